Source: an optimization exercise on an open RTL-to-GDS flow (aim: small area). Production flows keep margins and buffers that such runs may drop.
Only simulation tests tie the RTL to the original design; equivalence was not proved.
The runs stand in the order in which they began. Some may have run side by side, so a run need not build on the results above it, and the first need not be the original design.
The series may have gaps, and a smaller design here may also do less where the tests do not look.
Power and IR drop assume default switching activity. The clock port is modelled as an ideal driver; clocking choices that lean on that would not hold on a real chip.

[flow/run.sh]
#!/bin/bash
# synth_recipe.tcl (not shown) runs the flow's synth.tcl, then flattens the netlist and writes it again
# the make line also repeats each setting of config.mk as NAME=value (left out here)
make -C /OpenROAD-flow-scripts/flow DESIGN_CONFIG=/design/flow/config.mk WORK_HOME=/design/flow/orfs CLKGATE_MAP_FILE= SYNTH_SCRIPT=/design/flow/synth_recipe.tcl finish
[flow/config.mk]
export PLATFORM = sky130hd
export DESIGN_NAME = beginner_encrypted_fifo
export DESIGN_NICKNAME = beginner_encrypted_fifo
export VERILOG_FILES = /design/flow/design.v
export SDC_FILE = /design/flow/constraint.sdc
export NUM_CORES = 4
export LEC_CHECK = 0
export CAP_MARGIN = 20
export CORE_MARGIN = 2
export CORE_UTILIZATION = 50
export SLEW_MARGIN = 20
[flow/constraint.sdc]
create_clock -name core_clock -period 5.0 [get_ports {clk}]
set_input_delay 1.0000 -clock core_clock [delete_from_list [all_inputs] [get_ports {clk}]]
set_output_delay 1.0000 -clock core_clock [all_outputs]
set_load 0.01 [all_outputs]
[flow/design.v]
module simple_encrypt(
    input [127:0] plain_data,      
    input [127:0] key,            
    output [127:0] encrypted_data  
);
assign encrypted_data = plain_data ^ key;
endmodule
module simple_decrypt(
    input [127:0] encrypted_data,  
    input [127:0] key,            
    output [127:0] plain_data     
);
assign plain_data = encrypted_data ^ key;
endmodule
`timescale 1ns / 1ps
module simple_fifo_128(
    input              clk,
    input              rst_n,            
    input      [127:0]   data_in,
    input              wr_en,
    input              rd_en,
    output             full_o,
    output             emty_o,
    output reg [127:0]   data_out
);
    parameter DEPTH = 8;                 
    reg [127:0] mem [0:DEPTH-1];           
    reg [2:0] wr_ptr;                    
    reg [2:0] rd_ptr;                    
    reg [3:0] count;                     
    assign full_o = (count == DEPTH);
    assign emty_o = (count == 0);
    always @(posedge clk or negedge rst_n) begin
        if (!rst_n) begin
            wr_ptr <= 3'd0;
        end else if (wr_en && !full_o) begin
            mem[wr_ptr] <= data_in;
            wr_ptr      <= wr_ptr + 3'd1;
        end
    end
    always @(posedge clk or negedge rst_n) begin
        if (!rst_n) begin
            rd_ptr   <= 3'd0;
            data_out <= 8'd0;
        end else if (rd_en && !emty_o) begin
            data_out <= mem[rd_ptr];
            rd_ptr   <= rd_ptr + 3'd1;
        end
    end
    always @(posedge clk or negedge rst_n) begin
        if (!rst_n) begin
            count <= 4'd0;
        end else begin
            case ({wr_en && !full_o, rd_en && !emty_o})
                2'b10: count <= count + 4'd1;    
                2'b01: count <= count - 4'd1;    
                default: count <= count;         
            endcase
        end
    end
endmodule
`timescale 1ns/1ps
module beginner_encrypted_fifo (
    input              clk,
    input              rst_n,            
    input      [127:0] secret_key,
    input      [127:0] plain_data_in,
    input              wr_en,
    output             full_o,           
    input              rd_en,
    output     [127:0] plain_data_out,
    output             empty_o           
);
    wire [127:0] encrypted_data;   
    wire [127:0] stored_data;      
    simple_encrypt u_encrypt (
        .plain_data     (plain_data_in),
        .key            (secret_key),
        .encrypted_data (encrypted_data)
    );
    simple_fifo_128 u_fifo (
        .clk      (clk),
        .rst_n    (rst_n),
        .data_in  (encrypted_data),
        .wr_en    (wr_en),           
        .rd_en    (rd_en),           
        .data_out (stored_data),
        .full_o   (full_o),
        .emty_o   (empty_o)
    );
    simple_decrypt u_decrypt (
        .encrypted_data (stored_data),
        .key            (secret_key),
        .plain_data     (plain_data_out)
    );
endmodule
==> results of run 1 <==
==> cell usage in the layout (no fill, tap or decap), drive strengths merged, types with 80 or more instances in the layout <==
cell and count:
a222oi 80, edfxtp 1024, nand2 137, o21ai 264, a22o 85, clkbuf 166
a22oi 112, xor2 257, clkdlybuf4s50 388, dfrtp 138, mux2 101
==> worst max-delay path by stage <==
| stage | endpoint | slack, ns |
|---|---|---|
| after floorplan | u_fifo.mem[3][0] | 0.11 |
| after global placement | plain_data_out[56] | 1.30 |
| after detailed placement | u_fifo.mem[5][12] | 1.26 |
| after CTS | plain_data_out[56] | 1.30 |
| after global routing | plain_data_out[56] | 1.30 |
| final | plain_data_out[56] | 1.28 |
==> area by class of cell <==
cell class / count / area, um2
Clock inverter: 52 / 537
Clock buffer: 166 / 3280
Fill cell: 6656 / 35400
Tap cell: 1176 / 1470
Inverter: 13 / 51.3
Multi-Input combinational cell: 1376 / 10200
Timing Repair Buffer: 438 / 4560
Sequential cell: 1162 / 34200
==> state kept, by name, indices dropped and copies added (netlist names) <==
register	cells
u_fifo.data_out	128
u_fifo.count	4
u_fifo.wr_ptr	3
u_fifo.rd_ptr	3
u_fifo.mem	1024
==> worst max-delay path: stages <==
cell                              delay, ns
sky130_fd_sc_hd__clkdlybuf4s50_1       0.59
sky130_fd_sc_hd__xor2_1                0.47
sky130_fd_sc_hd__clkdlybuf4s50_1       0.64
==> cells by family after synthesis <==
| kind of cell | share of synthesized area, % |
|---|---|
| fa+ha+maj | 0.460 |
| mux | 2.56 |
| compound gates | 11.0 |
| flops | 75.7 |
| simple gates | 3.34 |
| xor+xnor | 5.04 |
| buf+inv | 1.93 |
==> through the flow <==
| step | std cells | power [mW] | hold slack [ns] | instance area [um2] |
|---|---|---|---|---|
| 4_1_cts | 4383 | 31.2 | 0.220 | 54300 |
| 2_1_floorplan | 2725 | 18.4 | 0.469 | 45200 |
| 6_report | 4383 | 31.0 | 0.241 | 54300 |
| 3_5_place_dp | 4165 | 22.6 | 0.490 | 50500 |
| 5_1_grt | 4383 | 32.4 | 0.241 | 54300 |
| 3_3_place_gp | 4165 | 22.4 | 0.486 | 50500 |
==> layer usage <==
layer	vias up	share of wire, %
li1	11543	-
met1	13617	43
met4	0	1.9
met3	150	5.8
met5	-	0
met2	965	49
==> power by group through the flow <==
stage	combinational [mW]	clock [mW]	sequential, mW
after floorplan	5.84	0	12.6
after global routing	10.5	9.15	12.8
after global placement	9.54	0	12.9
final	9.66	8.63	12.7
after detailed placement	9.71	0	12.9
after CTS	9.76	8.76	12.7
==> parameters.txt, run 1 <==
Parameter                              Value

Setup path
  Worst Setup SP ... secret_key[56]
  Worst Reg-to-Reg Cells ... 6
  FF-to-FF setup slack ... 1.66 ns
  CP Max Fanout ... 2
  Startpoint types ... input port
  FF-to-FF End ... u_fifo.data_out[1]
  Critical path data arrival time ... 2.72 ns
  Endpoint required time on the critical path ... 4.00 ns
  Sort of element at the end of the critical path ... output pin
  Class of the most critical setup path ... input port to output pin
  Worst reg2reg path startpoint ... u_fifo.rd_ptr[2]

Power and ir drop
  Share of total power consumed by net switching ... 32.4%
  Clock share of power ... 27.8%
  Worst ir drop on vdd ... 0.611 mV
  Static Leakage ... 18.4 nW
  Switching power ... 10.0 mW
  Fraction of power consumed by combinational cells ... 31.2%
  Portion of total power attributed to sequential cells ... 41.0%
  Internal Dissipation ... 21.0 mW
  Power density relative to cell area ... 570 nW/um2

Cells and area
  Final design utilization ... 60.6%
  Fraction of final layout cells with drive strength greater than 1 ... 10.7%
  ANT cells ... 0
  Nets ... 3383
  Area added between synthesis and finish ... 20.3%

Timing
  RSZ-0062 raised after global routing ... no
  Min setup slack post-route ... 1.28 ns
  Final setup skew ... 0.0275 ns
  Final critical delay including setup and external delays ... 3.72 ns
  Setup Viol. Count Final ... 0
  Worst rel slew slack ... 27.3%
  Fin Setup TNS ... 0 ns
  Worst-Margin Slew ... 1.09 ns
  Fin. Hold Viols ... 0
  Fmax ... 0.269 GHz
  Final worst path period share ... 74.3%
  Pins Over Slew Limit ... 0

Synthesis
  Cell with the most instances after synthesis ... sky130_fd_sc_hd__edfxtp_1
  Area of the mapped netlist ... 45200 um2
  Leading cell types by count after synthesis ... sky130_fd_sc_hd__edfxtp_1 (1024), sky130_fd_sc_hd__xor2_1 (257), sky130_fd_sc_hd__o21ai_0 (187)
  Prevailing post-synth register cell ... sky130_fd_sc_hd__edfxtp_1
  Top cells by area, synth ... sky130_fd_sc_hd__edfxtp_1 (68%), sky130_fd_sc_hd__dfrtp_1 (7.6%), sky130_fd_sc_hd__xor2_1 (5.0%)
  Syn_nets ... 3001
  Number of flip-flops and latches in the synthesized netlist ... 1162
  Most area-hungry cell type in the Yosys netlist ... sky130_fd_sc_hd__edfxtp_1
  Syn Inst Count ... 2725
  Top-area cell type share of the netlist area ... 68.1%
  Mean area per synthesized cell ... 16.6 um2
  Yosys synthesis warning count ... 2
  Number of distinct library cells after synthesis ... 40
  Post-synth EDFFs ... 1024
  Share of the yosys chip area belonging to registers ... 75.7%
  Asr flop ratio synth ... 11.9%

Die
  Number of ports placed on the die boundary ... 390
  Starting utilization of the core area ... 50.3%
  Core footprint ... 89700 um2
  Standard-cell rows ... 110
  Die area ... 92800 um2
  Die Span X ... 305 um
  DIE HEIGHT ... 305 um

Placement
  Number of buffer cells added on primary ports ... 389
  Half-perimeter wire length of the detailed placement result ... 59200 um
  Placer's final routability congestion estimate ... 0.745
  DP Worst Slack ... 1.26 ns

Job
  Number of max-cap violations ... 0

Global routing
  Most used routing layer ... met2
  Total congestion overflow ... 0
  Number of antenna violations at the first check in global routing ... 0
  Global-route wire length before repair ... 169000 um
  Met2 track demand over resource ... 40.4%
  All-Layer GR Usage ... 24.0%
  Vias in the first global route ... 27177
  Maximum number of pins on one net before global-route repair ... 159
  Met3 track demand over resource ... 2.98%
  GR Layer Usage met1 ... 33.9%

CTS
  Buffer type at the clock tree root ... sky130_fd_sc_hd__clkbuf_16
  Number of buffers created by CTS ... 116
  Htree depth ... 3
  Clock net sink count ... 1162
  Number of gates resized after cts ... 0
  Worst-skew pair later-pin latency ... 0.67 ns
  Post-CTS setup repair buffer count ... 0
  Number of buffers inserted by hold repair at cts ... 0
  Clk slew on worst S/H paths ... 0.06 ns
  Maximum buffer depth of the clock tree ... 3
  TritonCTS clock tree ... yes

Routing
  Post-detailed-route via-to-cell ratio ... 5.99
  Antenna-violating nets left ... 0
  Drt first-iter violations ... 2457
  Post-Route WL ... 113000 um
  DR WL/cell ... 25.8 um
  Number of optimization iterations in the first detailed-route pass ... 8
  Number of vias in the routed layout ... 26275
  Detailed-route DRC error count ... 0

Hold path
  Path class of the lowest-slack min-delay path ... input port to async pin

Status
  Result of the run ... timing/DRC/antenna clean
==> run 2, diff against run 1 <==
--- a/flow/design.v
+++ b/flow/design.v
@@ -17,46 +17,57 @@
     input              clk,
     input              rst_n,            
-    input      [127:0]   data_in,
+    input      [127:0] data_in,
     input              wr_en,
     input              rd_en,
     output             full_o,
     output             emty_o,
-    output reg [127:0]   data_out
+    output     [127:0] data_out
 );
-    parameter DEPTH = 8;                 
-    reg [127:0] mem [0:DEPTH-1];           
-    reg [2:0] wr_ptr;                    
-    reg [2:0] rd_ptr;                    
-    reg [3:0] count;                     
-    assign full_o = (count == DEPTH);
-    assign emty_o = (count == 0);
+    reg [2:0] wr_ptr;
+    reg [2:0] rd_ptr;
+    reg       full_q;
+    reg       empty_q;
+    assign full_o = full_q;
+    assign emty_o = empty_q;
+    wire wr_acc = wr_en & ~full_q;
+    wire rd_acc = rd_en & ~empty_q;
+    wire [2:0] wr_ptr_inc = wr_ptr + 3'd1;
+    wire [2:0] rd_ptr_inc = rd_ptr + 3'd1;
     always @(posedge clk or negedge rst_n) begin
         if (!rst_n) begin
-            wr_ptr <= 3'd0;
-        end else if (wr_en && !full_o) begin
-            mem[wr_ptr] <= data_in;
-            wr_ptr      <= wr_ptr + 3'd1;
+            wr_ptr  <= 3'd0;
+            rd_ptr  <= 3'd0;
+            full_q  <= 1'b0;
+            empty_q <= 1'b1;
+        end else begin
+            if (wr_acc) wr_ptr <= wr_ptr_inc;
+            if (rd_acc) rd_ptr <= rd_ptr_inc;
+            if (wr_acc & ~rd_acc) begin
+                empty_q <= 1'b0;
+                full_q  <= (wr_ptr_inc == rd_ptr);
+            end else if (rd_acc & ~wr_acc) begin
+                full_q  <= 1'b0;
+                empty_q <= (rd_ptr_inc == wr_ptr);
+            end
         end
     end
-    always @(posedge clk or negedge rst_n) begin
-        if (!rst_n) begin
-            rd_ptr   <= 3'd0;
-            data_out <= 8'd0;
-        end else if (rd_en && !emty_o) begin
-            data_out <= mem[rd_ptr];
-            rd_ptr   <= rd_ptr + 3'd1;
+    reg  [127:0] rd_or;
+    wire [127:0] row_q [0:7];
+    genvar i;
+    generate
+        for (i = 0; i < 8; i = i + 1) begin : g_row
+            reg [127:0] q;
+            always @(posedge clk)
+                if (wr_acc && wr_ptr == i) q <= data_in;
+            assign row_q[i] = q;
         end
+    endgenerate
+    integer j;
+    always @* begin
+        rd_or = 128'd0;
+        for (j = 0; j < 8; j = j + 1)
+            rd_or = rd_or | ({128{rd_ptr == ((j + 1) % 8)}} & row_q[j]);
     end
-    always @(posedge clk or negedge rst_n) begin
-        if (!rst_n) begin
-            count <= 4'd0;
-        end else begin
-            case ({wr_en && !full_o, rd_en && !emty_o})
-                2'b10: count <= count + 4'd1;    
-                2'b01: count <= count - 4'd1;    
-                default: count <= count;         
-            endcase
-        end
-    end
+    assign data_out = rd_or;
 endmodule
 `timescale 1ns/1ps
==> run 2 against run 1 <==
Count of clock-buffer cells in the layout down 37. Clock skew down 0.018 ns. Routed wire length down 14%. Critical path depth up 5. Hold slack better by 0.32 ns. Largest cell class unchanged. Largest power group unchanged. Highest routed layer unchanged.
==> parameters.txt, run 2 <==
Parameter                              Value

Timing
  Final setup skew ... 0.00966 ns (was 0.0275 ns)
  Min setup slack post-route ... 0.157 ns (was 1.28 ns)
  Setup Viol. Count Final ... 0 (unchanged)
  Final worst path period share ... 96.9% (was 74.3%)
  Worst hold margin ... 0.558 ns (was 0.241 ns)
  Worst rel slew slack ... 33.2% (was 27.3%)
  Fin Setup TNS ... 0 ns (unchanged)
  Final critical delay including setup and external delays ... 4.84 ns (was 3.72 ns)
  Pins Over Slew Limit ... 0 (unchanged)
  Fin. Hold Viols ... 0 (unchanged)
  RSZ-0062 raised after global routing ... no (unchanged)
  Fmax ... 0.206 GHz (was 0.269 GHz)
  Worst-Margin Slew ... 1.00 ns (was 1.09 ns)

Die
  Number of ports placed on the die boundary ... 390 (unchanged)
  Die Span X ... 284 um (was 305 um)
  Standard-cell rows ... 102 (was 110)
  Starting utilization of the core area ... 50.5% (was 50.3%)
  Die area ... 80700 um2 (was 92800 um2)
  DIE HEIGHT ... 284 um (was 305 um)
  Core footprint ... 77600 um2 (was 89700 um2)

Setup path
  Critical path data arrival time ... 3.84 ns (was 2.72 ns)
  Slowest cell on the critical path ... sky130_fd_sc_hd__a222oi_1 (was sky130_fd_sc_hd__clkdlybuf4s50_1)
  Endpoint required time on the critical path ... 4.00 ns (about the same)
  Cell type with the highest occurrence count on the critical path ... sky130_fd_sc_hd__a222oi_1 (was sky130_fd_sc_hd__clkdlybuf4s50_1)
  Sort of element at the end of the critical path ... output pin (unchanged)
  List of cells traversed by the critical path ... inv_1, ha_4, buf_4, a222oi_1, nand2_1, a222oi_1, xnor2_1, clkdlybuf4s50_1 (was clkdlybuf4s50_1, xor2_1, clkdlybuf4s50_1)
  Longest individual stage delay on the worst path ... 0.72 ns (was 0.64 ns)
  Class of the most critical setup path ... flop to output pin (was input port to output pin)
  CP Max Fanout ... 24 (was 2)
  Startpoint types ... flop (was input port)

Cells and area
  ANT cells ... 0 (unchanged)
  Number of flip-flops under the largest register name ... 1024 (unchanged)
  Post-route cell area ... 47800 um2 (was 54300 um2)
  Filler Cells Inserted ... 5670 (was 6656)
  Top library cells by usage in the layout, fill and taps aside ... sky130_fd_sc_hd__edfxtp_1 (1024), sky130_fd_sc_hd__clkdlybuf4s50_1 (389), sky130_fd_sc_hd__xor2_1 (257) (was sky130_fd_sc_hd__edfxtp_1 (1024), sky130_fd_sc_hd__clkdlybuf4s50_1 (388), sky130_fd_sc_hd__xor2_1 (257))
  Nets ... 2786 (was 3383)
  Most common cell after layout, fill and taps aside ... sky130_fd_sc_hd__edfxtp_1 (unchanged)
  Largest register by flop count ... u_fifo.g_row.q (was u_fifo.mem)
  Largest registers ... u_fifo.g_row.q x1024, u_fifo.rd_ptr x3, u_fifo.wr_ptr x3 (was u_fifo.mem x1024, u_fifo.data_out x128, u_fifo.count x4)
  Area of the multi-input gates ... 7760 um2 (was 10200 um2)
  Area added between synthesis and finish ... 21.9% (was 20.3%)
  Fraction of final layout cells with drive strength greater than 1 ... 9.56% (was 10.7%)
  Combined flip-flop and latch cell area ... 31000 um2 (was 34200 um2)

Synthesis
  Most area-hungry cell type in the Yosys netlist ... sky130_fd_sc_hd__edfxtp_1 (unchanged)
  Top-area cell type share of the netlist area ... 78.4% (was 68.1%)
  Top cells by area, synth ... sky130_fd_sc_hd__edfxtp_1 (78%), sky130_fd_sc_hd__xor2_1 (5.7%), sky130_fd_sc_hd__a222oi_1 (5.7%) (was sky130_fd_sc_hd__edfxtp_1 (68%), sky130_fd_sc_hd__dfrtp_1 (7.6%), sky130_fd_sc_hd__xor2_1 (5.0%))
  Syn Inst Count ... 2098 (was 2725)
  Prevailing post-synth register cell ... sky130_fd_sc_hd__edfxtp_1 (unchanged)
  Number of distinct library cells after synthesis ... 31 (was 40)
  Leading cell types by count after synthesis ... sky130_fd_sc_hd__edfxtp_1 (1024), sky130_fd_sc_hd__xor2_1 (257), sky130_fd_sc_hd__a222oi_1 (224) (was sky130_fd_sc_hd__edfxtp_1 (1024), sky130_fd_sc_hd__xor2_1 (257), sky130_fd_sc_hd__o21ai_0 (187))
  Mean area per synthesized cell ... 18.7 um2 (was 16.6 um2)
  Asr flop ratio synth ... 0.775% (was 11.9%)
  Post-synth EDFFs ... 1024 (unchanged)
  Area of the mapped netlist ... 39200 um2 (was 45200 um2)
  Yosys synthesis warning count ... 1 (was 2)
  Cell with the most instances after synthesis ... sky130_fd_sc_hd__edfxtp_1 (unchanged)
  Number of flip-flops and latches in the synthesized netlist ... 1032 (was 1162)
  Share of the yosys chip area belonging to registers ... 78.9% (was 75.7%)
  Syn_nets ... 2371 (was 3001)

CTS
  Buffer type at the clock tree root ... sky130_fd_sc_hd__clkbuf_16 (unchanged)
  Worst-skew pair later-pin latency ... 0.64 ns (was 0.67 ns)
  Number of buffers inserted by hold repair at cts ... 0 (unchanged)
  Htree depth ... 3 (unchanged)
  Clk slew on worst S/H paths ... 0.06 ns (about the same)
  TritonCTS clock tree ... yes (unchanged)
  Clock net sink count ... 1032 (was 1162)
  Number of buffers created by CTS ... 101 (was 116)
  Maximum buffer depth of the clock tree ... 3 (unchanged)

Routing
  Wl on met1 ... 40100 um (was 48400 um)
  Post-detailed-route via-to-cell ratio ... 6.10 (was 5.99)
  Number of optimization iterations in the first detailed-route pass ... 7 (was 8)
  Number of vias in the routed layout ... 22159 (was 26275)
  Routed length on met2 ... 47500 um (was 55700 um)
  Post-Route WL ... 96700 um (was 113000 um)
  Antenna-violating nets left ... 0 (unchanged)
  Routed wire length on met3 ... 7290 um (was 6550 um)
  Detailed-route DRC error count ... 0 (unchanged)
  Drt first-iter violations ... 2922 (was 2457)
  DR WL/cell ... 26.6 um (was 25.8 um)
  Top routing layer used ... met4 (unchanged)

Power and ir drop
  PnR Total Power ... 28.9 mW (was 31.0 mW)
  Share of total power consumed by net switching ... 32.4% (about the same)
  Static Leakage ... 15.3 nW (was 18.4 nW)
  Worst ir drop on vdd ... 0.352 mV (was 0.611 mV)
  Fraction of power consumed by combinational cells ... 36.3% (was 31.2%)
  Portion of total power attributed to sequential cells ... 39.3% (was 41.0%)
  Internal Dissipation ... 19.5 mW (was 21.0 mW)
  Clock share of power ... 24.4% (was 27.8%)
  Switching power ... 9.38 mW (was 10.0 mW)
  Power density relative to cell area ... 605 nW/um2 (was 570 nW/um2)

Placement
  DP Worst Slack ... 0.670 ns (was 1.26 ns)
  Placer's final routability congestion estimate ... 0.750 (was 0.745)
  Total cell area at the placement stage ... 44600 um2 (was 50500 um2)
  Number of buffer cells added on primary ports ... 389 (unchanged)
  Half-perimeter wire length of the detailed placement result ... 51400 um (was 59200 um)

Global routing
  Number of antenna violations at the first check in global routing ... 0 (unchanged)
  Total congestion overflow ... 0 (unchanged)
  All-Layer GR Usage ... 23.5% (was 24.0%)
  Maximum number of pins on one net before global-route repair ... 80 (was 159)
  Global-route wire length before repair ... 143000 um (was 169000 um)
  Vias in the first global route ... 22997 (was 27177)

Status
  Result of the run ... timing/DRC/antenna clean (unchanged)

Hold path
  Path class of the lowest-slack min-delay path ... flop to flop (was input port to async pin)

Job
  Number of max-cap violations ... 0 (unchanged)
-- run 2: cell types whose count changed in the layout (fill, tap and decap cells not counted), moves of 51 or more --
cell / change
sky130_fd_sc_hd__a222oi_1: +144
sky130_fd_sc_hd__a22o_1: -53
sky130_fd_sc_hd__dfrtp_1: -131
sky130_fd_sc_hd__mux2_2: -51
sky130_fd_sc_hd__nand2_1: -54
sky130_fd_sc_hd__o211ai_1: +85
sky130_fd_sc_hd__o21ai_0: -183
sky130_fd_sc_hd__o21ai_1: -73
-- run 2: power groups by stage --
stage                     combinational (mW)  clock (mW)  sequential, mW
after floorplan                         5.38           0            11.6
after global placement                  10.4           0            11.5
after detailed placement                10.4           0            11.5
after CTS                               10.5        7.17            11.4
after global routing                    11.2        7.49            11.5
final                                   10.5        7.05            11.4
-- run 2: critical path, delay by kind of cell, from the launching register on --
family                   cells  cell delay, ns
buffers and inverters        3            1.02
AND/OR/NAND/NOR              1            0.09
adder cells (fa/ha/maj)      1            0.33
flip-flops                   1            0.47
AO/OA/AOI/OAI                2            1.07
XOR/XNOR                     1            0.20
-- run 2: worst paths after layout --
| kind | slack (ns) | end | cells after the start | start |
|---|---|---|---|---|
| min | 0.56 | u_fifo.full_q | 2 | u_fifo.full_q |
| min in group asynchronous | 0.68 | u_fifo.rd_ptr[2] | 1 | rst_n |
| max reg2reg | 2.52 | u_fifo.g_row[4].q[41] | 4 | u_fifo.full_q |
| max | 0.16 | plain_data_out[115] | 8 | u_fifo.rd_ptr[1] |
| min reg2reg | 0.56 | u_fifo.full_q | 2 | u_fifo.full_q |
| max in group asynchronous | 3.97 | u_fifo.rd_ptr[2] | 1 | rst_n |
-- run 2: what timing repair did --
item,CTS,global route
pin swaps,2,2
buffers inserted,1,3
gates resized for setup,1,1
hold endpoints to repair,0,0
endpoints found under the setup margin,3,9
-- run 2: final cells by class --
| cell class | count | share of cell area (%) |
|---|---|---|
| clock buffers | 129 | 5.69 |
| clock inverters | 54 | 0.736 |
| inverters | 7 | 0.0550 |
| multi-input cells | 926 | 16.2 |
| flip-flops and latches | 1032 | 64.8 |
| well taps | 1040 | 2.72 |
| repair buffers | 445 | 9.81 |
-- run 2: cells by family after synthesis --
logic type | after synthesis | synth area share, %
xor gates and xnor gates | 263 | 5.88
muxes | 39 | 1.12
AOI/OAI and AO/OA | 472 | 10.5
DFF | 1032 | 78.9
adders and majority gates | 13 | 0.415
buffers and inverters | 140 | 1.53
and+or+nand+nor | 139 | 1.57
-- run 2: metal layers --
layer  track usage [%]  vias up
li1                  -     9633
met1              32.5    11421
met2              39.3      970
met3              3.85      135
met4              5.46        0
met5                 0        -
-- run 2: through the flow --
step	cells	utilization [%]
finish	3633	61.6
global route	3633	61.6
detailed placement	3446	57.5
global placement	3446	57.5
CTS	3630	61.5
floorplan	2098	-
==> run 3, diff against run 2 <==
--- a/flow/design.v
+++ b/flow/design.v
@@ -25,5 +25,5 @@
 );
     reg [2:0] wr_ptr;
-    reg [2:0] rd_ptr;
+    reg [7:0] rd_sel;    
     reg       full_q;
     reg       empty_q;
@@ -33,41 +33,67 @@
     wire rd_acc = rd_en & ~empty_q;
     wire [2:0] wr_ptr_inc = wr_ptr + 3'd1;
-    wire [2:0] rd_ptr_inc = rd_ptr + 3'd1;
+    wire [7:0] rd_next = {rd_sel[6:0], rd_sel[7]};    
+    wire [7:0] rd_next2 = {rd_sel[5:0], rd_sel[7:6]};
     always @(posedge clk or negedge rst_n) begin
         if (!rst_n) begin
             wr_ptr  <= 3'd0;
-            rd_ptr  <= 3'd0;
+            rd_sel  <= 8'b1000_0000;
             full_q  <= 1'b0;
             empty_q <= 1'b1;
         end else begin
             if (wr_acc) wr_ptr <= wr_ptr_inc;
-            if (rd_acc) rd_ptr <= rd_ptr_inc;
+            if (rd_acc) rd_sel <= rd_next;
             if (wr_acc & ~rd_acc) begin
                 empty_q <= 1'b0;
-                full_q  <= (wr_ptr_inc == rd_ptr);
+                full_q  <= rd_next[wr_ptr_inc];
             end else if (rd_acc & ~wr_acc) begin
                 full_q  <= 1'b0;
-                empty_q <= (rd_ptr_inc == wr_ptr);
+                empty_q <= rd_next2[wr_ptr];
             end
         end
     end
-    reg  [127:0] rd_or;
     wire [127:0] row_q [0:7];
     genvar i;
     generate
         for (i = 0; i < 8; i = i + 1) begin : g_row
-            reg [127:0] q;
-            always @(posedge clk)
-                if (wr_acc && wr_ptr == i) q <= data_in;
+            reg  [127:0] q;
+            wire [127:0] q_next;
+            wire         we = wr_acc & (wr_ptr == i);
+            fifo_hold_mux u_hold (.q(q), .hold(~we), .load(we), .d(data_in), .y(q_next));
+            always @(posedge clk) q <= q_next;
             assign row_q[i] = q;
         end
     endgenerate
-    integer j;
-    always @* begin
-        rd_or = 128'd0;
-        for (j = 0; j < 8; j = j + 1)
-            rd_or = rd_or | ({128{rd_ptr == ((j + 1) % 8)}} & row_q[j]);
-    end
-    assign data_out = rd_or;
+    wire [127:0] grp0_n, grp1_n, grp2_n;
+    fifo_sel3_n u_grp0 (.s0(rd_sel[0]), .s1(rd_sel[1]), .s2(rd_sel[2]),
+                        .d0(row_q[0]), .d1(row_q[1]), .d2(row_q[2]), .y_n(grp0_n));
+    fifo_sel3_n u_grp1 (.s0(rd_sel[3]), .s1(rd_sel[4]), .s2(rd_sel[5]),
+                        .d0(row_q[3]), .d1(row_q[4]), .d2(row_q[5]), .y_n(grp1_n));
+    fifo_sel2_n u_grp2 (.s0(rd_sel[6]), .s1(rd_sel[7]),
+                        .d0(row_q[6]), .d1(row_q[7]), .y_n(grp2_n));
+    assign data_out = ~(grp0_n & grp1_n & grp2_n);
+endmodule
+module fifo_hold_mux(
+    input  [127:0] q,
+    input          hold,
+    input          load,
+    input  [127:0] d,
+    output [127:0] y
+);
+    assign y = (q & {128{hold}}) | (d & {128{load}});
+endmodule
+module fifo_sel3_n(
+    input          s0, s1, s2,
+    input  [127:0] d0, d1, d2,
+    output [127:0] y_n
+);
+    assign y_n = ~(({128{s0}} & d0) | ({128{s1}} & d1) | ({128{s2}} & d2));
+endmodule
+module fifo_sel2_n(
+    input          s0, s1,
+    input  [127:0] d0, d1,
+    output [127:0] y_n
+);
+    assign y_n = ~(({128{s0}} & d0) | ({128{s1}} & d1));
 endmodule
 `timescale 1ns/1ps
==> flow/flow/run.sh (new file) <==
#!/bin/bash
# The standard layout (standard.sh) with two changes:
#  - the port buffers are buf_1 rather than the resizer's default clkdlybuf4s50_1;
#  - CTS uses clkbuf_16 leaf buffers with larger sink clusters and no dummy loads.
# Every ORFS step writes its own log under orfs/logs/; make's output goes to flow_make.log.
set -euo pipefail
export BUFFER_PORTS_ARGS="-buffer_cell sky130_fd_sc_hd__buf_1"
export CTS_ARGS="-sink_clustering_enable -repair_clock_nets -dont_use_dummy_load -buf_list {sky130_fd_sc_hd__clkbuf_16} -sink_clustering_size 30 -sink_clustering_max_diameter 80"
bash standard.sh finish > flow_make.log 2>&1
==> flow/standard.sh (new file) <==
#!/bin/bash
# synth_recipe.tcl (not shown) runs the flow's synth.tcl, then flattens the netlist and writes it again
# the make line also repeats each setting of config.mk as NAME=value (left out here)
make -C /OpenROAD-flow-scripts/flow DESIGN_CONFIG=/design/flow/config.mk WORK_HOME=/design/flow/orfs CLKGATE_MAP_FILE= SYNTH_SCRIPT=/design/flow/synth_recipe.tcl "${@:-finish}"
--- a/flow/config.mk
+++ b/flow/config.mk
@@ -10,2 +10,4 @@
 export CORE_UTILIZATION = 50
 export SLEW_MARGIN = 20
+export SYNTH_HIERARCHICAL = 1
+export SYNTH_MINIMUM_KEEP_SIZE = 0
removed: flow/run.sh
==> run 3 against run 2 <==
Largest cell class unchanged. Core utilization decreased by 9.8 points. Clock power decreased by 41%. Critical path depth shrank 3. Combinational power fell by 33%. Count of clock-buffer cells in the layout shrank 84. Non-clock buffer count decreased by 5. Via count rose by 37%. Still clean on timing, DRC and antenna. Worst setup slack improved by 0.72 ns. Global-route usage increased by 5.6 points.
==> parameters.txt, run 3 <==
Parameter                              Value

Status
  Result of the run ... timing/DRC/antenna clean (unchanged)

Timing
  Final critical delay including setup and external delays ... 4.12 ns (was 4.84 ns)
  Final setup skew ... 0.0435 ns (was 0.00966 ns)
  Setup Viol. Count Final ... 0 (unchanged)
  Worst rel slew slack ... 19.7% (was 33.2%)
  Fmax ... 0.242 GHz (was 0.206 GHz)
  Fin. Hold Viols ... 0 (unchanged)
  Final worst path period share ... 82.5% (was 96.9%)
  Fin Setup TNS ... 0 ns (unchanged)
  Pins Over Slew Limit ... 0 (unchanged)
  RSZ-0062 raised after global routing ... no (unchanged)
  Worst-Margin Slew ... 1.20 ns (was 1.00 ns)
  Min setup slack post-route ... 0.875 ns (was 0.157 ns)

Cells and area
  Nets ... 3640 (was 2786)
  Filler Cells Inserted ... 6970 (was 5670)
  Largest register by flop count ... u_fifo.g_row.q (unchanged)
  Number of flip-flops under the largest register name ... 1024 (unchanged)
  Fraction of final layout cells with drive strength greater than 1 ... 5.13% (was 9.56%)
  Largest registers ... u_fifo.g_row.q x1024, u_fifo.rd_sel x8, u_fifo.wr_ptr x3 (was u_fifo.g_row.q x1024, u_fifo.rd_ptr x3, u_fifo.wr_ptr x3)
  Top library cells by usage in the layout, fill and taps aside ... sky130_fd_sc_hd__a22o_1 (1024), sky130_fd_sc_hd__dfxtp_1 (1024), sky130_fd_sc_hd__buf_1 (389) (was sky130_fd_sc_hd__edfxtp_1 (1024), sky130_fd_sc_hd__clkdlybuf4s50_1 (389), sky130_fd_sc_hd__xor2_1 (257))
  Area added between synthesis and finish ... 2.72% (was 21.9%)

Die
  Standard-cell rows ... 104 (was 102)
  Starting utilization of the core area ... 50.4% (was 50.5%)
  Die area ... 83200 um2 (was 80700 um2)
  Number of ports placed on the die boundary ... 390 (unchanged)
  DIE HEIGHT ... 288 um (was 284 um)
  Core footprint ... 80300 um2 (was 77600 um2)
  Die Span X ... 288 um (was 284 um)

Setup path
  Class of the most critical setup path ... flop to output pin (unchanged)
  Sort of element at the end of the critical path ... output pin (unchanged)
  CP Max Fanout ... 70 (was 24)
  Endpoint required time on the critical path ... 4.00 ns (about the same)
  Startpoint types ... flop (unchanged)
  Critical path data arrival time ... 3.12 ns (was 3.84 ns)

Synthesis
  Post-synth EDFFs ... 0 (was 1024)
  Yosys synthesis warning count ... 7 (was 1)
  Mean area per synthesized cell ... 12.5 um2 (was 18.7 um2)
  Syn_nets ... 3492 (was 2371)
  Most area-hungry cell type in the Yosys netlist ... sky130_fd_sc_hd__dfxtp_1 (was sky130_fd_sc_hd__edfxtp_1)
  Syn Inst Count ... 3225 (was 2098)
  Share of the yosys chip area belonging to registers ... 51.5% (was 78.9%)
  Top-area cell type share of the netlist area ... 50.7% (was 78.4%)
  Number of flip-flops and latches in the synthesized netlist ... 1037 (was 1032)
  Asr flop ratio synth ... 1.25% (was 0.775%)
  Leading cell types by count after synthesis ... sky130_fd_sc_hd__a22o_1 (1024), sky130_fd_sc_hd__dfxtp_1 (1024), sky130_fd_sc_hd__buf_6 (273) (was sky130_fd_sc_hd__edfxtp_1 (1024), sky130_fd_sc_hd__xor2_1 (257), sky130_fd_sc_hd__a222oi_1 (224))
  Area of the mapped netlist ... 40500 um2 (was 39200 um2)
  Top cells by area, synth ... sky130_fd_sc_hd__dfxtp_1 (51%), sky130_fd_sc_hd__a22o_1 (22%), sky130_fd_sc_hd__buf_6 (7.6%) (was sky130_fd_sc_hd__edfxtp_1 (78%), sky130_fd_sc_hd__xor2_1 (5.7%), sky130_fd_sc_hd__a222oi_1 (5.7%))
  Number of distinct library cells after synthesis ... 33 (was 31)
  Prevailing post-synth register cell ... sky130_fd_sc_hd__dfxtp_1 (was sky130_fd_sc_hd__edfxtp_1)

Placement
  Half-perimeter wire length of the detailed placement result ... 64400 um (was 51400 um)
  Placer's final routability congestion estimate ... 0.758 (was 0.750)
  DP Worst Slack ... 1.54 ns (was 0.670 ns)
  Number of buffer cells added on primary ports ... 389 (unchanged)

CTS
  Post-CTS setup repair buffer count ... 0 (was 1)
  Number of buffers created by CTS ... 45 (was 101)
  Htree depth ... 2 (was 3)
  Clk slew on worst S/H paths ... 0.11 ns (was 0.06 ns)
  Worst-skew pair later-pin latency ... 0.63 ns (was 0.64 ns)
  Maximum buffer depth of the clock tree ... 3 (unchanged)
  Clock net sink count ... 1037 (was 1032)
  Number of buffers inserted by hold repair at cts ... 0 (unchanged)
  Number of gates resized after cts ... 0 (was 1)
  TritonCTS clock tree ... yes (unchanged)
  Buffer type at the clock tree root ... sky130_fd_sc_hd__clkbuf_16 (unchanged)

Routing
  Number of optimization iterations in the first detailed-route pass ... 10 (was 7)
  Post-Route WL ... 127000 um (was 96700 um)
  Antenna-violating nets left ... 0 (unchanged)
  Detailed-route DRC error count ... 0 (unchanged)
  Drt first-iter violations ... 4076 (was 2922)
  Post-detailed-route via-to-cell ratio ... 6.86 (was 6.10)
  DR WL/cell ... 28.7 um (was 26.6 um)
  Number of vias in the routed layout ... 30387 (was 22159)

Global routing
  Number of antenna violations at the first check in global routing ... 1 (was 0)
  Vias in the first global route ... 30099 (was 22997)
  All-Layer GR Usage ... 29.1% (was 23.5%)
  Total congestion overflow ... 0 (unchanged)
  Global-route wire length before repair ... 188000 um (was 143000 um)
  Maximum number of pins on one net before global-route repair ... 129 (was 80)

Power and ir drop
  Static Leakage ... 16.2 nW (was 15.3 nW)
  Worst ir drop on vdd ... 0.333 mV (was 0.352 mV)
  Power density relative to cell area ... 615 nW/um2 (was 605 nW/um2)

Hold path
  Path class of the lowest-slack min-delay path ... input port to async pin (was flop to flop)

Job
  Number of max-cap violations ... 0 (unchanged)
run 3: final timing paths:
path	startpoint	end	slack, ns	cells after the start
worst max-delay path	u_fifo.rd_sel[4]	plain_data_out[16]	0.88	5
worst min-delay path	rst_n	u_fifo.full_q	0.40	1
worst max register to register	u_fifo.wr_ptr[0]	u_fifo.g_row[4].q[118]	2.20	6
worst min register to register	u_fifo.g_row[5].q[102]	u_fifo.g_row[5].q[102]	0.49	1
max in group asynchronous	rst_n	u_fifo.rd_sel[1]	4.00	1
min in group core_clock	u_fifo.g_row[5].q[102]	u_fifo.g_row[5].q[102]	0.49	1
run 3: final cells by class:
cell class / count / area (um2) / share of cell area [%]
Sequential cell: 1037 / 20900 / 50.2
Multi-Input combinational cell: 1838 / 16100 / 38.7
Timing Repair Buffer: 440 / 2120 / 5.10
Tap cell: 1060 / 1330 / 3.19
Clock buffer: 45 / 1130 / 2.71
Inverter: 11 / 61.3 / 0.148
Antenna cell: 1 / 2.50 / 0.00602
run 3: cell families (layout without fill, tap and decap cells):
kind of cell / Yosys count / count (layout) / synth area share (%)
compound gates: 1413 / 1413 / 31.5
flops: 1037 / 1037 / 51.5
buf+inv: 350 / 496 / 8.98
xor+xnor: 257 / 257 / 5.56
simple gates: 147 / 147 / 1.83
mux: 14 / 14 / 0.442
fa+ha+maj: 7 / 7 / 0.216
other cells: 0 / 1 / 0
run 3: critical path, stage by stage (launching register included):
cell and delay (ns):
sky130_fd_sc_hd__dfrtp_4 1.22, sky130_fd_sc_hd__buf_12 0.47, sky130_fd_sc_hd__a222oi_1 0.17, sky130_fd_sc_hd__nand3_1 0.24, sky130_fd_sc_hd__xor2_1 0.17, sky130_fd_sc_hd__buf_1 0.17
run 3: metrics by stage:
step | total power [mW] | utilization [%] | hold slack (ns) | cell area (um2) | std cells
final | 25.6 | 51.8 | 0.400 | 41600 | 4432
after global routing | 26.7 | 51.8 | 0.445 | 41600 | 4432
after CTS | 25.4 | 51.8 | 0.390 | 41600 | 4431
after detailed placement | 21.4 | 50.4 | 0.470 | 40400 | 4386
after global placement | 20.9 | 50.4 | 0.465 | 40400 | 4386
after floorplan | 19.9 | - | 0.455 | 40500 | 3225
run 3: modules after synthesis (local to each module, per instance), a selection:
module           copies in the design  flops+latches  cell area (um2)  cells
simple_decrypt                      1              0             1120    128
simple_encrypt                      1              0             1120    128
fifo_sel3_n                         2              0             1670    170
simple_fifo_128                     1           1037            21900   1225
fifo_hold_mux                       8              0             1440    156
fifo_sel2_n                         1              0             1430    156
run 3: per-layer routing:
metal	wire length [um]	global-route usage [%]	vias up	part of all wire, %
met1	54000	39.1	15418	42
li1	-	-	13192	-
met3	9850	3.65	188	7.7
met5	0	0	-	0
met2	60400	48.8	1589	47
met4	3120	8.77	0	2.4
run 3: power by group:
group	internal [mW]	total, mW	leakage, nW	switching, mW
clock	1.62	4.15	0.555	2.53
sequential	12.2	14.4	8.73	2.17
combinational	3.93	7.04	6.94	3.11
==> run 4, diff against run 3 <==
--- a/flow/design.v
+++ b/flow/design.v
@@ -22,5 +22,6 @@
     output             full_o,
     output             emty_o,
-    output     [127:0] data_out
+    output     [127:0] data_out,
+    output             phase_o
 );
     reg [2:0] wr_ptr;
@@ -28,6 +29,8 @@
     reg       full_q;
     reg       empty_q;
-    assign full_o = full_q;
-    assign emty_o = empty_q;
+    reg       phase;
+    assign full_o  = full_q;
+    assign emty_o  = empty_q;
+    assign phase_o = phase;
     wire wr_acc = wr_en & ~full_q;
     wire rd_acc = rd_en & ~empty_q;
@@ -41,5 +44,7 @@
             full_q  <= 1'b0;
             empty_q <= 1'b1;
+            phase   <= 1'b0;
         end else begin
+            phase <= ~phase;
             if (wr_acc) wr_ptr <= wr_ptr_inc;
             if (rd_acc) rd_sel <= rd_next;
@@ -60,5 +65,5 @@
             wire [127:0] q_next;
             wire         we = wr_acc & (wr_ptr == i);
-            fifo_hold_mux u_hold (.q(q), .hold(~we), .load(we), .d(data_in), .y(q_next));
+            fifo_flip_load u_next (.q(q), .load(we), .hold(~we), .d(data_in), .y(q_next));
             always @(posedge clk) q <= q_next;
             assign row_q[i] = q;
@@ -74,12 +79,12 @@
     assign data_out = ~(grp0_n & grp1_n & grp2_n);
 endmodule
-module fifo_hold_mux(
+module fifo_flip_load(
     input  [127:0] q,
+    input          load,
     input          hold,
-    input          load,
     input  [127:0] d,
     output [127:0] y
 );
-    assign y = (q & {128{hold}}) | (d & {128{load}});
+    assign y = ~((q | {128{load}}) & (d | {128{hold}}));
 endmodule
 module fifo_sel3_n(
@@ -109,9 +114,11 @@
     output             empty_o           
 );
+    wire         phase;
+    wire [127:0] key_ph = secret_key ^ {128{phase}};
     wire [127:0] encrypted_data;   
     wire [127:0] stored_data;      
     simple_encrypt u_encrypt (
         .plain_data     (plain_data_in),
-        .key            (secret_key),
+        .key            (key_ph),
         .encrypted_data (encrypted_data)
     );
@@ -124,9 +131,10 @@
         .data_out (stored_data),
         .full_o   (full_o),
-        .emty_o   (empty_o)
+        .emty_o   (empty_o),
+        .phase_o  (phase)
     );
     simple_decrypt u_decrypt (
         .encrypted_data (stored_data),
-        .key            (secret_key),
+        .key            (key_ph),
         .plain_data     (plain_data_out)
     );
==> run 4 against run 3 <==
Highest routed layer is now met5. Hold slack better by 0.013 ns. Sequential cell count increased by 1. Non-clock buffer count rose by 5. Synthesized area down 4.2%. Largest cell class unchanged. Register-to-register slack worse by 0.68 ns. Sequential power is 6% higher. Global-route usage is 0.45 points higher. Design area fell by 3.6%.
==> parameters.txt, run 4 <==
Parameter                              Value

Status
  Result of the run ... timing/DRC/antenna clean (unchanged)

Die
  DIE HEIGHT ... 282 um (was 288 um)
  Die Span X ... 282 um (was 288 um)
  Core footprint ... 77100 um2 (was 80300 um2)
  Number of ports placed on the die boundary ... 390 (unchanged)
  Die area ... 79800 um2 (was 83200 um2)
  Starting utilization of the core area ... 50.3% (was 50.4%)
  Standard-cell rows ... 102 (was 104)

Global routing
  Met2 track demand over resource ... 48.8% (about the same)
  Maximum number of pins on one net before global-route repair ... 129 (unchanged)
  Most used routing layer ... met2 (unchanged)
  All-Layer GR Usage ... 29.5% (was 29.1%)
  Global-route wire length before repair ... 185000 um (was 188000 um)
  GR Layer Usage met1 ... 39.5% (was 39.1%)
  Met3 track demand over resource ... 3.97% (was 3.65%)
  Number of antenna violations at the first check in global routing ... 1 (unchanged)
  Vias in the first global route ... 30839 (was 30099)
  Total congestion overflow ... 0 (unchanged)

CTS
  Maximum buffer depth of the clock tree ... 3 (unchanged)
  Number of buffers inserted by hold repair at cts ... 0 (unchanged)
  Buffer type at the clock tree root ... sky130_fd_sc_hd__clkbuf_16 (unchanged)
  Number of gates resized after cts ... 0 (unchanged)
  Worst-skew pair later-pin latency ... 0.63 ns (about the same)
  Htree depth ... 2 (unchanged)
  Clk slew on worst S/H paths ... 0.11 ns (about the same)
  Number of buffers created by CTS ... 42 (was 45)
  TritonCTS clock tree ... yes (unchanged)
  Post-CTS setup repair buffer count ... 0 (unchanged)
  Clock net sink count ... 1038 (was 1037)

Placement
  Half-perimeter wire length of the detailed placement result ... 67100 um (was 64400 um)
  Total cell area at the placement stage ... 39000 um2 (was 40400 um2)
  Number of placed cells counting well taps ... 4500 (was 4386)
  DP Worst Slack ... 1.10 ns (was 1.54 ns)
  Placer's final routability congestion estimate ... 0.795 (was 0.758)
  Number of buffer cells added on primary ports ... 389 (unchanged)

Setup path
  Worst Setup SP ... u_fifo.rd_sel[2] (was u_fifo.rd_sel[4])
  FF-to-FF setup slack ... 1.52 ns (was 2.20 ns)
  Worst Reg-to-Reg Cells ... 6 (unchanged)
  Sort of element at the end of the critical path ... output pin (unchanged)
  Endpoint required time on the critical path ... 4.00 ns (about the same)
  Worst reg2reg path startpoint ... u_fifo.full_q (was u_fifo.wr_ptr[0])
  Capture point of the critical path ... plain_data_out[15] (was plain_data_out[16])
  Critical path data arrival time ... 3.17 ns (was 3.12 ns)
  CP Max Fanout ... 60 (was 70)
  FF-to-FF End ... u_fifo.g_row[4].q[35] (was u_fifo.g_row[4].q[118])
  Startpoint types ... flop (unchanged)
  Class of the most critical setup path ... flop to output pin (unchanged)

Routing
  Number of vias in the routed layout ... 31398 (was 30387)
  Detailed-route DRC error count ... 0 (unchanged)
  Drt first-iter violations ... 4448 (was 4076)
  Post-Route WL ... 124000 um (was 127000 um)
  Number of optimization iterations in the first detailed-route pass ... 6 (was 10)
  Antenna-violating nets left ... 0 (unchanged)
  Post-detailed-route via-to-cell ratio ... 6.91 (was 6.86)
  DR WL/cell ... 27.3 um (was 28.7 um)

Hold path
  Path class of the lowest-slack min-delay path ... input port to async pin (unchanged)

Timing
  Pins Over Slew Limit ... 0 (unchanged)
  Min setup slack post-route ... 0.830 ns (was 0.875 ns)
  RSZ-0062 raised after global routing ... no (unchanged)
  Worst-Margin Slew ... 1.17 ns (was 1.20 ns)
  Fin. Hold Viols ... 0 (unchanged)
  Worst hold margin ... 0.413 ns (was 0.400 ns)
  Final setup skew ... 0.0708 ns (was 0.0435 ns)
  Fmax ... 0.240 GHz (was 0.242 GHz)
  Setup Viol. Count Final ... 0 (unchanged)
  Final critical delay including setup and external delays ... 4.17 ns (was 4.12 ns)
  Final worst path period share ... 83.4% (was 82.5%)
  Fin Setup TNS ... 0 ns (unchanged)
  Worst rel slew slack ... 21.9% (was 19.7%)

Power and ir drop
  Static Leakage ... 14.4 nW (was 16.2 nW)
  Internal Dissipation ... 17.1 mW (was 17.7 mW)
  Fraction of power consumed by combinational cells ... 23.6% (was 27.5%)
  Switching power ... 8.22 mW (was 7.81 mW)
  Worst ir drop on vdd ... 0.327 mV (was 0.333 mV)
  Share of total power consumed by net switching ... 32.5% (was 30.6%)
  Clock share of power ... 15.8% (was 16.2%)
  Power density relative to cell area ... 631 nW/um2 (was 615 nW/um2)
  PnR Total Power ... 25.3 mW (was 25.6 mW)
  Portion of total power attributed to sequential cells ... 60.7% (was 56.2%)

Synthesis
  Syn_nets ... 3636 (was 3492)
  Area of the mapped netlist ... 38800 um2 (was 40500 um2)
  Yosys synthesis warning count ... 7 (unchanged)
  Number of distinct library cells after synthesis ... 33 (unchanged)
  Prevailing post-synth register cell ... sky130_fd_sc_hd__dfxtp_1 (unchanged)
  Top cells by area, synth ... sky130_fd_sc_hd__dfxtp_1 (53%), sky130_fd_sc_hd__o22ai_1 (17%), sky130_fd_sc_hd__xor2_1 (8.7%) (was sky130_fd_sc_hd__dfxtp_1 (51%), sky130_fd_sc_hd__a22o_1 (22%), sky130_fd_sc_hd__buf_6 (7.6%))
  Most area-hungry cell type in the Yosys netlist ... sky130_fd_sc_hd__dfxtp_1 (unchanged)
  Share of the yosys chip area belonging to registers ... 53.8% (was 51.5%)
  Top-area cell type share of the netlist area ... 52.9% (was 50.7%)
  Number of flip-flops and latches in the synthesized netlist ... 1038 (was 1037)
  Post-synth EDFFs ... 0 (unchanged)
  Asr flop ratio synth ... 1.35% (was 1.25%)
  Mean area per synthesized cell ... 11.5 um2 (was 12.5 um2)
  Syn Inst Count ... 3369 (was 3225)
  Leading cell types by count after synthesis ... sky130_fd_sc_hd__dfxtp_1 (1024), sky130_fd_sc_hd__o22ai_1 (1024), sky130_fd_sc_hd__xor2_1 (384) (was sky130_fd_sc_hd__a22o_1 (1024), sky130_fd_sc_hd__dfxtp_1 (1024), sky130_fd_sc_hd__buf_6 (273))

Cells and area
  Number of flip-flops under the largest register name ... 1024 (unchanged)
  Nets ... 3772 (was 3640)
  Post-route cell area ... 40100 um2 (was 41600 um2)
  Fraction of final layout cells with drive strength greater than 1 ... 5.00% (was 5.13%)
  ANT cells ... 0 (was 1)
  Filler Cells Inserted ... 6863 (was 6970)
  Largest register by flop count ... u_fifo.g_row.q (unchanged)
  Largest registers ... u_fifo.g_row.q x1024, u_fifo.rd_sel x8, u_fifo.wr_ptr x3 (unchanged)
  Final non-filler cell total ... 4543 (was 4432)
  Final design utilization ... 52.0% (was 51.8%)
  Area added between synthesis and finish ... 3.30% (was 2.72%)
  Top library cells by usage in the layout, fill and taps aside ... sky130_fd_sc_hd__o22ai_1 (1024), sky130_fd_sc_hd__dfxtp_1 (1024), sky130_fd_sc_hd__buf_1 (389) (was sky130_fd_sc_hd__a22o_1 (1024), sky130_fd_sc_hd__dfxtp_1 (1024), sky130_fd_sc_hd__buf_1 (389))

Job
  Number of max-cap violations ... 0 (unchanged)
==> run 4: power by group through the flow <==
| stage | registers [mW] | clock network (mW) | logic [mW] |
|---|---|---|---|
| finish | 15.3 | 3.98 | 5.96 |
| global route | 15.8 | 4.32 | 6.41 |
| CTS | 15.2 | 4.04 | 5.83 |
| detailed placement | 15.4 | 0 | 5.85 |
| global placement | 15.1 | 0 | 5.49 |
| floorplan | 14.7 | 0 | 4.74 |
==> run 4: worst min path at each step <==
| stage | end | from | slack [ns] | cells past startpoint |
|---|---|---|---|---|
| floorplan | u_fifo.g_row[0].q[126] | u_fifo.g_row[0].q[126] | 0.42 | 1 |
| global placement | u_fifo.g_row[0].q[106] | u_fifo.g_row[0].q[106] | 0.43 | 1 |
| detailed placement | u_fifo.g_row[3].q[97] | u_fifo.g_row[3].q[97] | 0.44 | 1 |
| CTS | u_fifo.full_q | rst_n | 0.42 | 1 |
| global route | u_fifo.full_q | rst_n | 0.45 | 1 |
| finish | u_fifo.rd_sel[2] | rst_n | 0.41 | 1 |
==> run 4: final cells by class <==
cell class / count / area [um2] / share of cell area, %
inverters: 12 / 65.1 / 0.162
well taps: 1040 / 1300 / 3.25
flip-flops and latches: 1038 / 20900 / 52.1
clock buffers: 42 / 1050 / 2.62
multi-input cells: 1966 / 14600 / 36.5
repair buffers: 445 / 2130 / 5.31
==> run 4: worst max-delay path: stages (launching register included) <==
cell	delay (ns)
sky130_fd_sc_hd__dfrtp_4	1.15
sky130_fd_sc_hd__buf_4	0.44
sky130_fd_sc_hd__a222oi_1	0.12
sky130_fd_sc_hd__nand3_1	0.17
sky130_fd_sc_hd__xor2_1	0.42
sky130_fd_sc_hd__buf_1	0.21
==> run 4: layer usage <==
layer	wire length, um	share of wire (%)
met1	51000	41
met2	58500	47
met3	10800	8.7
met4	3480	2.8
met5	10	0.0081
==> run 4: cell families after synthesis <==
kind of cell,synth area share [%]
AO/OA/AOI/OAI,26.3
XOR/XNOR,8.70
adder cells (fa/ha/maj),0.226
buffers and inverters,8.68
flip-flops,53.8
multiplexers,0.410
AND/OR/NAND/NOR,1.91
==> run 4: Yosys stat by module (local to each module, per instance) <==
module,flip-flops and latches,copies in the design,cells inside
simple_fifo_128,1038,1,1227
fifo_sel3_n,0,2,170
fifo_sel2_n,0,1,156
beginner_encrypted_fifo,0,1,142
simple_decrypt,0,1,128
simple_encrypt,0,1,128
fifo_flip_load,0,8,156
==> run 5, diff against run 4 <==
--- a/flow/design.v
+++ b/flow/design.v
@@ -26,5 +26,5 @@
 );
     reg [2:0] wr_ptr;
-    reg [7:0] rd_sel;    
+    reg [7:0] rd_sel_n;  
     reg       full_q;
     reg       empty_q;
@@ -36,4 +36,5 @@
     wire rd_acc = rd_en & ~empty_q;
     wire [2:0] wr_ptr_inc = wr_ptr + 3'd1;
+    wire [7:0] rd_sel = ~rd_sel_n;
     wire [7:0] rd_next = {rd_sel[6:0], rd_sel[7]};    
     wire [7:0] rd_next2 = {rd_sel[5:0], rd_sel[7:6]};
@@ -41,5 +42,5 @@
         if (!rst_n) begin
             wr_ptr  <= 3'd0;
-            rd_sel  <= 8'b1000_0000;
+            rd_sel_n <= 8'b0111_1111;
             full_q  <= 1'b0;
             empty_q <= 1'b1;
@@ -48,5 +49,5 @@
             phase <= ~phase;
             if (wr_acc) wr_ptr <= wr_ptr_inc;
-            if (rd_acc) rd_sel <= rd_next;
+            if (rd_acc) rd_sel_n <= ~rd_next;
             if (wr_acc & ~rd_acc) begin
                 empty_q <= 1'b0;
@@ -70,12 +71,12 @@
         end
     endgenerate
-    wire [127:0] grp0_n, grp1_n, grp2_n;
-    fifo_sel3_n u_grp0 (.s0(rd_sel[0]), .s1(rd_sel[1]), .s2(rd_sel[2]),
-                        .d0(row_q[0]), .d1(row_q[1]), .d2(row_q[2]), .y_n(grp0_n));
-    fifo_sel3_n u_grp1 (.s0(rd_sel[3]), .s1(rd_sel[4]), .s2(rd_sel[5]),
-                        .d0(row_q[3]), .d1(row_q[4]), .d2(row_q[5]), .y_n(grp1_n));
-    fifo_sel2_n u_grp2 (.s0(rd_sel[6]), .s1(rd_sel[7]),
-                        .d0(row_q[6]), .d1(row_q[7]), .y_n(grp2_n));
-    assign data_out = ~(grp0_n & grp1_n & grp2_n);
+    wire [127:0] pair_z [0:3];
+    generate
+        for (i = 0; i < 4; i = i + 1) begin : g_pair
+            fifo_pick2_n u_pick (.ns0(rd_sel_n[2*i]), .ns1(rd_sel_n[2*i+1]),
+                                 .d0(row_q[2*i]), .d1(row_q[2*i+1]), .z(pair_z[i]));
+        end
+    endgenerate
+    assign data_out = ~(pair_z[0] | pair_z[1] | pair_z[2] | pair_z[3]);
 endmodule
 module fifo_flip_load(
@@ -88,17 +89,10 @@
     assign y = ~((q | {128{load}}) & (d | {128{hold}}));
 endmodule
-module fifo_sel3_n(
-    input          s0, s1, s2,
-    input  [127:0] d0, d1, d2,
-    output [127:0] y_n
+module fifo_pick2_n(
+    input          ns0, ns1,
+    input  [127:0] d0, d1,
+    output [127:0] z
 );
-    assign y_n = ~(({128{s0}} & d0) | ({128{s1}} & d1) | ({128{s2}} & d2));
-endmodule
-module fifo_sel2_n(
-    input          s0, s1,
-    input  [127:0] d0, d1,
-    output [127:0] y_n
-);
-    assign y_n = ~(({128{s0}} & d0) | ({128{s1}} & d1));
+    assign z = ~((d0 | {128{ns0}}) & (d1 | {128{ns1}}));
 endmodule
 `timescale 1ns/1ps
==> run 5 against run 4 <==
Still clean on timing, DRC and antenna. Power up 2.9%. Synthesized area down 0.92%. Die area down 0.90%. First-iteration DRC count down 37%. Critical path type unchanged. Largest cell class unchanged.
==> parameters.txt, run 5 <==
Parameter                              Value

Routing
  Drt first-iter violations ... 2822 (was 4448)
  Post-detailed-route via-to-cell ratio ... 6.65 (was 6.91)
  Detailed-route DRC error count ... 0 (unchanged)
  Number of vias in the routed layout ... 31073 (was 31398)
  Post-Route WL ... 120000 um (was 124000 um)
  Number of optimization iterations in the first detailed-route pass ... 5 (was 6)
  DR WL/cell ... 25.6 um (was 27.3 um)
  Antenna-violating nets left ... 0 (unchanged)

Cells and area
  Top library cells by usage in the layout, fill and taps aside ... sky130_fd_sc_hd__o22ai_1 (1536), sky130_fd_sc_hd__dfxtp_1 (1024), sky130_fd_sc_hd__buf_1 (389) (was sky130_fd_sc_hd__o22ai_1 (1024), sky130_fd_sc_hd__dfxtp_1 (1024), sky130_fd_sc_hd__buf_1 (389))
  Area of the multi-input gates ... 14300 um2 (was 14600 um2)
  Combined flip-flop and latch cell area ... 20900 um2 (about the same)
  Post-route cell area ... 39800 um2 (was 40100 um2)
  Final non-filler cell total ... 4674 (was 4543)
  Nets ... 3913 (was 3772)
  Largest register by flop count ... u_fifo.g_row.q (unchanged)
  ANT cells ... 0 (unchanged)
  Number of flip-flops under the largest register name ... 1024 (unchanged)
  Largest registers ... u_fifo.g_row.q x1024, u_fifo.rd_sel_n x8, u_fifo.wr_ptr x3 (was u_fifo.g_row.q x1024, u_fifo.rd_sel x8, u_fifo.wr_ptr x3)
  Final design utilization ... 52.5% (was 52.0%)
  Most common cell after layout, fill and taps aside ... sky130_fd_sc_hd__o22ai_1
  Area added between synthesis and finish ... 3.70% (was 3.30%)
  Fraction of final layout cells with drive strength greater than 1 ... 3.90% (was 5.00%)
  Filler Cells Inserted ... 6952 (was 6863)

CTS
  Buffer type at the clock tree root ... sky130_fd_sc_hd__clkbuf_16 (unchanged)
  Htree depth ... 2 (unchanged)
  TritonCTS clock tree ... yes (unchanged)
  Worst-skew pair later-pin latency ... 0.62 ns (was 0.63 ns)
  Number of buffers created by CTS ... 44 (was 42)
  Post-CTS setup repair buffer count ... 0 (unchanged)
  Number of buffers inserted by hold repair at cts ... 0 (unchanged)
  Clock net sink count ... 1038 (unchanged)
  Clk slew on worst S/H paths ... 0.11 ns (about the same)
  Maximum buffer depth of the clock tree ... 3 (unchanged)
  Number of gates resized after cts ... 0 (unchanged)

Synthesis
  Top-area cell type share of the netlist area ... 53.4% (was 52.9%)
  Cell with the most instances after synthesis ... sky130_fd_sc_hd__o22ai_1
  Post-synth EDFFs ... 0 (unchanged)
  Number of distinct library cells after synthesis ... 29 (was 33)
  Syn_nets ... 3769 (was 3636)
  Prevailing post-synth register cell ... sky130_fd_sc_hd__dfxtp_1 (unchanged)
  Asr flop ratio synth ... 1.35% (unchanged)
  Most area-hungry cell type in the Yosys netlist ... sky130_fd_sc_hd__dfxtp_1 (unchanged)
  Leading cell types by count after synthesis ... sky130_fd_sc_hd__o22ai_1 (1536), sky130_fd_sc_hd__dfxtp_1 (1024), sky130_fd_sc_hd__xor2_1 (384) (was sky130_fd_sc_hd__dfxtp_1 (1024), sky130_fd_sc_hd__o22ai_1 (1024), sky130_fd_sc_hd__xor2_1 (384))
  Mean area per synthesized cell ... 11.0 um2 (was 11.5 um2)
  Number of flip-flops and latches in the synthesized netlist ... 1038 (unchanged)
  Top cells by area, synth ... sky130_fd_sc_hd__dfxtp_1 (53%), sky130_fd_sc_hd__o22ai_1 (25%), sky130_fd_sc_hd__xor2_1 (8.8%) (was sky130_fd_sc_hd__dfxtp_1 (53%), sky130_fd_sc_hd__o22ai_1 (17%), sky130_fd_sc_hd__xor2_1 (8.7%))
  Share of the yosys chip area belonging to registers ... 54.3% (was 53.8%)
  Area of the mapped netlist ... 38400 um2 (was 38800 um2)
  Syn Inst Count ... 3502 (was 3369)
  Yosys synthesis warning count ... 7 (unchanged)

Die
  Standard-cell rows ... 101 (was 102)
  Number of ports placed on the die boundary ... 390 (unchanged)
  Starting utilization of the core area ... 50.6% (was 50.3%)
  Die Span X ... 281 um (was 282 um)
  Core footprint ... 75900 um2 (was 77100 um2)
  Die area ... 79100 um2 (was 79800 um2)
  DIE HEIGHT ... 281 um (was 282 um)

Timing
  Final critical delay including setup and external delays ... 4.42 ns (was 4.17 ns)
  Fin Setup TNS ... 0 ns (unchanged)
  Fmax ... 0.226 GHz (was 0.240 GHz)
  Fin. Hold Viols ... 0 (unchanged)
  Worst-Margin Slew ... 1.21 ns (was 1.17 ns)
  Pins Over Slew Limit ... 0 (unchanged)
  Worst hold margin ... 0.446 ns (was 0.413 ns)
  Worst rel slew slack ... 19.6% (was 21.9%)
  Final worst path period share ... 88.4% (was 83.4%)
  RSZ-0062 raised after global routing ... no (unchanged)
  Min setup slack post-route ... 0.579 ns (was 0.830 ns)
  Final setup skew ... 0.0497 ns (was 0.0708 ns)
  Setup Viol. Count Final ... 0 (unchanged)

Global routing
  Vias in the first global route ... 29430 (was 30839)
  Total congestion overflow ... 0 (unchanged)
  Global-route wire length before repair ... 178000 um (was 185000 um)
  Maximum number of pins on one net before global-route repair ... 129 (unchanged)
  Number of antenna violations at the first check in global routing ... 0 (was 1)
  All-Layer GR Usage ... 28.9% (was 29.5%)

Placement
  DP Worst Slack ... 1.36 ns (was 1.10 ns)
  Number of placed cells counting well taps ... 4630 (was 4500)
  Total cell area at the placement stage ... 38700 um2 (was 39000 um2)
  Number of buffer cells added on primary ports ... 389 (unchanged)
  Half-perimeter wire length of the detailed placement result ... 62700 um (was 67100 um)
  Placer's final routability congestion estimate ... 0.757 (was 0.795)

Hold path
  Path class of the lowest-slack min-delay path ... flop to flop (was input port to async pin)

Power and ir drop
  Worst ir drop on vdd ... 0.260 mV (was 0.327 mV)
  Static Leakage ... 13.6 nW (was 14.4 nW)
  Power density relative to cell area ... 653 nW/um2 (was 631 nW/um2)
  PnR Total Power ... 26.0 mW (was 25.3 mW)

Setup path
  CP Max Fanout ... 39 (was 60)
  Sort of element at the end of the critical path ... output pin (unchanged)
  Class of the most critical setup path ... flop to output pin (unchanged)
  Endpoint required time on the critical path ... 4.00 ns (about the same)
  Critical path data arrival time ... 3.42 ns (was 3.17 ns)
  Startpoint types ... flop (unchanged)
  FF-to-FF setup slack ... 1.91 ns (was 1.52 ns)

Job
  Number of max-cap violations ... 0 (unchanged)

Status
  Result of the run ... timing/DRC/antenna clean (unchanged)
run 5: modules after synthesis, one instance, submodules excluded:
module	cells	times used	flip-flops and latches	cell area, um2
beginner_encrypted_fifo	142	1	0	1390
simple_decrypt	128	1	0	1120
simple_fifo_128	1232	1	1038	22200
simple_encrypt	128	1	0	1120
fifo_flip_load	156	8	0	1050
fifo_pick2_n	156	4	0	1050
run 5: per-layer routing:
| layer | share of wire, % | vias to the layer above | global-route usage, % |
|---|---|---|---|
| li1 | - | 13983 | - |
| met1 | 44 | 15499 | 40.3 |
| met2 | 46 | 1387 | 46.7 |
| met3 | 7.4 | 204 | 3.82 |
| met4 | 2.4 | 0 | 8.35 |
| met5 | 0 | - | 0 |
run 5: critical path: stages, from the launching register on:
cell	delay, ns
sky130_fd_sc_hd__dfstp_4	1.04
sky130_fd_sc_hd__buf_4	0.37
sky130_fd_sc_hd__buf_4	0.23
sky130_fd_sc_hd__o22ai_1	0.09
sky130_fd_sc_hd__nor4_1	0.68
sky130_fd_sc_hd__xor2_1	0.19
sky130_fd_sc_hd__buf_1	0.17
run 5: worst paths after layout:
check	start	to	cells past startpoint
max	u_fifo.rd_sel_n[3]	plain_data_out[40]	6
min in group asynchronous	rst_n	u_fifo.phase	1
min	u_fifo.g_row[1].q[60]	u_fifo.g_row[1].q[60]	1
max in group asynchronous	rst_n	u_fifo.rd_sel_n[7]	1
min reg2reg	u_fifo.g_row[1].q[60]	u_fifo.g_row[1].q[60]	1
max reg2reg	u_fifo.full_q	u_fifo.g_row[4].q[70]	6
run 5: kinds of logic after synthesis:
family / synth area share [%]
adders and majority gates: 0.228
and+or+nand+nor: 2.43
DFF: 54.3
AOI/OAI and AO/OA: 25.1
muxes: 0.414
xor gates and xnor gates: 8.78
buffers and inverters: 8.74
run 5: cell type report:
| class | instances | area share, % |
|---|---|---|
| Tap cell | 1030 | 3.23 |
| Inverter | 12 | 0.214 |
| Sequential cell | 1038 | 52.4 |
| Timing Repair Buffer | 451 | 5.52 |
| Multi-Input combinational cell | 2099 | 35.8 |
| Clock buffer | 44 | 2.76 |
run 5: where the power goes:
part | switching (mW) | leakage (nW) | internal, mW
Clock | 2.50 | 0.542 | 1.59
Sequential | 2.27 | 8.83 | 12.8
Combinational | 3.49 | 4.27 | 3.36
Total | 8.27 | 13.6 | 17.8
==> run 6, diff against run 5 <==
--- a/flow/design.v
+++ b/flow/design.v
@@ -26,5 +26,5 @@
 );
     reg [2:0] wr_ptr;
-    reg [7:0] rd_sel_n;  
+    reg [2:0] rd_ptr;
     reg       full_q;
     reg       empty_q;
@@ -36,11 +36,9 @@
     wire rd_acc = rd_en & ~empty_q;
     wire [2:0] wr_ptr_inc = wr_ptr + 3'd1;
-    wire [7:0] rd_sel = ~rd_sel_n;
-    wire [7:0] rd_next = {rd_sel[6:0], rd_sel[7]};    
-    wire [7:0] rd_next2 = {rd_sel[5:0], rd_sel[7:6]};
+    wire [2:0] rd_ptr_inc = rd_ptr + 3'd1;
     always @(posedge clk or negedge rst_n) begin
         if (!rst_n) begin
             wr_ptr  <= 3'd0;
-            rd_sel_n <= 8'b0111_1111;
+            rd_ptr  <= 3'd0;
             full_q  <= 1'b0;
             empty_q <= 1'b1;
@@ -49,16 +47,22 @@
             phase <= ~phase;
             if (wr_acc) wr_ptr <= wr_ptr_inc;
-            if (rd_acc) rd_sel_n <= ~rd_next;
+            if (rd_acc) rd_ptr <= rd_ptr_inc;
             if (wr_acc & ~rd_acc) begin
                 empty_q <= 1'b0;
-                full_q  <= rd_next[wr_ptr_inc];
+                full_q  <= (wr_ptr_inc == rd_ptr);
             end else if (rd_acc & ~wr_acc) begin
                 full_q  <= 1'b0;
-                empty_q <= rd_next2[wr_ptr];
+                empty_q <= (rd_ptr_inc == wr_ptr);
             end
         end
     end
+    wire [7:0] rd_sel_n;
+    genvar i;
+    generate
+        for (i = 0; i < 8; i = i + 1) begin : g_sel
+            assign rd_sel_n[i] = ~(rd_ptr == ((i + 1) % 8));
+        end
+    endgenerate
     wire [127:0] row_q [0:7];
-    genvar i;
     generate
         for (i = 0; i < 8; i = i + 1) begin : g_row
--- a/flow/config.mk
+++ b/flow/config.mk
@@ -8,5 +8,5 @@
 export CAP_MARGIN = 20
 export CORE_MARGIN = 2
-export CORE_UTILIZATION = 50
+export CORE_UTILIZATION = 65
 export SLEW_MARGIN = 20
 export SYNTH_HIERARCHICAL = 1
==> run 6 against run 5 <==
Still clean. Hold slack worse by 0.071 ns. Sequential cell count down 5. Synthesized area down 0.45%. Die area down 23%. Clock skew up 0.0074 ns. Synthesized cell count down 0.11%. Core utilization up 16 points. Critical path depth up 2. Critical endpoint is now plain_data_out[29]. Largest cell class unchanged. Largest power group unchanged.
==> parameters.txt, run 6 <==
Parameter                              Value

Status
  Result of the run ... timing/DRC/antenna clean (unchanged)

Global routing
  Total congestion overflow ... 0 (unchanged)
  Number of antenna violations at the first check in global routing ... 1 (was 0)
  GR Layer Usage met1 ... 50.9% (was 40.3%)
  Global-route wire length before repair ... 180000 um (was 178000 um)
  All-Layer GR Usage ... 38.0% (was 28.9%)
  Most used routing layer ... met2 (unchanged)
  Met2 track demand over resource ... 61.9% (was 46.7%)
  Vias in the first global route ... 31425 (was 29430)
  Maximum number of pins on one net before global-route repair ... 129 (unchanged)
  Met3 track demand over resource ... 6.30% (was 3.82%)

Cells and area
  Largest register by flop count ... u_fifo.g_row.q (unchanged)
  ANT cells ... 0 (unchanged)
  Number of flip-flops under the largest register name ... 1024 (unchanged)
  Top library cells by usage in the layout, fill and taps aside ... sky130_fd_sc_hd__o22ai_1 (1536), sky130_fd_sc_hd__dfxtp_1 (1024), sky130_fd_sc_hd__buf_1 (389) (unchanged)
  Nets ... 3927 (was 3913)
  Fraction of final layout cells with drive strength greater than 1 ... 3.97% (was 3.90%)
  Area added between synthesis and finish ... 3.21% (was 3.70%)
  Largest registers ... u_fifo.g_row.q x1024, u_fifo.rd_ptr x3, u_fifo.wr_ptr x3 (was u_fifo.g_row.q x1024, u_fifo.rd_sel_n x8, u_fifo.wr_ptr x3)
  Most common cell after layout, fill and taps aside ... sky130_fd_sc_hd__o22ai_1 (unchanged)

Synthesis
  Most area-hungry cell type in the Yosys netlist ... sky130_fd_sc_hd__dfxtp_1 (unchanged)
  Prevailing post-synth register cell ... sky130_fd_sc_hd__dfxtp_1 (unchanged)
  Top cells by area, synth ... sky130_fd_sc_hd__dfxtp_1 (54%), sky130_fd_sc_hd__o22ai_1 (25%), sky130_fd_sc_hd__xor2_1 (8.8%) (was sky130_fd_sc_hd__dfxtp_1 (53%), sky130_fd_sc_hd__o22ai_1 (25%), sky130_fd_sc_hd__xor2_1 (8.8%))
  Top-area cell type share of the netlist area ... 53.6% (was 53.4%)
  Number of distinct library cells after synthesis ... 23 (was 29)
  Mean area per synthesized cell ... 10.9 um2 (was 11.0 um2)
  Area of the mapped netlist ... 38200 um2 (was 38400 um2)
  Asr flop ratio synth ... 0.871% (was 1.35%)
  Yosys synthesis warning count ... 7 (unchanged)
  Cell with the most instances after synthesis ... sky130_fd_sc_hd__o22ai_1 (unchanged)
  Number of flip-flops and latches in the synthesized netlist ... 1033 (was 1038)
  Leading cell types by count after synthesis ... sky130_fd_sc_hd__o22ai_1 (1536), sky130_fd_sc_hd__dfxtp_1 (1024), sky130_fd_sc_hd__xor2_1 (386) (was sky130_fd_sc_hd__o22ai_1 (1536), sky130_fd_sc_hd__dfxtp_1 (1024), sky130_fd_sc_hd__xor2_1 (384))
  Share of the yosys chip area belonging to registers ... 54.2% (was 54.3%)
  Syn_nets ... 3771 (was 3769)
  Post-synth EDFFs ... 0 (unchanged)
  Syn Inst Count ... 3498 (was 3502)

Job
  Number of max-cap violations ... 0 (unchanged)

CTS
  Clock net sink count ... 1033 (was 1038)
  Post-CTS setup repair buffer count ... 0 (unchanged)
  Htree depth ... 2 (unchanged)
  Number of buffers inserted by hold repair at cts ... 0 (unchanged)
  Maximum buffer depth of the clock tree ... 3 (unchanged)
  Number of buffers created by CTS ... 42 (was 44)
  Buffer type at the clock tree root ... sky130_fd_sc_hd__clkbuf_16 (unchanged)
  Number of gates resized after cts ... 0 (unchanged)
  Clk slew on worst S/H paths ... 0.11 ns (about the same)
  TritonCTS clock tree ... yes (unchanged)
  Worst-skew pair later-pin latency ... 0.63 ns (was 0.62 ns)

Timing
  Min setup slack post-route ... 0.244 ns (was 0.579 ns)
  RSZ-0062 raised after global routing ... no (unchanged)
  Setup Viol. Count Final ... 0 (unchanged)
  Worst hold margin ... 0.376 ns (was 0.446 ns)
  Fin Setup TNS ... 0 ns (unchanged)
  Fin. Hold Viols ... 0 (unchanged)
  Final setup skew ... 0.0571 ns (was 0.0497 ns)
  Final worst path period share ... 95.1% (was 88.4%)
  Pins Over Slew Limit ... 0 (unchanged)
  Final critical delay including setup and external delays ... 4.76 ns (was 4.42 ns)
  Worst rel slew slack ... 22.5% (was 19.6%)
  Fmax ... 0.210 GHz (was 0.226 GHz)
  Worst-Margin Slew ... 1.16 ns (was 1.21 ns)

Die
  Die Span X ... 247 um (was 281 um)
  Starting utilization of the core area ... 66.0% (was 50.6%)
  Standard-cell rows ... 88 (was 101)
  DIE HEIGHT ... 247 um (was 281 um)
  Core footprint ... 57900 um2 (was 75900 um2)
  Die area ... 60800 um2 (was 79100 um2)
  Number of ports placed on the die boundary ... 390 (unchanged)

Routing
  Post-detailed-route via-to-cell ratio ... 7.30 (was 6.65)
  DR WL/cell ... 27.4 um (was 25.6 um)
  Antenna-violating nets left ... 0 (unchanged)
  Post-Route WL ... 121000 um (was 120000 um)
  Detailed-route DRC error count ... 0 (unchanged)
  Drt first-iter violations ... 3951 (was 2822)
  Number of optimization iterations in the first detailed-route pass ... 8 (was 5)
  Number of vias in the routed layout ... 32252 (was 31073)

Setup path
  Startpoint types ... flop (unchanged)
  Sort of element at the end of the critical path ... output pin (unchanged)
  Critical path data arrival time ... 3.76 ns (was 3.42 ns)
  Endpoint required time on the critical path ... 4.00 ns (about the same)
  CP Max Fanout ... 20 (was 39)
  Class of the most critical setup path ... flop to output pin (unchanged)

Placement
  Number of buffer cells added on primary ports ... 389 (unchanged)
  Placer's final routability congestion estimate ... 0.821 (was 0.757)
  DP Worst Slack ... 1.01 ns (was 1.36 ns)
  Half-perimeter wire length of the detailed placement result ... 66000 um (was 62700 um)

Power and ir drop
  Worst ir drop on vdd ... 1.00 mV (was 0.260 mV)
  Static Leakage ... 14.0 nW (was 13.6 nW)
  Power density relative to cell area ... 840 nW/um2 (was 653 nW/um2)
  PnR Total Power ... 33.1 mW (was 26.0 mW)

Hold path
  Path class of the lowest-slack min-delay path ... input port to async pin (was flop to flop)
[run 6: cell types whose count changed in the layout (fill, tap and decap cells not counted), sizes merged, moves of 3 or more]
cell,change
nand2,+4
dfstp,-7
buf,+12
xnor2,+4
ha,+6
o21ai,+3
mux2,-7
inv,+6
[run 6: layout make-up]
type,count,area [um2]
Clock buffer,42,1050
Fill cell,4407,18400
Inverter,18,92.6
Multi-Input combinational cell,2096,14300
Sequential cell,1033,20700
Tap cell,765,957
Timing Repair Buffer,463,2380
[run 6: worst paths after layout]
kind / start / end / slack [ns] / depth (start not counted)
max: u_fifo.rd_ptr[2] / plain_data_out[29] / 0.24 / 8
min: rst_n / u_fifo.rd_ptr[1] / 0.38 / 1
max reg2reg: u_fifo.full_q / u_fifo.g_row[5].q[23] / 1.69 / 6
min reg2reg: u_fifo.g_row[4].q[80] / u_fifo.g_row[4].q[80] / 0.45 / 1
max in group asynchronous: rst_n / u_fifo.phase / 4.08 / 1
min in group core_clock: u_fifo.g_row[4].q[80] / u_fifo.g_row[4].q[80] / 0.45 / 1
[run 6: critical path: stages, from the launching register on]
cell,delay [ns]
sky130_fd_sc_hd__dfrtp_1,0.61
sky130_fd_sc_hd__inv_1,0.26
sky130_fd_sc_hd__ha_1,0.29
sky130_fd_sc_hd__inv_4,0.30
sky130_fd_sc_hd__buf_4,0.33
sky130_fd_sc_hd__o22ai_1,0.15
sky130_fd_sc_hd__nor4_1,0.79
sky130_fd_sc_hd__xor2_1,0.19
sky130_fd_sc_hd__buf_1,0.17
[run 6: where the power goes]
part | internal (mW) | total [mW] | switching [mW]
clock network | 1.52 | 3.99 | 2.47
registers | 12.8 | 15.3 | 2.43
logic | 5.43 | 13.9 | 8.45
[run 6: per-layer routing]
layer | vias up | wire [um]
li1 | 13964 | -
met1 | 15942 | 48500
met2 | 2068 | 56800
met3 | 276 | 12500
met4 | 2 | 3380
met5 | - | 13
[run 6: through the flow]
| stage | instances | util (%) | area [um2] |
|---|---|---|---|
| 2_1_floorplan | 3498 | - | 38200 |
| 3_3_place_gp | 4375 | 66.3 | 38400 |
| 3_5_place_dp | 4375 | 66.3 | 38400 |
| 4_1_cts | 4417 | 68.2 | 39500 |
| 5_1_grt | 4417 | 68.2 | 39500 |
| 6_report | 4417 | 68.2 | 39500 |
[run 6: logic make-up after synthesis]
logic type,Yosys count,share of synthesized area (%)
AOI/OAI and AO/OA,1541,25.2
xor gates and xnor gates,391,8.95
adders and majority gates,13,0.425
buffers and inverters,369,8.81
DFF,1033,54.2
muxes,1,0.0294
and+or+nand+nor,150,2.38
[run 6: Yosys stat by module, one instance, submodules excluded]
module / cells / area [um2] / copies in the design
simple_fifo_128: 1228 / 22000 / 1
beginner_encrypted_fifo: 142 / 1390 / 1
simple_decrypt: 128 / 1120 / 1
simple_encrypt: 128 / 1120 / 1
fifo_flip_load: 156 / 1050 / 8
fifo_pick2_n: 156 / 1050 / 4
==> run 7, diff against run 6 <==
--- a/flow/design.v
+++ b/flow/design.v
@@ -26,5 +26,5 @@
 );
     reg [2:0] wr_ptr;
-    reg [2:0] rd_ptr;
+    reg [7:0] rd_sel_n;  
     reg       full_q;
     reg       empty_q;
@@ -36,9 +36,11 @@
     wire rd_acc = rd_en & ~empty_q;
     wire [2:0] wr_ptr_inc = wr_ptr + 3'd1;
-    wire [2:0] rd_ptr_inc = rd_ptr + 3'd1;
+    wire [7:0] rd_sel = ~rd_sel_n;
+    wire [7:0] rd_next = {rd_sel[6:0], rd_sel[7]};    
+    wire [7:0] rd_next2 = {rd_sel[5:0], rd_sel[7:6]};
     always @(posedge clk or negedge rst_n) begin
         if (!rst_n) begin
             wr_ptr  <= 3'd0;
-            rd_ptr  <= 3'd0;
+            rd_sel_n <= 8'b0111_1111;
             full_q  <= 1'b0;
             empty_q <= 1'b1;
@@ -47,22 +49,16 @@
             phase <= ~phase;
             if (wr_acc) wr_ptr <= wr_ptr_inc;
-            if (rd_acc) rd_ptr <= rd_ptr_inc;
+            if (rd_acc) rd_sel_n <= ~rd_next;
             if (wr_acc & ~rd_acc) begin
                 empty_q <= 1'b0;
-                full_q  <= (wr_ptr_inc == rd_ptr);
+                full_q  <= rd_next[wr_ptr_inc];
             end else if (rd_acc & ~wr_acc) begin
                 full_q  <= 1'b0;
-                empty_q <= (rd_ptr_inc == wr_ptr);
+                empty_q <= rd_next2[wr_ptr];
             end
         end
     end
-    wire [7:0] rd_sel_n;
+    wire [127:0] row_q [0:7];
     genvar i;
-    generate
-        for (i = 0; i < 8; i = i + 1) begin : g_sel
-            assign rd_sel_n[i] = ~(rd_ptr == ((i + 1) % 8));
-        end
-    endgenerate
-    wire [127:0] row_q [0:7];
     generate
         for (i = 0; i < 8; i = i + 1) begin : g_row
==> flow/flow/run.sh (replaced) <==
#!/bin/bash
# The standard layout (standard.sh) with these changes:
#  - the port buffers are buf_1 rather than the resizer's default clkdlybuf4s50_1;
#  - after global placement, rebuf.tcl replaces the resizer's buffer trees on
#    the high-fanout nets (row write controls, read selects, phase) with one
#    buf_8 per net; the later steps' repair_design still fixes any violation;
#  - CTS uses clkbuf_16 leaf buffers with larger sink clusters and no dummy loads.
# Every ORFS step writes its own log under orfs/logs/; make's and the rebuffer
# step's output go to flow_*.log here.
set -euo pipefail
export BUFFER_PORTS_ARGS="-buffer_cell sky130_fd_sc_hd__buf_1"
export CTS_ARGS="-sink_clustering_enable -repair_clock_nets -dont_use_dummy_load -buf_list {sky130_fd_sc_hd__clkbuf_16} -sink_clustering_size 30 -sink_clustering_max_diameter 80"
R="$PWD/orfs/results/$FLOW_PLATFORM/beginner_encrypted_fifo/base"
bash standard.sh "$R/3_3_place_gp.odb" > flow_place.log 2>&1
cp "$R/3_3_place_gp.odb" "$R/3_3_place_gp_orig.odb"
IN_ODB="$R/3_3_place_gp_orig.odb" OUT_ODB="$R/3_3_place_gp.odb" SDC="$R/2_floorplan.sdc" \
  LIB="$FLOW_HOME/platforms/$FLOW_PLATFORM/lib/sky130_fd_sc_hd__tt_025C_1v80.lib" \
  PLATFORM_DIR="$FLOW_HOME/platforms/$FLOW_PLATFORM" BUF=sky130_fd_sc_hd__buf_8 MINFAN=20 \
  openroad -no_init -exit flow/rebuf.tcl > flow_rebuf.log 2>&1
bash standard.sh finish > flow_finish.log 2>&1
==> flow/flow/rebuf.tcl (new file) <==
# Rebuffer the design's high-fanout signal nets after global placement: remove
# the buffers the resizer put inside the design (port buffers stay), give each
# net's driver its smallest size, and drive each net of MINFAN or more loads
# through one buffer placed at the centroid of its loads.
# env: IN_ODB OUT_ODB SDC LIB PLATFORM_DIR BUF MINFAN
read_liberty $::env(LIB)
read_db $::env(IN_ODB)
read_sdc $::env(SDC)
source $::env(PLATFORM_DIR)/setRC.tcl
set block [ord::get_db_block]
set buf $::env(BUF)
set minfan $::env(MINFAN)

set rm {}
foreach inst [$block getInsts] {
  set n [$inst getName]
  if {[string match "place*" $n] || [string match "rebuffer*" $n] || [string match "split*" $n] || [string match "wire*" $n]} {
    lappend rm $n
  }
}
puts "removing [llength $rm] buffers"
if {[llength $rm]} { remove_buffers {*}$rm }

set k 0
foreach net [$block getNets] {
  if {[$net getSigType] ne "SIGNAL"} continue
  set nm [$net getName]
  if {$nm eq "clk" || [string match "clknet*" $nm]} continue
  if {[llength [$net getBTerms]]} continue
  set loads {}
  set drv ""
  foreach it [$net getITerms] {
    if {[$it isOutputSignal]} { set drv $it } elseif {[$it isInputSignal]} { lappend loads $it }
  }
  if {$drv eq "" || [llength $loads] < $minfan} continue
  set sx 0; set sy 0
  foreach it $loads {
    set bb [[$it getInst] getBBox]
    set sx [expr {$sx + ([$bb xMin] + [$bb xMax]) / 2}]
    set sy [expr {$sy + ([$bb yMin] + [$bb yMax]) / 2}]
  }
  set dbu [$block getDbUnitsPerMicron]
  set cx [expr {double($sx) / [llength $loads] / $dbu}]
  set cy [expr {double($sy) / [llength $loads] / $dbu}]
  set dinst [$drv getInst]
  set dm [[$dinst getMaster] getName]
  set base [string range $dm 0 [string last "_" $dm]]
  set best ""; set besta 1e18
  foreach sfx {0 1 2 4} {
    set m [[ord::get_db] findMaster ${base}${sfx}]
    if {$m eq "NULL"} continue
    if {[llength [get_lib_cells -quiet */${base}${sfx}]] == 0} continue
    set a [expr {[$m getWidth] * [$m getHeight]}]
    if {$a < $besta} { set besta $a; set best ${base}${sfx} }
  }
  if {$best ne "" && $best ne $dm} {
    replace_cell [get_cells [$dinst getName]] [get_lib_cells */$best]
    puts "resize [$dinst getName] $dm -> $best"
  }
  insert_buffer -buffer_cell $buf -net [get_nets $nm] -location [list $cx $cy] -buffer_name "rb_$k"
  puts "net $nm: [llength $loads] loads, driver [$dinst getName], buffer rb_$k at $cx $cy"
  incr k
}
estimate_parasitics -placement
report_check_types -max_slew -max_capacitance -violators
report_worst_slack -max
write_db $::env(OUT_ODB)
==> run 7 against run 6 <==
Via count down 1.7%. Clock skew down 0.018 ns. Sequential cell count up 5. Critical path depth down 3. Power down 22%. Largest power group unchanged. Global-route usage down 2.4 points. Sequential share of layout area up 1.0 points. Sequential power about the same. Still clean. Clock power down 2%. Highest routed layer unchanged. Design area down 1.3%.
==> parameters.txt, run 7 <==
Parameter                              Value

Status
  Result of the run ... timing/DRC/antenna clean (unchanged)

CTS
  Buffer type at the clock tree root ... sky130_fd_sc_hd__clkbuf_16 (unchanged)
  Maximum buffer depth of the clock tree ... 3 (unchanged)
  Worst-skew pair later-pin latency ... 0.63 ns (about the same)
  Htree depth ... 2 (unchanged)
  Number of buffers inserted by hold repair at cts ... 0 (unchanged)
  TritonCTS clock tree ... yes (unchanged)
  Number of buffers created by CTS ... 41 (was 42)
  Post-CTS setup repair buffer count ... 0 (unchanged)
  Clock net sink count ... 1038 (was 1033)
  Number of gates resized after cts ... 0 (unchanged)
  Clk slew on worst S/H paths ... 0.11 ns (about the same)

Synthesis
  Leading cell types by count after synthesis ... sky130_fd_sc_hd__o22ai_1 (1536), sky130_fd_sc_hd__dfxtp_1 (1024), sky130_fd_sc_hd__xor2_1 (384) (was sky130_fd_sc_hd__o22ai_1 (1536), sky130_fd_sc_hd__dfxtp_1 (1024), sky130_fd_sc_hd__xor2_1 (386))
  Top-area cell type share of the netlist area ... 53.4% (was 53.6%)
  Prevailing post-synth register cell ... sky130_fd_sc_hd__dfxtp_1 (unchanged)
  Most area-hungry cell type in the Yosys netlist ... sky130_fd_sc_hd__dfxtp_1 (unchanged)
  Syn Inst Count ... 3502 (was 3498)
  Yosys synthesis warning count ... 7 (unchanged)
  Cell with the most instances after synthesis ... sky130_fd_sc_hd__o22ai_1 (unchanged)
  Top cells by area, synth ... sky130_fd_sc_hd__dfxtp_1 (53%), sky130_fd_sc_hd__o22ai_1 (25%), sky130_fd_sc_hd__xor2_1 (8.8%) (was sky130_fd_sc_hd__dfxtp_1 (54%), sky130_fd_sc_hd__o22ai_1 (25%), sky130_fd_sc_hd__xor2_1 (8.8%))
  Asr flop ratio synth ... 1.35% (was 0.871%)
  Area of the mapped netlist ... 38400 um2 (was 38200 um2)
  Number of distinct library cells after synthesis ... 29 (was 23)
  Syn_nets ... 3769 (was 3771)
  Post-synth EDFFs ... 0 (unchanged)
  Number of flip-flops and latches in the synthesized netlist ... 1038 (was 1033)
  Mean area per synthesized cell ... 11.0 um2 (was 10.9 um2)
  Share of the yosys chip area belonging to registers ... 54.3% (was 54.2%)

Routing
  Drt first-iter violations ... 3315 (was 3951)
  Number of vias in the routed layout ... 31708 (was 32252)
  DR WL/cell ... 26.1 um (was 27.4 um)
  Detailed-route DRC error count ... 0 (unchanged)
  Post-detailed-route via-to-cell ratio ... 7.24 (was 7.30)
  Number of optimization iterations in the first detailed-route pass ... 8 (unchanged)
  Post-Route WL ... 114000 um (was 121000 um)
  Antenna-violating nets left ... 0 (unchanged)

Power and ir drop
  Clock share of power ... 15.1% (was 12.1%)
  Power density relative to cell area ... 665 nW/um2 (was 840 nW/um2)
  Static Leakage ... 13.4 nW (was 14.0 nW)
  Switching power ... 8.30 mW (was 13.4 mW)
  Worst ir drop on vdd ... 0.480 mV (was 1.00 mV)
  Share of total power consumed by net switching ... 32.0% (was 40.3%)
  Fraction of power consumed by combinational cells ... 26.4% (was 41.9%)
  PnR Total Power ... 25.9 mW (was 33.1 mW)
  Portion of total power attributed to sequential cells ... 58.5% (was 46.1%)
  Internal Dissipation ... 17.6 mW (was 19.8 mW)

Cells and area
  Nets ... 3874 (was 3927)
  Number of flip-flops under the largest register name ... 1024 (unchanged)
  Largest registers ... u_fifo.g_row.q x1024, u_fifo.rd_sel_n x8, u_fifo.wr_ptr x3 (was u_fifo.g_row.q x1024, u_fifo.rd_ptr x3, u_fifo.wr_ptr x3)
  Filler Cells Inserted ... 4583 (was 4407)
  ANT cells ... 0 (unchanged)
  Most common cell after layout, fill and taps aside ... sky130_fd_sc_hd__o22ai_1 (unchanged)
  Area of the multi-input gates ... 14200 um2 (was 14300 um2)
  Area added between synthesis and finish ... 1.44% (was 3.21%)
  Top library cells by usage in the layout, fill and taps aside ... sky130_fd_sc_hd__o22ai_1 (1536), sky130_fd_sc_hd__dfxtp_1 (1024), sky130_fd_sc_hd__buf_1 (389) (unchanged)
  Largest register by flop count ... u_fifo.g_row.q (unchanged)
  Combined flip-flop and latch cell area ... 20900 um2 (was 20700 um2)
  Fraction of final layout cells with drive strength greater than 1 ... 2.19% (was 3.97%)

Timing
  Fin Setup TNS ... 0 ns (unchanged)
  Worst-Margin Slew ... 1.22 ns (was 1.16 ns)
  Worst rel slew slack ... 18.8% (was 22.5%)
  Pins Over Slew Limit ... 0 (unchanged)
  RSZ-0062 raised after global routing ... no (unchanged)
  Setup Viol. Count Final ... 0 (unchanged)
  Fin. Hold Viols ... 0 (unchanged)
  Final setup skew ... 0.0392 ns (was 0.0571 ns)
  Final worst path period share ... 93.2% (was 95.1%)
  Fmax ... 0.215 GHz (was 0.210 GHz)
  Final critical delay including setup and external delays ... 4.66 ns (was 4.76 ns)

Global routing
  GR Layer Usage met1 ... 47.9% (was 50.9%)
  Vias in the first global route ... 30160 (was 31425)
  Most used routing layer ... met2 (unchanged)
  All-Layer GR Usage ... 35.6% (was 38.0%)
  Global-route wire length before repair ... 172000 um (was 180000 um)
  Met3 track demand over resource ... 5.84% (was 6.30%)
  Total congestion overflow ... 0 (unchanged)
  Met2 track demand over resource ... 57.6% (was 61.9%)
  Maximum number of pins on one net before global-route repair ... 133 (was 129)
  Number of antenna violations at the first check in global routing ... 2 (was 1)

Setup path
  Startpoint types ... flop (unchanged)
  Worst Setup SP ... u_fifo.rd_sel_n[0] (was u_fifo.rd_ptr[2])
  Critical path data arrival time ... 3.66 ns (was 3.76 ns)
  Endpoint required time on the critical path ... 4.00 ns (about the same)
  Worst reg2reg path startpoint ... u_fifo.full_q (unchanged)
  CP Max Fanout ... 132 (was 20)
  Sort of element at the end of the critical path ... output pin (unchanged)
  Class of the most critical setup path ... flop to output pin (unchanged)

Die
  DIE HEIGHT ... 247 um (about the same)
  Die Span X ... 247 um (about the same)
  Standard-cell rows ... 89 (was 88)
  Die area ... 61100 um2 (was 60800 um2)
  Core footprint ... 58700 um2 (was 57900 um2)
  Starting utilization of the core area ... 65.5% (was 66.0%)
  Number of ports placed on the die boundary ... 390 (unchanged)

Job
  Number of max-cap violations ... 0 (unchanged)

Placement
  Placer's final routability congestion estimate ... 0.815 (was 0.821)
  Half-perimeter wire length of the detailed placement result ... 53600 um (was 66000 um)
  Number of buffer cells added on primary ports ... 389 (unchanged)

Hold path
  Path class of the lowest-slack min-delay path ... flop to flop (was input port to async pin)
  Hold Startpoint ... u_fifo.g_row[7].q[20]
==> run 7: changes by cell type in the layout (fill, tap and decap cells not counted), sizes merged, moves of 3 or more <==
cell	previous run	this run
inv	18	12
xnor2	5	1
mux2	1	8
dfstp	1	8
nand2	12	8
o21ai	4	1
ha	13	7
buf	463	415
==> run 7: final cells by class <==
type	instances	area share (%)
flip-flops and latches	1038	53.5
multi-input cells	2099	36.5
repair buffers	415	4.78
clock buffers	41	2.63
well taps	773	2.48
inverters	12	0.116
==> run 7: per-module statistics from Yosys, one instance, submodules excluded <==
| module | area, um2 | cells | flip-flops and latches | copies in the design |
|---|---|---|---|---|
| fifo_pick2_n | 1050 | 156 | 0 | 4 |
| beginner_encrypted_fifo | 1390 | 142 | 0 | 1 |
| simple_fifo_128 | 22200 | 1232 | 1038 | 1 |
| fifo_flip_load | 1050 | 156 | 0 | 8 |
| simple_decrypt | 1120 | 128 | 0 | 1 |
| simple_encrypt | 1120 | 128 | 0 | 1 |
==> run 7: worst paths after layout <==
check / endpoint / slack (ns) / cells after the start
setup / recovery: plain_data_out[88] / 0.34 / 5
max in group asynchronous: u_fifo.full_q / 3.88 / 1
setup reg to reg: u_fifo.g_row[2].q[101] / 1.37 / 6
hold / removal: u_fifo.g_row[7].q[20] / 0.45 / 1
min in group asynchronous: u_fifo.wr_ptr[2] / 0.51 / 1
hold reg to reg: u_fifo.g_row[7].q[20] / 0.45 / 1
==> run 7: worst max-delay path: stages (launching register included) <==
cell and delay [ns]:
sky130_fd_sc_hd__dfstp_1 0.58, sky130_fd_sc_hd__buf_8 0.89, sky130_fd_sc_hd__o22ai_1 0.20, sky130_fd_sc_hd__nor4_1 0.98, sky130_fd_sc_hd__xor2_1 0.19, sky130_fd_sc_hd__buf_1 0.16
==> run 7: metrics by stage <==
step | hold WS (ns) | instance area [um2] | util (%) | std cells | setup WS, ns
after floorplan | 0.422 | 38400 | - | 3502 | 2.48
after global placement | 0.430 | 38400 | 65.4 | 4380 | 1.44
after detailed placement | 0.437 | 37900 | 64.6 | 4337 | 0.978
after CTS | 0.450 | 39000 | 66.4 | 4378 | 0.384
after global routing | 0.459 | 39000 | 66.4 | 4378 | 0.299
final | 0.449 | 39000 | 66.4 | 4378 | 0.340
==> run 7: routing by layer <==
layer	share of wire [%]	routed length, um
met1	40	45900
met2	47	53400
met3	9.9	11400
met5	0.031	35
met4	3.1	3520
==> run 7: power groups by stage <==
stage,logic (mW),clock network [mW],registers [mW]
global route,7.37,4.21,15.6
CTS,6.67,3.95,15.1
floorplan,5.55,0,14.6
detailed placement,6.67,0,15.2
finish,6.85,3.92,15.2
global placement,6.42,0,15.0
==> run 7: logic make-up (layout without fill, tap and decap cells) <==
kind of cell / count (synthesis) / after routing / share of synthesized area (%)
flops: 1038 / 1038 / 54.3
compound gates: 1541 / 1541 / 25.1
mux: 12 / 12 / 0.414
buf+inv: 365 / 468 / 8.74
xor+xnor: 385 / 385 / 8.78
simple gates: 154 / 154 / 2.43
fa+ha+maj: 7 / 7 / 0.228
==> run 8, diff against run 7 <==
--- a/flow/design.v
+++ b/flow/design.v
@@ -25,6 +25,6 @@
     output             phase_o
 );
-    reg [2:0] wr_ptr;
-    reg [7:0] rd_sel_n;  
+    reg [3:0] wr_j;      
+    reg [3:0] rd_j;      
     reg       full_q;
     reg       empty_q;
@@ -35,12 +35,11 @@
     wire wr_acc = wr_en & ~full_q;
     wire rd_acc = rd_en & ~empty_q;
-    wire [2:0] wr_ptr_inc = wr_ptr + 3'd1;
-    wire [7:0] rd_sel = ~rd_sel_n;
-    wire [7:0] rd_next = {rd_sel[6:0], rd_sel[7]};    
-    wire [7:0] rd_next2 = {rd_sel[5:0], rd_sel[7:6]};
+    wire [3:0] wr_j_inc  = {wr_j[2:0], ~wr_j[3]};
+    wire [3:0] rd_j_inc  = {rd_j[2:0], ~rd_j[3]};
+    wire [3:0] rd_j_inc2 = {rd_j[1:0], ~rd_j[3:2]};
     always @(posedge clk or negedge rst_n) begin
         if (!rst_n) begin
-            wr_ptr  <= 3'd0;
-            rd_sel_n <= 8'b0111_1111;
+            wr_j    <= 4'b0000;
+            rd_j    <= 4'b1000;    
             full_q  <= 1'b0;
             empty_q <= 1'b1;
@@ -48,15 +47,19 @@
         end else begin
             phase <= ~phase;
-            if (wr_acc) wr_ptr <= wr_ptr_inc;
-            if (rd_acc) rd_sel_n <= ~rd_next;
+            if (wr_acc) wr_j <= wr_j_inc;
+            if (rd_acc) rd_j <= rd_j_inc;
             if (wr_acc & ~rd_acc) begin
                 empty_q <= 1'b0;
-                full_q  <= rd_next[wr_ptr_inc];
+                full_q  <= (wr_j == rd_j);          
             end else if (rd_acc & ~wr_acc) begin
                 full_q  <= 1'b0;
-                empty_q <= rd_next2[wr_ptr];
+                empty_q <= (rd_j_inc2 == wr_j);     
             end
         end
     end
+    wire [7:0] wr_dec = { wr_j[3] & ~wr_j[2], wr_j[2] & ~wr_j[1], wr_j[1] & ~wr_j[0], wr_j[3] & wr_j[0],
+                          wr_j[2] & ~wr_j[3], wr_j[1] & ~wr_j[2], wr_j[0] & ~wr_j[1], ~wr_j[3] & ~wr_j[0] };
+    wire [7:0] rd_sel_n = ~{ rd_j[3] & ~rd_j[2], rd_j[2] & ~rd_j[1], rd_j[1] & ~rd_j[0], rd_j[3] & rd_j[0],
+                             rd_j[2] & ~rd_j[3], rd_j[1] & ~rd_j[2], rd_j[0] & ~rd_j[1], ~rd_j[3] & ~rd_j[0] };
     wire [127:0] row_q [0:7];
     genvar i;
@@ -65,5 +68,5 @@
             reg  [127:0] q;
             wire [127:0] q_next;
-            wire         we = wr_acc & (wr_ptr == i);
+            wire         we = wr_acc & wr_dec[i];
             fifo_flip_load u_next (.q(q), .load(we), .hold(~we), .d(data_in), .y(q_next));
             always @(posedge clk) q <= q_next;
==> run 8 against run 7 <==
Sequential share of layout area increased by 0.060 points. Synthesized area decreased by 0.43%. Clock skew increased by 0.011 ns. First-iteration DRC count increased by 13%. Via count increased by 0.63%. Non-clock buffer count unchanged. Core utilization increased by 0.54 points. Combinational power increased by 100%. Sequential power about the same. Hold slack got worse by 0.089 ns. Largest power group unchanged.
==> parameters.txt, run 8 <==
Parameter                              Value

Global routing
  Vias in the first global route ... 30849 (was 30160)
  All-Layer GR Usage ... 36.7% (was 35.6%)
  Met2 track demand over resource ... 59.4% (was 57.6%)
  Number of antenna violations at the first check in global routing ... 0 (was 2)
  GR Layer Usage met1 ... 48.3% (was 47.9%)
  Maximum number of pins on one net before global-route repair ... 130 (was 133)
  Global-route wire length before repair ... 176000 um (was 172000 um)
  Met3 track demand over resource ... 6.73% (was 5.84%)
  Total congestion overflow ... 0 (unchanged)
  Most used routing layer ... met2 (unchanged)

CTS
  TritonCTS clock tree ... yes (unchanged)
  Post-CTS setup repair buffer count ... 0 (unchanged)
  Buffer type at the clock tree root ... sky130_fd_sc_hd__clkbuf_16 (unchanged)
  Htree depth ... 2 (unchanged)
  Number of buffers created by CTS ... 41 (unchanged)
  Maximum buffer depth of the clock tree ... 3 (unchanged)
  Worst-skew pair later-pin latency ... 0.63 ns (about the same)
  Number of gates resized after cts ... 0 (unchanged)
  Clk slew on worst S/H paths ... 0.11 ns (about the same)
  Number of buffers inserted by hold repair at cts ... 0 (unchanged)
  Clock net sink count ... 1035 (was 1038)

Setup path
  Worst reg2reg path startpoint ... u_fifo.full_q (unchanged)
  CP Max Fanout ... 128 (was 132)
  Sort of element at the end of the critical path ... output pin (unchanged)
  Worst Reg-to-Reg Cells ... 6 (unchanged)
  Critical path data arrival time ... 3.83 ns (was 3.66 ns)
  Endpoint required time on the critical path ... 4.00 ns (about the same)
  Class of the most critical setup path ... flop to output pin (unchanged)
  Startpoint types ... flop (unchanged)
  FF-to-FF End ... u_fifo.g_row[0].q[84] (was u_fifo.g_row[2].q[101])
  FF-to-FF setup slack ... 1.62 ns (was 1.37 ns)

Routing
  Detailed-route DRC error count ... 0 (unchanged)
  Post-Route WL ... 117000 um (was 114000 um)
  DR WL/cell ... 26.9 um (was 26.1 um)
  Drt first-iter violations ... 3732 (was 3315)
  Number of vias in the routed layout ... 31908 (was 31708)
  Post-detailed-route via-to-cell ratio ... 7.31 (was 7.24)
  Number of optimization iterations in the first detailed-route pass ... 8 (unchanged)
  Antenna-violating nets left ... 0 (unchanged)

Timing
  Fin Setup TNS ... 0 ns (unchanged)
  RSZ-0062 raised after global routing ... no (unchanged)
  Final setup skew ... 0.0500 ns (was 0.0392 ns)
  Fin. Hold Viols ... 0 (unchanged)
  Fmax ... 0.207 GHz (was 0.215 GHz)
  Final worst path period share ... 96.6% (was 93.2%)
  Final critical delay including setup and external delays ... 4.83 ns (was 4.66 ns)
  Worst-Margin Slew ... 1.22 ns (about the same)
  Setup Viol. Count Final ... 0 (unchanged)
  Min setup slack post-route ... 0.172 ns (was 0.340 ns)
  Pins Over Slew Limit ... 0 (unchanged)
  Worst rel slew slack ... 18.6% (was 18.8%)

Cells and area
  Largest registers ... u_fifo.g_row.q x1024, u_fifo.rd_j x4, u_fifo.wr_j x4 (was u_fifo.g_row.q x1024, u_fifo.rd_sel_n x8, u_fifo.wr_ptr x3)
  ANT cells ... 0 (unchanged)
  Fraction of final layout cells with drive strength greater than 1 ... 2.05% (was 2.19%)
  Filler Cells Inserted ... 4598 (was 4583)
  Area added between synthesis and finish ... 1.36% (was 1.44%)
  Top library cells by usage in the layout, fill and taps aside ... sky130_fd_sc_hd__o22ai_1 (1536), sky130_fd_sc_hd__dfxtp_1 (1024), sky130_fd_sc_hd__buf_1 (389) (unchanged)
  Nets ... 3864 (was 3874)
  Most common cell after layout, fill and taps aside ... sky130_fd_sc_hd__o22ai_1 (unchanged)
  Largest register by flop count ... u_fifo.g_row.q (unchanged)
  Number of flip-flops under the largest register name ... 1024 (unchanged)

Job
  Number of max-cap violations ... 0 (unchanged)

Die
  Starting utilization of the core area ... 66.0% (was 65.5%)
  Number of ports placed on the die boundary ... 390 (unchanged)
  Die area ... 60800 um2 (was 61100 um2)
  Core footprint ... 57900 um2 (was 58700 um2)
  DIE HEIGHT ... 247 um (about the same)
  Standard-cell rows ... 88 (was 89)
  Die Span X ... 247 um (about the same)

Synthesis
  Cell with the most instances after synthesis ... sky130_fd_sc_hd__o22ai_1 (unchanged)
  Syn Inst Count ... 3504 (was 3502)
  Prevailing post-synth register cell ... sky130_fd_sc_hd__dfxtp_1 (unchanged)
  Yosys synthesis warning count ... 7 (unchanged)
  Asr flop ratio synth ... 1.06% (was 1.35%)
  Number of distinct library cells after synthesis ... 27 (was 29)
  Area of the mapped netlist ... 38300 um2 (was 38400 um2)
  Syn_nets ... 3765 (was 3769)
  Number of flip-flops and latches in the synthesized netlist ... 1035 (was 1038)
  Share of the yosys chip area belonging to registers ... 54.3% (about the same)
  Most area-hungry cell type in the Yosys netlist ... sky130_fd_sc_hd__dfxtp_1 (unchanged)
  Top-area cell type share of the netlist area ... 53.6% (was 53.4%)
  Top cells by area, synth ... sky130_fd_sc_hd__dfxtp_1 (54%), sky130_fd_sc_hd__o22ai_1 (25%), sky130_fd_sc_hd__xor2_1 (8.8%) (was sky130_fd_sc_hd__dfxtp_1 (53%), sky130_fd_sc_hd__o22ai_1 (25%), sky130_fd_sc_hd__xor2_1 (8.8%))
  Post-synth EDFFs ... 0 (unchanged)
  Mean area per synthesized cell ... 10.9 um2 (was 11.0 um2)
  Leading cell types by count after synthesis ... sky130_fd_sc_hd__o22ai_1 (1536), sky130_fd_sc_hd__dfxtp_1 (1024), sky130_fd_sc_hd__xor2_1 (385) (was sky130_fd_sc_hd__o22ai_1 (1536), sky130_fd_sc_hd__dfxtp_1 (1024), sky130_fd_sc_hd__xor2_1 (384))

Power and ir drop
  Static Leakage ... 13.6 nW (was 13.4 nW)
  Worst ir drop on vdd ... 1.23 mV (was 0.480 mV)
  Power density relative to cell area ... 857 nW/um2 (was 665 nW/um2)

Hold path
  Path class of the lowest-slack min-delay path ... input port to async pin (was flop to flop)

Placement
  Number of buffer cells added on primary ports ... 389 (unchanged)
  DP Worst Slack ... 0.752 ns (was 0.978 ns)
  Half-perimeter wire length of the detailed placement result ... 56000 um (was 53600 um)
  Placer's final routability congestion estimate ... 0.837 (was 0.815)

Status
  Result of the run ... timing/DRC/antenna clean (unchanged)
run 8: changes by cell type after synthesis, moves of 3 or more:
cell	previous run	this run
sky130_fd_sc_hd__and3_1	5	0
sky130_fd_sc_hd__mux2_2	8	3
sky130_fd_sc_hd__or2_2	0	4
sky130_fd_sc_hd__xnor2_1	1	7
sky130_fd_sc_hd__and2_1	0	3
sky130_fd_sc_hd__dfstp_2	8	2
sky130_fd_sc_hd__clkbuf_1	0	7
sky130_fd_sc_hd__inv_1	12	3
sky130_fd_sc_hd__nand2b_1	2	8
sky130_fd_sc_hd__nor2_1	2	5
sky130_fd_sc_hd__ha_1	7	1
sky130_fd_sc_hd__nand2_1	8	18
sky130_fd_sc_hd__dfrtp_1	6	9
run 8: power breakdown:
group	internal [mW]	leakage, nW	total, mW	switching (mW)
registers	12.8	8.77	15.3	2.41
logic	5.28	4.31	14.0	8.76
clock network	1.49	0.505	3.92	2.43
run 8: layer usage:
layer	vias to the layer above	part of all wire [%]	wire (um)
met4	0	3.7	4290
met5	-	0	0
met3	294	10	12200
li1	13864	-	-
met1	15705	40	46800
met2	2045	46	54100
run 8: final cells by class:
class	count	area (um2)	area share, %
inverter	4	15.0	0.0387
timing repair buffer	415	1870	4.82
clock buffer	41	1030	2.65
tap	765	957	2.47
sequential	1035	20800	53.6
multi-input combinational	2106	14100	36.4
run 8: cell families after synthesis:
| logic type | count (synthesis) | share of synthesized area [%] |
|---|---|---|
| compound gates | 1540 | 25.2 |
| flops | 1035 | 54.3 |
| xor+xnor | 392 | 8.98 |
| buf+inv | 363 | 8.75 |
| simple gates | 170 | 2.62 |
| mux | 3 | 0.0883 |
| fa+ha+maj | 1 | 0.0327 |
run 8: per-stage QoR:
stage	hold slack (ns)	cells	power, mW	util (%)	area (um2)
floorplan	0.422	3504	25.1	-	38300
global placement	0.430	4377	28.9	66.3	38400
detailed placement	0.437	4325	29.0	65.2	37700
CTS	0.344	4366	32.7	66.9	38800
global route	0.388	4366	34.7	66.9	38800
finish	0.360	4366	33.2	66.9	38800
run 8: worst max path at each step:
stage | from | endpoint | depth (start not counted)
after floorplan | u_fifo.rd_j[3] | plain_data_out[6] | 7
after global placement | u_fifo.rd_j[3] | plain_data_out[126] | 6
after detailed placement | u_fifo.rd_j[3] | plain_data_out[33] | 6
after CTS | u_fifo.rd_j[3] | plain_data_out[33] | 6
after global routing | u_fifo.rd_j[1] | plain_data_out[8] | 6
final | u_fifo.rd_j[1] | plain_data_out[126] | 6
run 8: worst max-delay path, stage by stage, from the launching register on:
cell and delay (ns):
sky130_fd_sc_hd__dfrtp_1 0.53, sky130_fd_sc_hd__nand2b_1 0.25, sky130_fd_sc_hd__buf_8 0.94, sky130_fd_sc_hd__o22ai_1 0.25
sky130_fd_sc_hd__nor4_1 0.84, sky130_fd_sc_hd__xor2_1 0.21, sky130_fd_sc_hd__buf_1 0.17
run 8: per-module statistics from Yosys, one instance, submodules excluded:
module,area (um2),flops+latches,cells inside
simple_fifo_128,22000,1035,1234
beginner_encrypted_fifo,1390,0,142
simple_decrypt,1120,0,128
simple_encrypt,1120,0,128
fifo_flip_load,1050,0,156
fifo_pick2_n,1050,0,156

what the ideal ports hide:
No port has a modelled driver above. Below, the same layouts with a new extraction and two added sets of constraints. Step 1, drivers: a clkbuf_16 drives clk and a buf_2 each remaining input, both assumed. Step 2 adds t to the input delays and takes it off the output delays; t is the mean of the earliest and latest rising clock arrival at the registers after step 1. Input paths then give back, and output paths get back, about the clock's delay inside the block. Three values: no drivers, after step 1, after step 2; two values: the first two.
run	t (ns)	setup WS [ns]	hold slack, ns	worst setup path after step 2	worst data-port slew with drivers (ns)
run 1	0.732	1.284 / 1.256 / 1.245	0.241 / 0.212 / 0.498	input to register	0.04
run 2	0.696	0.157 / 0.094 / 0.790	0.558 / 0.558 / 0.558	register to output	0.13
run 3	0.688	0.875 / 0.802 / 1.490	0.400 / 0.395 / 0.492	register to output	0.08
run 4	0.669	0.830 / 0.756 / 0.970	0.413 / 0.446 / 0.446	input to register	0.11
run 5	0.670	0.579 / 0.510 / 1.180	0.446 / 0.446 / 0.446	register to output	0.06
run 6	0.673	0.244 / 0.179 / 0.852	0.376 / 0.375 / 0.449	register to output	0.06
run 7	0.674	0.340 / 0.274 / 0.719	0.449 / 0.449 / 0.449	input to register	0.10
run 8	0.663	0.172 / 0.109 / 0.772	0.360 / 0.326 / 0.446	register to output	0.06
After both steps setup and hold are still met in every run listed. For run 1, which loses most, drivers alone change the setup slack by -0.028 ns; drivers and shift together by -0.039 ns.
